Source: an optimization exercise on an open RTL-to-GDS flow (aim: small area). Production flows keep margins and buffers that such runs may drop.
RTL that was checked went through simulation tests only; none was proved equivalent to the original.
Order is by start time. A run may have started before the one above it ended, and the first run may already hold edits.
Some runs may be left out. An edit can pass the tests and still lose a function that they never use.
For runs 2 and 11, only the layout was checked, not whether the RTL still works.
The clock cells of runs 9 to 12 come from the design's own scripts or RTL, not from TritonCTS.
No driver is modelled on the clock port, so clock power and skew are understated where the tree is cut down; a real chip needs a root buffer or a tree.

### design/flow/config.mk
export PLATFORM = sky130hd
export DESIGN_NAME = calculator
export DESIGN_NICKNAME = calculator
export VERILOG_FILES = /design/flow/design.v
export SDC_FILE = /design/flow/constraint.sdc
export NUM_CORES = 4
export LEC_CHECK = 0
export CAP_MARGIN = 20
export CORE_MARGIN = 2
export CORE_UTILIZATION = 40
export SLEW_MARGIN = 20
### design/flow/constraint.sdc
create_clock -name core_clock -period 15.0 [get_ports {clk_in}]
set_input_delay 3.0000 -clock core_clock [delete_from_list [all_inputs] [get_ports {clk_in}]]
set_output_delay 3.0000 -clock core_clock [all_outputs]
set_load 0.01 [all_outputs]
### design/flow/design.v
module keyboard (line, column, flag, out, clk, rst, tick);
input  clk;
input  rst;
input  tick;
output [3:0] line; 
input [3:0]column; 
output flag;
output [4:0] out;
reg [3:0] cflag;
reg [4:0] out;
reg [3:0] line; 
reg [1:0] i;
wire [1:0] i_next = i + 2'd1;
always @ (posedge clk) begin
    if (rst) begin
        out <= 5'd0;
        cflag <= 4'd0;
    end else if (tick) begin
        if (column[0]) begin
            out <= i + 5'd0;
            cflag[i] <= 1'b1;
        end else
        if (column[1]) begin
            out <= i + 5'd4;
            cflag[i] <= 1'b1;
        end else
        if (column[2]) begin
            out <= i + 5'd8;
            cflag[i] <= 1'b1;
        end else
        if (column[3]) begin
            out <= i + 5'd12;
            cflag[i] <= 1'b1;
        end else begin
            cflag[i] <= 1'b0;
        end
    end
end
always @(posedge clk) begin
    if (rst) begin
        line <= 4'd0;
        i <= 2'd0;
    end else if (tick) begin
        line <= (line & ~(4'b0001 << i)) | (4'b0001 << i_next);
        i <= i_next;
    end
end
assign flag = |cflag;
endmodule
module display_controller(num, first, second, third);
input logic[9:0] num;
output logic [6:0] first;
output logic [6:0] second;
output logic [6:0] third;
logic[3:0] num0;
logic[3:0] num1;
logic[3:0] num2;
always @* begin
        num0 = num % 10;
        num1 = (num / 10) % 10;
        num2 = ((num / 10) / 10) % 10;
        case (num0)
            4'd0 : first = 7'b0111111;
            4'd1 : first = 7'b0000110;
            4'd2 : first = 7'b1011011;
            4'd3 : first = 7'b1001111;
            4'd4 : first = 7'b1100110;
            4'd5 : first = 7'b1101101;
            4'd6 : first = 7'b1111101;
            4'd7 : first = 7'b0000111;
            4'd8 : first = 7'b1111111;
            4'd9 : first = 7'b1101111;    
            default : first = 7'b0000000;
        endcase
        case (num1)
            4'd0 : second = 7'b0111111;
            4'd1 : second = 7'b0000110;
            4'd2 : second = 7'b1011011;
            4'd3 : second = 7'b1001111;
            4'd4 : second = 7'b1100110;
            4'd5 : second = 7'b1101101;
            4'd6 : second = 7'b1111101;
            4'd7 : second = 7'b0000111;
            4'd8 : second = 7'b1111111;
            4'd9 : second = 7'b1101111;    
            default : second = 7'b0000000;
        endcase
        case (num2)
            4'd0 : third = 7'b0111111;
            4'd1 : third = 7'b0000110;
            4'd2 : third = 7'b1011011;
            4'd3 : third = 7'b1001111;
            4'd4 : third = 7'b1100110;
            4'd5 : third = 7'b1101101;
            4'd6 : third = 7'b1111101;
            4'd7 : third = 7'b0000111;
            4'd8 : third = 7'b1111111;
            4'd9 : third = 7'b1101111;    
            default : third = 7'b0000000;
        endcase
end
endmodule
module calculator(line, column, flag, out, first, second, third, clk_in, rst);
output [3:0] line; 
input [3:0]column; 
output flag;
output [4:0] out;
output logic [6:0] first;
output logic [6:0] second;
output logic [6:0] third;
input logic clk_in;
input logic rst;
logic [9:0] num;
logic [9:0] answ;
display_controller display(num, first, second, third); 
typedef enum {FIRST_NUM, SECOND_NUM, EQUAL} state_t;
state_t state, next_state; 
logic [9:0] clk_counter;
always @(posedge clk_in)
    if (rst)
        clk_counter <= 10'd0;
    else
        clk_counter <= clk_counter + 1;
logic tick;
assign tick = (clk_counter == 10'd511);
keyboard board(line, column, flag, out, clk_in, rst, tick);
logic prev_flag;
always @(posedge clk_in)
   if (rst)
       prev_flag <= 1'b0;
   else if (tick)
       prev_flag <= flag;
logic key_pressed;
assign key_pressed = !prev_flag & flag;
always @(posedge clk_in) begin
  if (rst) begin
    state <= FIRST_NUM;
    num = 0;
    answ = 0;
  end else if (tick) begin
    next_state = state;
    case(state)
    FIRST_NUM:
        if(out == 3 && key_pressed) begin
            next_state = SECOND_NUM;
            answ = num;
            num = 0;
        end
        else begin
            if (out >= 0 && out <= 2 && key_pressed) begin
                num = num * 10;
                num = num + out + 1;
            end else if (out >= 4 && out <= 6 && key_pressed) begin
                num = num * 10;
                num = num + out;
            end else if (out >= 8 && out <= 10 && key_pressed) begin
                num = num * 10;
                num = num + out - 1;
            end else if (out == 13 && key_pressed) begin
                num = num * 10;
                num = num + 0;
            end
        end
     SECOND_NUM:
        if(out == 7 && key_pressed) begin
             next_state = EQUAL;
             num = answ + num;
         end
         else begin
             if (out >= 0 && out <= 2 && key_pressed) begin
                num = num * 10;
                num = num + out + 1;
            end else if (out >= 4 && out <= 6 && key_pressed) begin
                num = num * 10;
                num = num + out;
            end else if (out >= 8 && out <= 10 && key_pressed) begin
                num = num * 10;
                num = num + out - 1;
            end else if (out == 13 && key_pressed) begin
                num = num * 10;
                num = num + 0;
            end
         end
      EQUAL:
        if(key_pressed) begin
            next_state = FIRST_NUM;
            num = 0;
            answ = 0;
        end
      default: ;
      endcase
      state <= next_state;
  end
end
endmodule
### design/flow/run.sh
#!/bin/bash
# synth_recipe.tcl (not shown) runs the flow's synth.tcl, then flattens the netlist and writes it again
# the make line also repeats each setting of config.mk as NAME=value (left out here)
make -C /OpenROAD-flow-scripts/flow DESIGN_CONFIG=/design/flow/config.mk WORK_HOME=/design/flow/orfs CLKGATE_MAP_FILE= SYNTH_SCRIPT=/design/flow/synth_recipe.tcl finish
==> impl_metrics.json, run 1 <==
{
  "netlist_instances": 907,
  "crit_buf_inv": 10,
  "gr-usage-met3": 0.0216,
  "nFillCells": 1637,
  "io_pins": 37,
  "grt_max_degree": 48,
  "cp-start-kind": "register",
  "core_area_um2": 15900,
  "synth_warnings": 3,
  "clock_latency_ps": 290,
  "clk_pin_slew_ps": 70,
  "syn_avg_cell_area_um2": 7.18,
  "ys_seq_area_frac": 0.144,
  "finalCritPeriodShare": 0.807,
  "clock_path_buffers": 2,
  "grt_usage": 0.194,
  "synthesis.nets": 977,
  "grtUsageMet2": 0.301,
  "required_ps": 12000,
  "slew_headroom": 0.444,
  "finalSetupViolations": 0,
  "cts-root-buf": "clkbuf_16",
  "fin_hold_ws_ps": 446,
  "cp_num_cells": 34,
  "die_h_um": 132,
  "ys_ff_latch": 47,
  "drc": 0,
  "critical_path_arrival_ps": 9100,
  "hold-path-cell-count": 1,
  "tightest_slew_ps": 827,
  "start_util": 0.410,
  "drt-initial-drc-count": 600,
  "wirelength_mm": 17.3,
  "dp_hpwl_mm": 13.2,
  "grt_pass1_vias": 5805,
  "wire_per_inst_um": 15.3,
  "routabilityCongestion": 0.945,
  "slowest_stage": "dfxtp_1",
  "netlist-cell-type-count": 93,
  "overflow": 0,
  "die_area_um2": 17300,
  "htree_levels": 2,
  "viasPerCell": 5.75,
  "ant_nets": 0,
  "io_buffer_count": 35,
  "clock_skew_ps": 4.90,
  "critPathKind": "reg -> out",
  "crit_path_frequent_cell": "inv_1",
  "finalHoldViolCount": 0,
  "cts_resized": 0,
  "slowest_delay_ps": 730,
  "crit_fanout": 16,
  "reg2reg_depth": 16,
  "status": "finished clean",
  "syn-cell-area_um2": 6510,
  "slew_violations": 0,
  "die_w_um": 132,
  "max_freq_mhz": 82.6,
  "rsz0062_at_grt": "no",
  "finalNetCount": 984,
  "async_flop_share": 0,
  "post_cts_buffers": 0,
  "maxCapViolCount": 0,
  "grt_first_pass_wirelength_mm": 28.9,
  "post-route-min-period_ps": 12100,
  "synth-edff-count": 0,
  "numCtsBuffers": 5,
  "diodes": 0,
  "cp_top_family": "compound AO/OA/AOI/OAI gates",
  "tritoncts": "yes",
  "antenna_found_initial": 0,
  "min_path_type": "reg -> reg",
  "drive_gt1_frac": 0.0623,
  "end_kind": "output pin",
  "drt-pass1-iter-count": 5,
  "rows": 46,
  "cts.sinks": 47,
  "vias": 6505,
  "grt.busiest_layer": "met2",
  "tns_ps": 0,
  "use_met1": 0.290,
  "hold_buffers": 0,
  "syn_to_final_growth_pct": 10.0,
  "synthFlopType": "dfxtp_1"
}
-- path summary, 6_finish.rpt --
| check | endpoint | from | slack (ps) |
|---|---|---|---|
| max | second[3] | num[8] | 2900 |
| min | clk_counter[0] | clk_counter[0] | 450 |
| max reg2reg | num[8] | num[2] | 10860 |
| min reg2reg | clk_counter[0] | clk_counter[0] | 450 |
-- logic make-up (layout without fill, tap and decap cells) --
group	after synthesis	after routing	share of synthesized area
flops	47	47	0.144
compound gates	295	295	0.311
fa+ha+maj	65	65	0.128
buf+inv	91	99	0.0574
mux	26	26	0.0419
xor+xnor	43	43	0.0578
simple gates	339	339	0.259
other cells	1	1	0.000576
-- worst reg2reg max path, delay by kind of cell (launching register included) --
| kind | cells | cell delay (ps) |
|---|---|---|
| AO/OA/AOI/OAI | 5 | 770 |
| XOR/XNOR | 2 | 710 |
| adder cells (fa/ha/maj) | 3 | 870 |
| buffers and inverters | 2 | 200 |
| flip-flops | 1 | 770 |
| AND/OR/NAND/NOR | 4 | 670 |
-- synth_stat cells, types with 9 or more instances --
| library cell | n | share of area |
|---|---|---|
| nor2_1 | 87 | 0.050 |
| a21oi_1 | 74 | 0.057 |
| nand2_1 | 95 | 0.055 |
| mux2i_1 | 22 | 0.034 |
| nor3b_1 | 9 | 0.010 |
| o22ai_1 | 9 | 0.0086 |
| ha_1 | 61 | 0.12 |
| a21o_1 | 24 | 0.028 |
| xnor2_1 | 30 | 0.040 |
| a211oi_1 | 15 | 0.017 |
| nor4_1 | 9 | 0.0086 |
| and3_1 | 10 | 0.0096 |
| o221ai_1 | 9 | 0.012 |
| nor3_1 | 19 | 0.015 |
| a31oi_1 | 11 | 0.011 |
| nand3_1 | 36 | 0.028 |
| o211ai_1 | 12 | 0.014 |
| o21ai_0 | 60 | 0.046 |
| or3_1 | 18 | 0.017 |
| xor2_1 | 13 | 0.017 |
| dfxtp_1 | 47 | 0.14 |
| clkbuf_1 | 27 | 0.016 |
| inv_1 | 44 | 0.025 |
-- metal layers --
metal  part of all wire  vias to the layer above
met5                  0                        -
met4             0.0088                        0
met3              0.039                       17
met2               0.43                      164
met1               0.52                     2976
li1                   -                     3348
-- cell type report --
type / instances / area [µm²] / share of cell area
clock buffers: 5 / 125 / 0.0175
inverters: 50 / 188 / 0.0262
repair buffers: 41 / 395 / 0.0552
flip-flops and latches: 47 / 941 / 0.131
well taps: 216 / 270 / 0.0377
multi-input cells: 769 / 5200 / 0.726
clock inverters: 3 / 47.5 / 0.00663
-- metrics by stage --
stage,cells,area (µm²),setup slack [ps],util
after floorplan,907,6510,5400,-
after global routing,1131,7170,1980,0.451
after detailed placement,1123,6990,3410,0.440
final,1131,7170,2900,0.451
after global placement,1123,6990,3510,0.440
after CTS,1131,7160,3060,0.451
-- cell usage in the layout (no fill, tap or decap), types with 5 or more instances in the layout --
master,netlist,layout
mux2i_1,22,22
nor4_1,9,9
buf_4,2,6
o221ai_1,9,9
a31oi_1,11,11
nor2_1,87,86
clkbuf_16,0,5
a21oi_1,74,74
xor2_1,13,13
dfxtp_1,47,47
o32ai_1,5,5
nor3_1,19,19
o21a_1,5,5
and2_1,7,7
o21bai_1,8,8
o211ai_1,12,12
nand4_1,6,6
a21o_1,24,24
nand3_1,36,36
nor3b_1,9,9
and3_1,10,10
inv_1,44,44
o21ai_0,60,60
a211oi_1,15,15
nand2b_1,8,8
clkdlybuf4s50_1,0,35
ha_1,61,61
xnor2_1,30,30
or2_2,8,8
or3_1,18,18
o22ai_1,9,9
nand2_1,95,95
Power of run 1 is not shown: the default activity estimate is doubtful for this run.
==> run 2, diff against run 1 <==
==> design/flow/design.v (replaced) <==
module keyboard (line, column, flag, out, clk, rst, tick, key_pressed);
input  clk;
input  rst;
input  tick;
output [3:0] line;
input [3:0] column;
output flag;
output [4:0] out;
output key_pressed;
reg [2:0] fs;
reg [3:0] code;
reg [1:0] i;
wire hit = |column;
wire started = |fs;
assign flag = fs[2] | fs[1];
assign key_pressed = ~fs[2] & fs[1];
assign out = {1'b0, code};
assign line = started ? (4'b0001 << i) : 4'b0000;
always @(posedge clk) begin
    if (rst) begin
        fs <= 3'b000;
        code <= 4'd0;
        i <= 2'd0;
    end else if (tick) begin
        i <= i + 2'd1;
        if (hit) begin
            code[1:0] <= i;
            code[3:2] <= column[0] ? 2'd0 : column[1] ? 2'd1 : column[2] ? 2'd2 : 2'd3;
            fs <= flag ? 3'b100 : 3'b010;
        end else if (fs[2])
            fs <= (fs == 3'b111) ? 3'b001 : fs + 3'd1;
        else if (fs[1])
            fs <= 3'b101;
        else
            fs <= 3'b001;
    end
end
endmodule
module seg7(input [3:0] d, output reg [6:0] s);
always @* begin
    case (d)
        4'd0 : s = 7'b0111111;
        4'd1 : s = 7'b0000110;
        4'd2 : s = 7'b1011011;
        4'd3 : s = 7'b1001111;
        4'd4 : s = 7'b1100110;
        4'd5 : s = 7'b1101101;
        4'd6 : s = 7'b1111101;
        4'd7 : s = 7'b0000111;
        4'd8 : s = 7'b1111111;
        4'd9 : s = 7'b1101111;
        default : s = 7'bxxxxxxx;
    endcase
end
endmodule
module display_controller(num, first, second, third);
input logic [9:0] num;
output logic [6:0] first;
output logic [6:0] second;
output logic [6:0] third;
function automatic [3:0] a3(input [3:0] x);
    a3 = (x >= 4'd5) ? x + 4'd3 : x;
endfunction
logic [25:0] s;
integer k;
always @* begin
    s = {16'd0, num};
    for (k = 0; k < 10; k = k + 1) begin
        if (k >= 3) begin
            s[13:10] = a3(s[13:10]);
            s[17:14] = a3(s[17:14]);
            s[21:18] = a3(s[21:18]);
        end
        s = s << 1;
    end
end
seg7 u0(s[13:10], first);
seg7 u1(s[17:14], second);
seg7 u2(s[21:18], third);
endmodule
module calculator(line, column, flag, out, first, second, third, clk_in, rst);
output [3:0] line;
input [3:0]column;
output flag;
output [4:0] out;
output logic [6:0] first;
output logic [6:0] second;
output logic [6:0] third;
input logic clk_in;
input logic rst;
logic [9:0] num;
logic [9:0] answ;
display_controller display(num, first, second, third);
localparam [1:0] FIRST_NUM = 2'd0, SECOND_NUM = 2'd1, EQUAL = 2'd2;
logic [1:0] state;
logic [9:0] clk_counter;
always @(posedge clk_in)
    if (rst)
        clk_counter <= 10'd0;
    else
        clk_counter <= clk_counter + 10'd1;
logic tick;
assign tick = (clk_counter == 10'd511);
logic key_pressed;
keyboard board(line, column, flag, out, clk_in, rst, tick, key_pressed);
wire [3:0] k = out[3:0];
wire is_plus = (k == 4'd3);
wire is_eq = (k == 4'd7);
logic is_digit;
logic [3:0] d;
always @* begin
    is_digit = 1'b1;
    case (k)
        4'd0: d = 4'd1;  4'd1: d = 4'd2;  4'd2: d = 4'd3;
        4'd4: d = 4'd4;  4'd5: d = 4'd5;  4'd6: d = 4'd6;
        4'd8: d = 4'd7;  4'd9: d = 4'd8;  4'd10: d = 4'd9;
        4'd13: d = 4'd0;
        default: begin d = 4'bxxxx; is_digit = 1'b0; end
    endcase
end
wire [9:0] num_d = {num[6:0], 3'b000} + {num[8:0], 1'b0} + {6'd0, d};
wire [9:0] num_s = answ + num;
always @(posedge clk_in) begin
    if (rst) begin
        state <= FIRST_NUM;
        num <= 10'd0;
    end else if (tick && key_pressed) begin
        case (state)
        FIRST_NUM:
            if (is_plus) begin
                state <= SECOND_NUM;
                num <= 10'd0;
            end else if (is_digit)
                num <= num_d;
        SECOND_NUM:
            if (is_eq) begin
                state <= EQUAL;
                num <= num_s;
            end else if (is_digit)
                num <= num_d;
        EQUAL: begin
            state <= FIRST_NUM;
            num <= 10'd0;
        end
        default: ;
        endcase
    end
end
always @(posedge clk_in)
    if (tick && key_pressed && state == FIRST_NUM && is_plus)
        answ <= num;
endmodule
==> impl_metrics.json, run 2 <==
{
  "io_pins": 37,
  "synth_warnings": 4,
  "synth_top_area_frac": 0.191,
  "finalSetupViolations": 0,
  "slew_violations": 0,
  "clock_skew_ps": 5.12,
  "htree_levels": 2,
  "clock_latency_ps": 280,
  "cp-start-kind": "register",
  "max_freq_mhz": 78.1,
  "top_regs": "answ x10, clk_counter x10, num x10",
  "maxCapViolCount": 0,
  "overflow": 0,
  "wire_per_inst_um": 12.5,
  "nFillCells": 1158,
  "drt-initial-drc-count": 109,
  "die_h_um": 116,
  "cts.sinks": 46,
  "synthesis.nets": 686,
  "grt_usage": 0.155,
  "wirelength_mm": 9.95,
  "slowest_delay_ps": 570,
  "io_buffer_count": 35,
  "ys_ff_latch": 46,
  "crit_fanout": 13,
  "viasPerCell": 5.15,
  "rsz0062_at_grt": "no",
  "ys_top_cells_by_area": "ha_1 19%, dfxtp_1 14%, edfxtp_1 6.0%",
  "syn_avg_cell_area_um2": 8.39,
  "async_flop_share": 0,
  "ys_seq_area_frac": 0.203,
  "post_cts_buffers": 0,
  "drc": 0,
  "hold_buffers": 0,
  "routabilityCongestion": 0.840,
  "grt_max_degree": 34,
  "grt_first_pass_wirelength_mm": 17.6,
  "finalNetCount": 715,
  "crit_path_frequent_cell": "ha_1",
  "dp_hpwl_mm": 7.89,
  "syn_to_final_growth_pct": 13.2,
  "critical_path_arrival_ps": 9800,
  "vias": 4109,
  "tightest_slew_ps": 980,
  "netlist_instances": 600,
  "drt-pass1-iter-count": 4,
  "rows": 40,
  "grt_pass1_vias": 3986,
  "cts_resized": 0,
  "antenna_found_initial": 0,
  "cts-root-buf": "clkbuf_16",
  "numCtsBuffers": 5,
  "drive_gt1_frac": 0.0825,
  "die_w_um": 116,
  "synth_common_cells": "77 x ha_1, 73 x nor2_1, 51 x inv_1, 38 x a21oi_1",
  "start_util": 0.414,
  "core_area_um2": 12200,
  "syn-cell-area_um2": 5030,
  "synth-edff-count": 10,
  "end_kind": "output pin",
  "post-route-min-period_ps": 12800,
  "clk_pin_slew_ps": 60,
  "yosysMostFrequentCell": "ha_1",
  "final_common_cell": "ha_1",
  "tritoncts": "yes",
  "status": "finished clean",
  "slew_headroom": 0.344,
  "critPathKind": "reg -> out",
  "tns_ps": 0,
  "netlist-cell-type-count": 77,
  "min_path_type": "reg -> reg",
  "synthFlopType": "dfxtp_1",
  "ant_nets": 0,
  "required_ps": 12000,
  "clock_path_buffers": 2,
  "finalCritPeriodShare": 0.853,
  "die_area_um2": 13500,
  "slowest_stage": "clkdlybuf4s50_1",
  "finalHoldViolCount": 0,
  "diodes": 0,
  "final_cell_mix": "77 x ha_1, 73 x nor2_1, 51 x inv_1, 38 x a21oi_1",
  "synth_top_cell_by_area": "ha_1"
}
-- run 2: cell types whose count changed after synthesis, moves of 11 or more --
cell / change
dfxtp_1: -11
a21oi_1: -36
nor3_1: -14
nand2_1: -59
clkbuf_1: -19
a21o_1: -15
nand3_1: -25
ha_1: +16
nor2_1: -14
o21ai_0: -39
-- run 2: worst max-delay path: cells and delay by family, from the launching register on --
family	cells	cell delay, ps
simple gates	10	1740
buf+inv	5	970
compound gates	13	3010
xor+xnor	5	1130
flops	1	560
mux	1	60
fa+ha+maj	8	2020
-- run 2: cell families (layout without fill, tap and decap cells) --
group | Yosys count | in the layout | synth area share
AO/OA/AOI/OAI | 144 | 144 | 0.196
multiplexers | 47 | 47 | 0.108
flip-flops | 46 | 46 | 0.203
buffers and inverters | 69 | 99 | 0.0562
other | 1 | 1 | 0.000745
AND/OR/NAND/NOR | 182 | 182 | 0.178
adder cells (fa/ha/maj) | 80 | 80 | 0.203
XOR/XNOR | 31 | 31 | 0.0554
-- run 2: worst paths after layout --
| kind | from | end | slack [ps] | depth (start not counted) |
|---|---|---|---|---|
| max reg2reg | num[0] | num[9] | 11790 | 13 |
| min reg2reg | clk_counter[0] | clk_counter[0] | 450 | 1 |
| max | num[8] | first[6] | 2200 | 42 |
| min | clk_counter[0] | clk_counter[0] | 450 | 1 |
-- run 2: stage by stage --
step	hold WS [ps]	std cells	util	area, µm²	setup slack (ps)
6_report	453	798	0.469	5700	2200
5_1_grt	487	798	0.469	5700	1260
4_1_cts	459	798	0.469	5700	2150
3_5_place_dp	444	790	0.455	5530	2470
3_3_place_gp	434	790	0.455	5530	3000
2_1_floorplan	418	600	-	5030	4020
-- run 2: cell type report --
cell class / instances / area [µm²] / area share
flip-flops and latches: 46 / 1020 / 0.179
multi-input cells: 485 / 3730 / 0.655
inverters: 54 / 203 / 0.0356
clock inverters: 3 / 43.8 / 0.00768
repair buffers: 37 / 365 / 0.0641
clock buffers: 5 / 125 / 0.0220
well taps: 168 / 210 / 0.0369
-- run 2: layer usage --
metal,GRT usage,routed length (µm),vias to the layer above,part of all wire
met2,0.286,4910,46,0.49
met4,0.0310,70,0,0.0070
li1,-,-,2173,-
met1,0.196,4760,1884,0.48
met3,0.0182,208,6,0.021
met5,0,0,-,0
Power of run 2 is not shown: the default activity estimate is doubtful for this run.
==> run 3, diff against run 2 <==
--- a/design/flow/design.v
+++ b/design/flow/design.v
@@ -37,20 +37,18 @@
 end
 endmodule
-module seg7(input [3:0] d, output reg [6:0] s);
-always @* begin
-    case (d)
-        4'd0 : s = 7'b0111111;
-        4'd1 : s = 7'b0000110;
-        4'd2 : s = 7'b1011011;
-        4'd3 : s = 7'b1001111;
-        4'd4 : s = 7'b1100110;
-        4'd5 : s = 7'b1101101;
-        4'd6 : s = 7'b1111101;
-        4'd7 : s = 7'b0000111;
-        4'd8 : s = 7'b1111111;
-        4'd9 : s = 7'b1101111;
-        default : s = 7'bxxxxxxx;
-    endcase
-end
+module dd_add3(input [3:0] x, output [3:0] y);
+assign y[0] = (~x[0]&x[1]&x[2]) | (~x[0]&x[3]) | (x[0]&~x[2]&~x[3]);
+assign y[1] = (x[0]&x[1]) | (x[1]&~x[2]) | (~x[0]&x[3]);
+assign y[2] = (~x[0]&~x[1]&x[2]) | (x[0]&x[3]);
+assign y[3] = (x[0]&x[2]) | (x[1]&x[2]) | x[3];
+endmodule
+module seg7(input [3:0] d, output [6:0] s);
+assign s[0] = d[1] | (~d[0]&~d[2]) | (d[0]&d[2]) | d[3];
+assign s[1] = (~d[0]&~d[1]) | (d[0]&d[1]) | ~d[2];
+assign s[2] = d[0] | ~d[1] | d[2];
+assign s[3] = (~d[0]&d[1]) | (~d[0]&~d[2]) | (d[1]&~d[2]) | (d[0]&~d[1]&d[2]) | d[3];
+assign s[4] = ~(d[0] | (~d[1]&d[2]));
+assign s[5] = (~d[0]&~d[1]) | (~d[0]&d[2]) | (~d[1]&d[2]) | d[3];
+assign s[6] = ~((d[0]&d[1]&d[2]) | (~d[1]&~d[2]&~d[3]));
 endmodule
 module display_controller(num, first, second, third);
@@ -59,23 +57,26 @@
 output logic [6:0] second;
 output logic [6:0] third;
-function automatic [3:0] a3(input [3:0] x);
-    a3 = (x >= 4'd5) ? x + 4'd3 : x;
-endfunction
-logic [25:0] s;
-integer k;
-always @* begin
-    s = {16'd0, num};
-    for (k = 0; k < 10; k = k + 1) begin
-        if (k >= 3) begin
-            s[13:10] = a3(s[13:10]);
-            s[17:14] = a3(s[17:14]);
-            s[21:18] = a3(s[21:18]);
-        end
-        s = s << 1;
-    end
-end
-seg7 u0(s[13:10], first);
-seg7 u1(s[17:14], second);
-seg7 u2(s[21:18], third);
+wire [3:0] o1, o2, o3, o4, o5, o6, o7;
+wire [3:0] p1, p2, p3, p4, p5, p6, p7;
+dd_add3 a1({1'b0, num[9:7]}, o1);
+dd_add3 a2({o1[2:0], num[6]}, o2);
+dd_add3 a3({o2[2:0], num[5]}, o3);
+dd_add3 a4({o3[2:0], num[4]}, o4);
+dd_add3 a5({o4[2:0], num[3]}, o5);
+dd_add3 a6({o5[2:0], num[2]}, o6);
+dd_add3 a7({o6[2:0], num[1]}, o7);
+wire [3:0] ones = {o7[2:0], num[0]};
+wire [3:0] t1, t2, t3, t4;
+dd_add3 b1({1'b0, o1[3], o2[3], o3[3]}, t1);
+dd_add3 b2({t1[2:0], o4[3]}, t2);
+dd_add3 b3({t2[2:0], o5[3]}, t3);
+dd_add3 b4({t3[2:0], o6[3]}, t4);
+wire [3:0] tens = {t4[2:0], o7[3]};
+wire [3:0] h1;
+dd_add3 c1({1'b0, t1[3], t2[3], t3[3]}, h1);
+wire [3:0] hund = {h1[2:0], t4[3]};
+seg7 u0(ones, first);
+seg7 u1(tens, second);
+seg7 u2(hund, third);
 endmodule
 module calculator(line, column, flag, out, first, second, third, clk_in, rst);
@@ -95,11 +96,12 @@
 logic [1:0] state;
 logic [9:0] clk_counter;
+wire low_zero = ~|clk_counter[8:0];
+logic tick;
+assign tick = low_zero & ~clk_counter[9];
 always @(posedge clk_in)
     if (rst)
-        clk_counter <= 10'd0;
+        clk_counter <= 10'b1000010000;
     else
-        clk_counter <= clk_counter + 10'd1;
-logic tick;
-assign tick = (clk_counter == 10'd511);
+        clk_counter <= {clk_counter[8:0], clk_counter[9] ^ clk_counter[6] ^ low_zero};
 logic key_pressed;
 keyboard board(line, column, flag, out, clk_in, rst, tick, key_pressed);
@@ -107,18 +109,23 @@
 wire is_plus = (k == 4'd3);
 wire is_eq = (k == 4'd7);
-logic is_digit;
-logic [3:0] d;
-always @* begin
-    is_digit = 1'b1;
-    case (k)
-        4'd0: d = 4'd1;  4'd1: d = 4'd2;  4'd2: d = 4'd3;
-        4'd4: d = 4'd4;  4'd5: d = 4'd5;  4'd6: d = 4'd6;
-        4'd8: d = 4'd7;  4'd9: d = 4'd8;  4'd10: d = 4'd9;
-        4'd13: d = 4'd0;
-        default: begin d = 4'bxxxx; is_digit = 1'b0; end
-    endcase
+wire is_digit = ~((k[0] & k[1]) | (~k[0] & k[2] & k[3]));
+wire d0 = (~k[0] & ~k[2]) | (k[0] & k[2] & ~k[3]);
+wire [1:0] ep;
+assign ep[0] = k[1] | (k[0] & ~k[2]) | (~k[0] & k[3]);
+assign ep[1] = (k[2] & ~k[3]) | (~k[2] & k[3]);
+wire e4 = k[3] & ~k[2] & (k[0] | k[1]);
+wire [9:0] add_a = is_eq ? answ : {num[7:0], ep};
+wire add_c = ~is_eq & e4;
+logic [9:0] sum;
+always @* begin : adder
+    reg c;
+    integer n;
+    c = add_c;
+    for (n = 0; n < 10; n = n + 1) begin
+        sum[n] = add_a[n] ^ num[n] ^ c;
+        c = (add_a[n] & num[n]) | (c & (add_a[n] ^ num[n]));
+    end
 end
-wire [9:0] num_d = {num[6:0], 3'b000} + {num[8:0], 1'b0} + {6'd0, d};
-wire [9:0] num_s = answ + num;
+wire [9:0] num_d = {sum[8:0], d0};
 always @(posedge clk_in) begin
     if (rst) begin
@@ -136,5 +143,5 @@
             if (is_eq) begin
                 state <= EQUAL;
-                num <= num_s;
+                num <= sum;
             end else if (is_digit)
                 num <= num_d;
--- a/design/flow/config.mk
+++ b/design/flow/config.mk
@@ -6,4 +6,5 @@
 export NUM_CORES = 4
 export LEC_CHECK = 0
+export ABC_AREA = 1
 export CAP_MARGIN = 20
 export CORE_MARGIN = 2
==> impl_metrics.json, run 3 <==
{
  "ys_ff_latch": 41,
  "synth-edff-count": 10,
  "slowest_delay_ps": 560,
  "die_h_um": 98.5,
  "overflow": 0,
  "reg2reg_slack_ps": 9270,
  "drc": 0,
  "crit_path_frequent_cell": "nand2_1",
  "final_common_cell": "nand2_1",
  "yosysMostFrequentCell": "nand2_1",
  "slew_headroom": 0.471,
  "htree_levels": 2,
  "ys_seq_area_frac": 0.258,
  "synth_warnings": 2,
  "tns_ps": 0,
  "die_w_um": 98.5,
  "slew_violations": 0,
  "clk_pin_slew_ps": 80,
  "clock_path_buffers": 2,
  "r2r-end": "num[9]",
  "status": "finished clean",
  "finalNetCount": 588,
  "top_regs": "answ x10, clk_counter x10, num x10",
  "rows": 34,
  "vias": 3331,
  "async_flop_share": 0,
  "end_kind": "output pin",
  "cp-start-kind": "register",
  "instances_no_fill": 658,
  "synthFlopType": "dfxtp_1",
  "finalSetupViolations": 0,
  "netlist_instances": 516,
  "maxCapViolCount": 0,
  "nFillCells": 889,
  "grt_first_pass_wirelength_mm": 13.4,
  "clock_skew_ps": 13.0,
  "slowest_stage": "dfxtp_1",
  "synth_top_cell_by_area": "dfxtp_1",
  "drt-pass1-iter-count": 4,
  "tightest_slew_ps": 791,
  "reg2reg_depth": 21,
  "finalHoldViolCount": 0,
  "core_area_um2": 8680,
  "io_pins": 37,
  "die_area_um2": 9710,
  "syn_to_final_growth_pct": 15.8,
  "hold-path-endpoint": "clk_counter[6]",
  "placed_cells": 650,
  "post_cts_buffers": 0,
  "wire_per_inst_um": 11.1,
  "hold_buffers": 0,
  "hp-start": "clk_counter[5]",
  "diodes": 0,
  "start_util": 0.412,
  "hold-path-cell-count": 2,
  "viasPerCell": 5.06,
  "r2r_start": "board.code[3]",
  "finalCritPeriodShare": 0.447,
  "cts_resized": 0,
  "synth_top_area_frac": 0.174,
  "ant_nets": 0,
  "cp_cell_sequence": "nand2_1, nand2_1, nand2_2, inv_2, nand2_2, nand2_4, nand2_1, nand2_2, nand2_2, nand2_1, nand2_1, nand2_2, inv_1, o21ai_2, inv_1, nand2_1, nand3_2, nand2_1, nand2_2, nand2_4, inv_1, ha_1, or2_1, clkdlybuf4s50_1",
  "synthesis.nets": 555,
  "post-route-min-period_ps": 6710,
  "critical_path_arrival_ps": 3710,
  "routabilityCongestion": 0.820,
  "cts-root-buf": "clkbuf_8",
  "syn_avg_cell_area_um2": 6.93,
  "rsz0062_at_grt": "no",
  "netlist-cell-type-count": 44,
  "max_freq_mhz": 149,
  "syn-cell-area_um2": 3570,
  "required_ps": 12000,
  "min_path_type": "reg -> reg",
  "dp_hpwl_mm": 5.77,
  "cts.sinks": 41,
  "final_cell_mix": "128 x nand2_1, 64 x inv_1, 37 x nor2_1, 35 x clkdlybuf4s50_1, 33 x nand3_1",
  "drt-initial-drc-count": 127,
  "ys_top_cells_by_area": "dfxtp_1 17%, nand2_1 13%, edfxtp_1 8.4%",
  "numCtsBuffers": 5,
  "critPathKind": "reg -> out",
  "antenna_found_initial": 0,
  "grt_pass1_vias": 3054,
  "grt_usage": 0.160,
  "tritoncts": "yes",
  "wirelength_mm": 7.32,
  "io_buffer_count": 35,
  "drive_gt1_frac": 0.125,
  "grt_max_degree": 24,
  "synth_common_cells": "128 x nand2_1, 64 x inv_1, 37 x nor2_1, 33 x nand3_1",
  "clock_latency_ps": 310,
  "crit_fanout": 11
}
run 3: cell count changes after synthesis, moves of 9 or more:
cell     previous run  this run
nand2_1            36       128
ha_1               77        24
nor2_1             73        37
mux2i_1            30         0
nand2_2             0        25
nand3_1            11        33
xnor2_1            22         0
a21oi_1            38        22
inv_1              51        64
o21ai_0            21        31
a21o_1              9         0
and2_1              9         0
run 3: layer usage:
| layer | wire length, µm | global-route usage | up-vias |
|---|---|---|---|
| met5 | 0 | 0 | - |
| met4 | 85 | 0.0464 | 0 |
| met3 | 178 | 0.0213 | 7 |
| met2 | 3200 | 0.253 | 39 |
| met1 | 3850 | 0.230 | 1526 |
| li1 | - | - | 1759 |
run 3: worst max-delay path by stage:
| stage | startpoint | end | depth (start not counted) |
|---|---|---|---|
| final | num[9] | first[1] | 24 |
| after global routing | num[9] | third[3] | 23 |
| after CTS | num[9] | first[1] | 24 |
| after detailed placement | num[9] | first[1] | 24 |
| after global placement | num[9] | third[3] | 23 |
| after floorplan | num[8] | first[1] | 21 |
run 3: area by class of cell:
class | count | area [µm²] | share of cell area
clock inverters | 1 | 8.76 | 0.00212
inverters | 76 | 288 | 0.0695
multi-input cells | 389 | 2310 | 0.558
repair buffers | 36 | 358 | 0.0865
clock buffers | 7 | 119 | 0.0287
flip-flops and latches | 41 | 921 | 0.223
well taps | 108 | 135 | 0.0327
run 3: logic make-up after synthesis:
| group | share of synthesized area |
|---|---|
| AOI/OAI and AO/OA | 0.160 |
| xor gates and xnor gates | 0.00490 |
| adders and majority gates | 0.134 |
| buffers and inverters | 0.0966 |
| DFF | 0.258 |
| other | 0.00105 |
| and+or+nand+nor | 0.345 |
run 3: critical path, delay by kind of cell, from the launching register on:
kind | cells | cell delay (ps)
compound gates | 1 | 200
fa+ha+maj | 1 | 280
buf+inv | 5 | 730
flops | 1 | 560
simple gates | 17 | 1650
run 3: stage by stage:
stage | hold slack (ps) | util | area [µm²] | setup slack [ps]
floorplan | 403 | - | 3570 | 9430
global placement | 407 | 0.462 | 4010 | 8720
detailed placement | 412 | 0.462 | 4010 | 8610
CTS | 424 | 0.477 | 4140 | 8270
global route | 446 | 0.477 | 4140 | 7890
finish | 421 | 0.477 | 4140 | 8290
Power of run 3 is not shown: the default activity estimate is doubtful for this run.
==> run 4, diff against run 3 <==
==> design/flow/flow/run.sh (new file) <==
#!/bin/bash
# Own layout flow: the standard synthesis, then its combinational logic
# mapped again with a stronger ABC script (the registers, their cells and
# names are kept as the standard synthesis made them), then the standard
# layout with the ports buffered by buf_1 cells.
set -euo pipefail
W=$PWD
R=$W/orfs/results/$FLOW_PLATFORM/calculator/base
bash standard.sh $R/1_2_yosys.v > $W/std_synth.log 2>&1
cp $R/1_2_yosys.v $W/std_1_2_yosys.v
bash flow/resynth.sh $W/std_1_2_yosys.v $W/resynth_1_2_yosys.v > $W/resynth.log 2>&1
cp $W/resynth_1_2_yosys.v $R/1_2_yosys.v
bash standard.sh finish "BUFFER_PORTS_ARGS=-buffer_cell sky130_fd_sc_hd__buf_1" > $W/finish.log 2>&1
==> design/flow/flow/resynth.sh (new file) <==
#!/bin/bash
# resynth.sh IN.v OUT.v: map the combinational logic of a mapped netlist
# again; the flip-flop cells stay as they are (black boxes).
set -euo pipefail
LIB=$FLOW_HOME/platforms/sky130hd/lib/sky130_fd_sc_hd__tt_025C_1v80.lib
IN=$1; OUT=$2
S="+strash;&get,-n;&deepsyn,-T,60;&dch,-f;&nf,-R,1000;&put;topo"
FFS=$(grep -o "sky130_fd_sc_hd__e*df[a-z0-9_]*" $IN | sort -u | tr '\n' ' ')
DU="-dont_use *lpflow* -dont_use *probe* -dont_use *clkdlybuf* -dont_use *dlygate* -dont_use *dlymetal* -dont_use *clkbuf* -dont_use *clkinv* -dont_use sky130_fd_sc_hd__buf_*"
yosys -p "read_liberty -ignore_miss_func $LIB; blackbox $FFS; read_verilog $IN; hierarchy -top $FLOW_TOP; flatten; delete t:\$scopeinfo; opt -purge; abc -liberty $LIB $DU -script $S; opt_clean -purge; rename -hide w:*.*; opt_clean -purge; hilomap -singleton -hicell sky130_fd_sc_hd__conb_1 HI -locell sky130_fd_sc_hd__conb_1 LO; opt_clean -purge; splitnets; opt_clean -purge; read_liberty -lib $LIB; stat -liberty $LIB; write_verilog -noattr -noexpr -nohex -nodec $OUT"
==> design/flow/standard.sh (new file) <==
#!/bin/bash
# synth_recipe.tcl (not shown) runs the flow's synth.tcl, then flattens the netlist and writes it again
# the make line also repeats each setting of config.mk as NAME=value (left out here)
make -C /OpenROAD-flow-scripts/flow DESIGN_CONFIG=/design/flow/config.mk WORK_HOME=/design/flow/orfs CLKGATE_MAP_FILE= SYNTH_SCRIPT=/design/flow/synth_recipe.tcl "${@:-finish}"
removed: design/flow/run.sh
==> impl_metrics.json, run 4 <==
{
  "max_freq_mhz": 109,
  "io_buffer_count": 35,
  "wirelength_mm": 5.94,
  "drc": 0,
  "hold_buffers": 0,
  "post_cts_buffers": 0,
  "ant_nets": 0,
  "tritoncts": "yes",
  "rsz0062_at_grt": "no",
  "clk_pin_slew_ps": 80,
  "viasPerCell": 5.53,
  "final_common_cell": "nor2_1",
  "grt_first_pass_wirelength_mm": 10.3,
  "finalSetupViolations": 0,
  "finalCritPeriodShare": 0.613,
  "core_area_um2": 6310,
  "required_ps": 12000,
  "cts-root-buf": "clkbuf_8",
  "dp_hpwl_mm": 4.45,
  "netlist_instances": 336,
  "die_h_um": 84.8,
  "crit_fanout": 11,
  "tns_ps": 0,
  "slew_headroom": 0.452,
  "clock_skew_ps": 7.15,
  "clock_path_buffers": 2,
  "syn_avg_cell_area_um2": 7.76,
  "end_kind": "output pin",
  "fin_hold_ws_ps": 449,
  "drive_gt1_frac": 0.0262,
  "grt_max_degree": 19,
  "critical_path_arrival_ps": 6200,
  "grt_pass1_vias": 2368,
  "drt-pass1-iter-count": 5,
  "routabilityCongestion": 0.860,
  "cts.sinks": 41,
  "cp-start-kind": "register",
  "use_met1": 0.219,
  "numCtsBuffers": 5,
  "antenna_found_initial": 0,
  "grt.busiest_layer": "met2",
  "start_util": 0.413,
  "vias": 2532,
  "min_path_type": "reg -> reg",
  "finalNetCount": 386,
  "maxCapViolCount": 0,
  "grtUsageMet2": 0.288,
  "status": "finished clean",
  "htree_levels": 2,
  "critPathKind": "reg -> out",
  "syn_to_final_growth_pct": 14.0,
  "die_w_um": 84.8,
  "rows": 29,
  "die_area_um2": 7180,
  "slew_violations": 0,
  "gr-usage-met3": 0.0324,
  "io_pins": 37,
  "synth_warnings": 2,
  "grt_usage": 0.171,
  "overflow": 0,
  "wire_per_inst_um": 13.0,
  "syn-cell-area_um2": 2610,
  "post-route-min-period_ps": 9200,
  "synthesis.nets": 342,
  "diodes": 0,
  "finalHoldViolCount": 0,
  "clock_latency_ps": 290,
  "final_cell_mix": "45 x nor2_1, 35 x buf_1, 32 x nand2_1, 31 x o21ai_0, 31 x dfxtp_1",
  "drt-initial-drc-count": 86,
  "top_regs": "answ x10, clk_counter x10, num x10",
  "tightest_slew_ps": 814,
  "cts_resized": 0
}
==> run 4: routing by layer <==
metal  wire (µm)  share of wire
met1        2710           0.46
met2        2850           0.48
met3         289          0.049
met4          89          0.015
met5           0              0
==> run 4: worst max-delay path, stage by stage (launching register included) <==
cell	delay, ps
dfxtp_1	550
inv_1	180
nor2_1	300
o21ai_0	160
o21ai_0	140
a32oi_1	140
a31oi_1	360
xnor2_1	150
o21ai_0	150
o21ai_0	680
nand2_1	150
a21oi_1	310
nor2_1	140
a22oi_1	440
inv_1	120
a221o_1	460
xnor2_1	460
nor3_1	120
a211o_1	310
nor2_1	130
a22oi_1	100
a31o_1	210
buf_1	120
==> run 4: final timing paths <==
kind / slack (ps) / end / depth (start not counted) / startpoint
worst max register to register: 11050 / num[9] / 19 / board.code[0]
worst max-delay path: 5800 / second[0] / 22 / num[6]
worst min register to register: 450 / clk_counter[9] / 1 / clk_counter[8]
worst min-delay path: 450 / clk_counter[9] / 1 / clk_counter[8]
==> run 4: cell type report <==
type | instances | area (µm²)
fill | 638 | 3340
multi-input combinational | 281 | 1640
sequential | 41 | 921
timing repair buffer | 37 | 146
tap | 77 | 96.3
clock buffer | 7 | 86.3
inverter | 14 | 52.6
clock inverter | 1 | 30.0
==> run 4: metrics by stage <==
| stage | std cells | utilization | area, µm² | setup slack, ps |
|---|---|---|---|---|
| after floorplan | 336 | - | 2610 | 7100 |
| after global placement | 450 | 0.452 | 2850 | 6530 |
| after detailed placement | 450 | 0.452 | 2850 | 6270 |
| after CTS | 458 | 0.470 | 2970 | 5920 |
| after global routing | 458 | 0.471 | 2970 | 5100 |
| final | 458 | 0.471 | 2970 | 5800 |
Power of run 4 is not shown: the default activity estimate is doubtful for this run.
==> run 5, diff against run 4 <==
--- a/design/flow/config.mk
+++ b/design/flow/config.mk
@@ -10,3 +10,4 @@
 export CORE_MARGIN = 2
 export CORE_UTILIZATION = 40
+export CTS_BUF_LIST = sky130_fd_sc_hd__clkbuf_4
 export SLEW_MARGIN = 20
==> impl_metrics.json, run 5 <==
{
  "status": "finished clean",
  "tritoncts": "yes",
  "clock_path_buffers": 2,
  "wirelength_mm": 5.91,
  "finalSetupViolations": 0,
  "synthesis.nets": 342,
  "critPathKind": "reg -> out",
  "drt-initial-drc-count": 92,
  "fin_util": 0.465,
  "grt_first_pass_wirelength_mm": 10.3,
  "post_cts_buffers": 0,
  "crit_path_frequent_cell": "o21ai_0",
  "grt_usage": 0.171,
  "required_ps": 12000,
  "htree_levels": 2,
  "post-route-min-period_ps": 9270,
  "grt_max_degree": 19,
  "crit_fanout": 11,
  "die_h_um": 84.8,
  "cp_cell_sequence": "inv_1, nor2_1, o21ai_0, o21ai_0, a32oi_1, a31oi_1, xnor2_1, o21ai_0, o21ai_0, nand2_1, a21oi_1, nor2_1, a22oi_1, inv_1, a221o_1, xnor2_1, nor3_1, a211o_1, nor2_1, a22oi_1, a31o_1, buf_1",
  "syn-cell-area_um2": 2610,
  "synth_warnings": 2,
  "finalNetCount": 386,
  "io_buffer_count": 35,
  "start_util": 0.413,
  "cts.sinks": 41,
  "diodes": 0,
  "timing.final.ws_setup_ps": 5730,
  "instances_no_fill": 458,
  "nFillCells": 650,
  "slew_violations": 0,
  "reg2reg_slack_ps": 11040,
  "overflow": 0,
  "drc": 0,
  "viasPerCell": 5.48,
  "crit_buf_inv": 3,
  "cp_top_family": "compound AO/OA/AOI/OAI gates",
  "cts-root-buf": "clkbuf_4",
  "finalCritPeriodShare": 0.618,
  "placed_cells": 450,
  "critical_path_arrival_ps": 6270,
  "min_path_type": "reg -> reg",
  "cts_resized": 0,
  "grt_pass1_vias": 2359,
  "ant_nets": 0,
  "slowest_stage": "o21ai_0",
  "top_regs": "answ x10, clk_counter x10, num x10",
  "cp-start-kind": "register",
  "io_pins": 37,
  "clk_pin_slew_ps": 110,
  "antenna_found_initial": 0,
  "tightest_slew_ps": 811,
  "drive_gt1_frac": 0.0262,
  "vias": 2509,
  "slew_headroom": 0.454,
  "final_common_cell": "nor2_1",
  "rsz0062_at_grt": "no",
  "slowest_delay_ps": 680,
  "die_area_um2": 7180,
  "maxCapViolCount": 0,
  "max_freq_mhz": 108,
  "hold_buffers": 0,
  "clock_skew_ps": 12.8,
  "end_kind": "output pin",
  "tns_ps": 0,
  "drt-pass1-iter-count": 5,
  "numCtsBuffers": 5,
  "finalHoldViolCount": 0,
  "routabilityCongestion": 0.860,
  "syn_avg_cell_area_um2": 7.76,
  "die_w_um": 84.8,
  "syn_to_final_growth_pct": 12.5,
  "clock_latency_ps": 340,
  "final_cell_mix": "45 x nor2_1, 35 x buf_1, 32 x nand2_1, 31 x o21ai_0, 31 x dfxtp_1",
  "core_area_um2": 6310,
  "dp_hpwl_mm": 4.45,
  "rows": 29,
  "dp_slack_ps": 6270,
  "netlist_instances": 336,
  "wire_per_inst_um": 12.9
}
==> run 5: through the flow <==
step                hold WS (ps)  cell area (µm²)
finish                       459             2940
global route                 476             2940
CTS                          465             2930
detailed placement           442             2850
global placement             428             2850
floorplan                    417             2610
==> run 5: layout make-up <==
| type | instances | area [µm²] | area share |
|---|---|---|---|
| Sequential cell | 41 | 921 | 0.314 |
| Multi-Input combinational cell | 281 | 1640 | 0.559 |
| Clock buffer | 6 | 45.0 | 0.0153 |
| Clock inverter | 2 | 33.8 | 0.0115 |
| Timing Repair Buffer | 37 | 146 | 0.0499 |
| Tap cell | 77 | 96.3 | 0.0328 |
| Inverter | 14 | 52.6 | 0.0179 |
==> run 5: worst reg2reg max path, stage by stage, from the launching register on <==
cell	delay, ps
dfxtp_1	430
inv_1	90
o21ai_0	180
o21a_1	170
xor2_1	90
and2_0	170
o21ai_0	220
a22oi_1	200
maj3_1	420
nor2_1	130
nor3_1	70
o21a_1	230
nor2_1	90
a21oi_1	70
maj3_1	420
o21ai_0	300
xor2_1	290
a21oi_1	100
o21ai_0	90
nand3_1	90
==> run 5: routing by layer <==
layer	track usage	wire length [µm]	part of all wire	vias to the layer above
met5	0	0	0	-
met4	0.0577	89	0.015	0
met3	0.0265	266	0.045	8
met2	0.291	2850	0.48	72
met1	0.221	2710	0.46	1119
li1	-	-	-	1310
==> run 5: final timing paths <==
check	from	to	cells after the start
setup reg to reg	board.code[0]	num[9]	19
hold reg to reg	clk_counter[8]	clk_counter[9]	1
hold / removal	clk_counter[8]	clk_counter[9]	1
setup / recovery	num[6]	second[0]	22
Power of run 5 is not shown: the default activity estimate is doubtful for this run.
==> run 6, diff against run 5 <==
--- a/design/flow/design.v
+++ b/design/flow/design.v
@@ -128,30 +128,21 @@
 end
 wire [9:0] num_d = {sum[8:0], d0};
-always @(posedge clk_in) begin
-    if (rst) begin
+wire upd = tick & key_pressed;
+wire go_second = upd & (state == FIRST_NUM) & is_plus;    
+wire go_equal = upd & (state == SECOND_NUM) & is_eq;      
+wire go_first = upd & (state == EQUAL);                   
+wire do_digit = upd & ~state[1] & is_digit;               
+always @(posedge clk_in)
+    if (rst | go_first)
         state <= FIRST_NUM;
-        num <= 10'd0;
-    end else if (tick && key_pressed) begin
-        case (state)
-        FIRST_NUM:
-            if (is_plus) begin
-                state <= SECOND_NUM;
-                num <= 10'd0;
-            end else if (is_digit)
-                num <= num_d;
-        SECOND_NUM:
-            if (is_eq) begin
-                state <= EQUAL;
-                num <= sum;
-            end else if (is_digit)
-                num <= num_d;
-        EQUAL: begin
-            state <= FIRST_NUM;
-            num <= 10'd0;
-        end
-        default: ;
-        endcase
-    end
-end
+    else if (go_second)
+        state <= SECOND_NUM;
+    else if (go_equal)
+        state <= EQUAL;
+wire num_en = rst | go_second | go_equal | go_first | do_digit;
+wire [9:0] num_next = (rst | go_second | go_first) ? 10'd0 : go_equal ? sum : num_d;
+always @(posedge clk_in)
+    if (num_en)
+        num <= num_next;
 always @(posedge clk_in)
     if (tick && key_pressed && state == FIRST_NUM && is_plus)
==> design/flow/flow/resynth.sh (replaced) <==
#!/bin/bash
# resynth.sh IN.v OUT.v: map the combinational logic of a mapped netlist
# again with several ABC scripts; the flip-flop cells stay as they are
# (black boxes). Each result is proved equivalent to IN.v with Yosys; the
# smallest proved one is written to OUT.v (IN.v itself if none is).
set -uo pipefail
LIB=$FLOW_HOME/platforms/sky130hd/lib/sky130_fd_sc_hd__tt_025C_1v80.lib
IN=$1; OUT=$2
D=$(dirname $OUT)/resynth
mkdir -p $D
FFS=$(grep -o "sky130_fd_sc_hd__e*df[a-z0-9_]*" $IN | sort -u | tr '\n' ' ')
DU="-dont_use *lpflow* -dont_use *probe* -dont_use *clkdlybuf* -dont_use *dlygate* -dont_use *dlymetal* -dont_use *clkbuf* -dont_use *clkinv* -dont_use sky130_fd_sc_hd__buf_*"
SCRIPTS=(
"+strash;&get,-n;&deepsyn,-T,40;&put;dch,-f;amap,-F,20,-A,30;topo"
"+strash;&get,-n;&deepsyn,-T,40;&put;dch,-f;amap;topo"
"+strash;&get,-n;&deepsyn,-T,40;&dch,-f;&nf,-R,1000;&put;topo"
"+strash;dch,-f;amap,-F,20,-A,30;topo"
)
n=0
for S in "${SCRIPTS[@]}"; do
  n=$((n+1))
  (
  yosys -p "read_liberty -ignore_miss_func $LIB; blackbox $FFS; read_verilog $IN; hierarchy -top $FLOW_TOP; flatten; delete t:\$scopeinfo; opt -purge; abc -liberty $LIB $DU -script $S; opt_clean -purge; rename -hide w:*.*; opt_clean -purge; hilomap -singleton -hicell sky130_fd_sc_hd__conb_1 HI -locell sky130_fd_sc_hd__conb_1 LO; opt_clean -purge; splitnets; opt_clean -purge; read_liberty -lib $LIB; tee -o $D/stat_$n.txt stat -liberty $LIB; write_verilog -noattr -noexpr -nohex -nodec $D/cand_$n.v" > $D/map_$n.log 2>&1
  yosys -p "read_liberty -ignore_miss_func $LIB; read_verilog $IN; rename $FLOW_TOP gold; read_verilog $D/cand_$n.v; rename $FLOW_TOP gate; flatten; delete t:\$scopeinfo; rename -hide w:_*; opt_clean; equiv_make gold gate eq; hierarchy -top eq; equiv_simple -seq 2; equiv_induct -seq 2; equiv_status -assert" > $D/eq_$n.log 2>&1 && touch $D/ok_$n
  ) &
done
wait
best=""; barea=""
for i in $(seq 1 $n); do
  [[ -f $D/ok_$i ]] || { echo "candidate $i: not proved"; continue; }
  a=$(grep "Chip area" $D/stat_$i.txt | awk '{print $NF}')
  echo "candidate $i: area $a"
  if [[ -z "$best" ]] || awk "BEGIN{exit !($a < $barea)}"; then best=$i; barea=$a; fi
done
if [[ -n "$best" ]]; then echo "using candidate $best ($barea)"; cp $D/cand_$best.v $OUT; else echo "using the standard netlist"; cp $IN $OUT; fi
--- a/design/flow/config.mk
+++ b/design/flow/config.mk
@@ -10,4 +10,3 @@
 export CORE_MARGIN = 2
 export CORE_UTILIZATION = 40
-export CTS_BUF_LIST = sky130_fd_sc_hd__clkbuf_4
 export SLEW_MARGIN = 20
==> impl_metrics.json, run 6 <==
{
  "finalNetCount": 394,
  "wire_per_inst_um": 11.5,
  "drc": 0,
  "die_area_um2": 6890,
  "synthesis.nets": 352,
  "clock_latency_ps": 300,
  "drt-initial-drc-count": 135,
  "syn_avg_cell_area_um2": 7.22,
  "max_freq_mhz": 98.9,
  "io_pins": 37,
  "netlist_instances": 346,
  "finalHoldViolCount": 0,
  "end_kind": "output pin",
  "drt-pass1-iter-count": 4,
  "syn_to_final_growth_pct": 12.5,
  "required_ps": 12000,
  "cp-start-kind": "register",
  "core_area_um2": 5990,
  "final_cell_mix": "79 x nor2_1, 50 x o21ai_0, 47 x inv_1, 35 x buf_1, 24 x nand2_1",
  "overflow": 0,
  "antenna_found_initial": 0,
  "slowest_delay_ps": 500,
  "slew_violations": 0,
  "crit_fanout": 7,
  "rsz0062_at_grt": "no",
  "vias": 2464,
  "numCtsBuffers": 5,
  "cts-root-buf": "clkbuf_8",
  "finalSetupViolations": 0,
  "grt_first_pass_wirelength_mm": 9.24,
  "grt_pass1_vias": 2108,
  "dp_hpwl_mm": 4.11,
  "hold_buffers": 0,
  "grt_usage": 0.158,
  "clk_pin_slew_ps": 80,
  "routabilityCongestion": 0.788,
  "grt_max_degree": 20,
  "htree_levels": 2,
  "critPathKind": "reg -> out",
  "slowest_stage": "o21ai_0",
  "die_h_um": 83.0,
  "cts.sinks": 41,
  "tns_ps": 0,
  "reg2reg_depth": 25,
  "io_buffer_count": 35,
  "post_cts_buffers": 0,
  "die_w_um": 83.0,
  "viasPerCell": 5.31,
  "maxCapViolCount": 0,
  "clock_skew_ps": 8.92,
  "ant_nets": 0,
  "tritoncts": "yes",
  "top_regs": "answ x10, clk_counter x10, num x10",
  "clock_path_buffers": 2,
  "rows": 28,
  "post-route-min-period_ps": 10110,
  "min_path_type": "reg -> reg",
  "status": "finished clean",
  "hold-path-cell-count": 1,
  "start_util": 0.417,
  "wirelength_mm": 5.36,
  "cts_resized": 0,
  "slew_headroom": 0.288,
  "finalCritPeriodShare": 0.674,
  "diodes": 0,
  "critical_path_arrival_ps": 7110,
  "final_common_cell": "nor2_1",
  "tightest_slew_ps": 1060,
  "syn-cell-area_um2": 2500,
  "drive_gt1_frac": 0.0206,
  "synth_warnings": 2
}
[run 6: critical path: cells and delay by family (launching register included)]
kind / cells / cell delay (ps)
buffers and inverters: 6 / 790
AND/OR/NAND/NOR: 15 / 2330
AO/OA/AOI/OAI: 15 / 3310
flip-flops: 1 / 400
[run 6: layout make-up]
| cell class | instances | area (µm²) |
|---|---|---|
| fill | 626 | 3180 |
| multi-input combinational | 258 | 1300 |
| sequential | 41 | 1020 |
| inverter | 47 | 176 |
| timing repair buffer | 35 | 131 |
| tap | 75 | 93.8 |
| clock buffer | 5 | 68.8 |
| clock inverter | 3 | 17.5 |
[run 6: per-layer routing]
metal  routed length [µm]  GRT usage  part of all wire
met3                  160     0.0239             0.030
met5                    0          0                 0
met2                 2510      0.269              0.47
met4                   76     0.0537             0.014
met1                 2610      0.205              0.49
[run 6: per-stage QoR]
| step | setup slack [ps] | cells | util | area, µm² | hold WS (ps) |
|---|---|---|---|---|---|
| after floorplan | 6150 | 346 | - | 2500 | 416 |
| after global placement | 5550 | 456 | 0.454 | 2720 | 428 |
| after detailed placement | 5280 | 456 | 0.454 | 2720 | 435 |
| after CTS | 4910 | 464 | 0.469 | 2810 | 450 |
| after global routing | 3780 | 464 | 0.469 | 2810 | 464 |
| final | 4890 | 464 | 0.469 | 2810 | 446 |
[run 6: worst paths after layout]
path,start,endpoint,slack [ps]
worst max-delay path,num[8],first[0],4890
worst min-delay path,clk_counter[3],clk_counter[4],450
worst max register to register,board.code[2],num[9],10960
worst min register to register,clk_counter[3],clk_counter[4],450
Power of run 6 is not shown: the default activity estimate is doubtful for this run.
==> run 7, diff against run 6 <==
--- a/design/flow/config.mk
+++ b/design/flow/config.mk
@@ -10,3 +10,4 @@
 export CORE_MARGIN = 2
 export CORE_UTILIZATION = 40
+export CTS_BUF_LIST = sky130_fd_sc_hd__clkbuf_4 sky130_fd_sc_hd__clkbuf_8
 export SLEW_MARGIN = 20
==> impl_metrics.json, run 7 <==
{
  "syn_to_final_growth_pct": 12.5,
  "vias": 2464,
  "wirelength_mm": 5.36,
  "clock_latency_ps": 300,
  "dp_slack_ps": 5280,
  "die_area_um2": 6890,
  "final_common_cell": "nor2_1",
  "finalNetCount": 394,
  "crit_start": "num[8]",
  "ant_nets": 0,
  "syn_avg_cell_area_um2": 7.22,
  "cts_resized": 0,
  "synth_warnings": 2,
  "numCtsBuffers": 5,
  "slew_headroom": 0.288,
  "wire_per_inst_um": 11.5,
  "drt-pass1-iter-count": 4,
  "crit_fanout": 7,
  "fin_util": 0.469,
  "tns_ps": 0,
  "post-route-min-period_ps": 10110,
  "fin_hold_ws_ps": 446,
  "final_cell_mix": "79 x nor2_1, 50 x o21ai_0, 47 x inv_1, 35 x buf_1, 24 x nand2_1",
  "antenna_found_initial": 0,
  "clk_pin_slew_ps": 80,
  "cts-root-buf": "clkbuf_8",
  "maxCapViolCount": 0,
  "die_h_um": 83.0,
  "drt-initial-drc-count": 135,
  "drive_gt1_frac": 0.0206,
  "required_ps": 12000,
  "core_area_um2": 5990,
  "hold_buffers": 0,
  "rsz0062_at_grt": "no",
  "grt_usage": 0.158,
  "htree_levels": 2,
  "grt_pass1_vias": 2108,
  "viasPerCell": 5.31,
  "start_util": 0.417,
  "tritoncts": "yes",
  "r2r_start": "board.code[2]",
  "crit_buf_inv": 6,
  "die_w_um": 83.0,
  "clock_skew_ps": 8.92,
  "diodes": 0,
  "grt_max_degree": 20,
  "grt_first_pass_wirelength_mm": 9.24,
  "critPathKind": "reg -> out",
  "cp_top_family": "compound AO/OA/AOI/OAI gates",
  "slowest_delay_ps": 500,
  "critical_path_arrival_ps": 7110,
  "rows": 28,
  "end_kind": "output pin",
  "cp-start-kind": "register",
  "finalHoldViolCount": 0,
  "cts.sinks": 41,
  "timing.final.ws_setup_ps": 4890,
  "status": "finished clean",
  "tightest_slew_ps": 1060,
  "io_buffer_count": 35,
  "dp_hpwl_mm": 4.11,
  "min_path_type": "reg -> reg",
  "routabilityCongestion": 0.788,
  "overflow": 0,
  "clock_path_buffers": 2,
  "max_freq_mhz": 98.9,
  "syn-cell-area_um2": 2500,
  "hp-start": "clk_counter[3]",
  "post_cts_buffers": 0,
  "synthesis.nets": 352,
  "drc": 0,
  "finalSetupViolations": 0,
  "slowest_stage": "o21ai_0",
  "io_pins": 37,
  "top_regs": "answ x10, clk_counter x10, num x10",
  "netlist_instances": 346,
  "finalCritPeriodShare": 0.674,
  "slew_violations": 0
}
-- run 7: cell counts in the layout (fill, tap and decap cells not counted) --
Identical to the previous run, type by type.
-- run 7: through the flow --
stage / area [µm²] / cells
3_3_place_gp: 2720 / 456
4_1_cts: 2810 / 464
6_report: 2810 / 464
5_1_grt: 2810 / 464
2_1_floorplan: 2500 / 346
3_5_place_dp: 2720 / 456
-- run 7: worst reg2reg max path: cells and delay by family (launching register included) --
kind	cells	cell delay [ps]
compound gates	10	1320
simple gates	12	1570
buf+inv	3	490
flops	1	400
-- run 7: layout make-up --
class	count	area, µm²
clock buffer	5	68.8
multi-input combinational	258	1300
fill	626	3180
tap	75	93.8
inverter	47	176
sequential	41	1020
clock inverter	3	17.5
timing repair buffer	35	131
-- run 7: path summary, 6_finish.rpt --
kind | endpoint | slack [ps] | cells past startpoint
hold / removal | clk_counter[4] | 450 | 1
setup reg to reg | num[9] | 10960 | 25
hold reg to reg | clk_counter[4] | 450 | 1
setup / recovery | first[0] | 4890 | 36
-- run 7: metal layers --
layer,global-route usage,vias up,routed length (µm)
li1,-,1303,-
met1,0.205,1120,2610
met2,0.269,35,2510
met3,0.0239,6,160
met4,0.0537,0,76
met5,0,-,0
Power of run 7 is not shown: the default activity estimate is doubtful for this run.
==> run 8, diff against run 7 <==
==> design/flow/flow/run.sh (replaced) <==
#!/bin/bash
# Own layout flow: the standard synthesis, then its combinational logic
# mapped again with stronger ABC scripts (the registers, their cells and
# names are kept as the standard synthesis made them), then the standard
# layout with the ports buffered by buf_1 cells and a clock tree built from
# one cluster of sinks without dummy loads.
set -euo pipefail
W=$PWD
R=$W/orfs/results/$FLOW_PLATFORM/calculator/base
bash standard.sh $R/1_2_yosys.v > $W/std_synth.log 2>&1
cp $R/1_2_yosys.v $W/std_1_2_yosys.v
bash flow/resynth.sh $W/std_1_2_yosys.v $W/resynth_1_2_yosys.v > $W/resynth.log 2>&1
cp $W/resynth_1_2_yosys.v $R/1_2_yosys.v
CTS="-sink_clustering_enable -repair_clock_nets -dont_use_dummy_load $(cat flow/cts_args.txt)"
bash standard.sh finish "BUFFER_PORTS_ARGS=-buffer_cell sky130_fd_sc_hd__buf_1" "CTS_ARGS=$CTS" > $W/finish.log 2>&1
==> design/flow/flow/cts_args.txt (new file) <==
-buf_list sky130_fd_sc_hd__clkbuf_8 -sink_clustering_size 50 -sink_clustering_max_diameter 500
--- a/design/flow/config.mk
+++ b/design/flow/config.mk
@@ -10,4 +10,4 @@
 export CORE_MARGIN = 2
 export CORE_UTILIZATION = 40
-export CTS_BUF_LIST = sky130_fd_sc_hd__clkbuf_4 sky130_fd_sc_hd__clkbuf_8
+export GPL_TIMING_DRIVEN = 0
 export SLEW_MARGIN = 20
==> impl_metrics.json, run 8 <==
{
  "status": "finished clean",
  "numCtsBuffers": 5,
  "routabilityCongestion": 0.797,
  "antenna_found_initial": 0,
  "drc": 0,
  "wire_per_inst_um": 11.5,
  "slew_headroom": 0.306,
  "cp-start-kind": "register",
  "start_util": 0.417,
  "dp_hpwl_mm": 4.14,
  "grt_first_pass_wirelength_mm": 9.30,
  "clk_pin_slew_ps": 80,
  "core_area_um2": 5990,
  "critical_path_arrival_ps": 7280,
  "critPathKind": "reg -> out",
  "io_pins": 37,
  "post_cts_buffers": 0,
  "required_ps": 12000,
  "syn_avg_cell_area_um2": 7.22,
  "r2r_start": "board.code[2]",
  "tightest_slew_ps": 1040,
  "die_w_um": 83.0,
  "io_buffer_count": 35,
  "htree_levels": 2,
  "max_freq_mhz": 97.3,
  "final_cell_mix": "79 x nor2_1, 50 x o21ai_0, 47 x inv_1, 35 x buf_1, 24 x nand2_1",
  "clock_path_buffers": 2,
  "top_regs": "answ x10, clk_counter x10, num x10",
  "final_common_cell": "nor2_1",
  "grt_usage": 0.157,
  "grt_pass1_vias": 2152,
  "min_path_type": "reg -> reg",
  "syn_to_final_growth_pct": 11.8,
  "slew_violations": 0,
  "finalNetCount": 394,
  "drive_gt1_frac": 0.0130,
  "post-route-min-period_ps": 10280,
  "cts_resized": 0,
  "synthesis.nets": 352,
  "reg2reg_slack_ps": 11030,
  "overflow": 0,
  "cts.sinks": 41,
  "synth_warnings": 2,
  "hp-start": "clk_counter[3]",
  "clock_skew_ps": 15.1,
  "wirelength_mm": 5.31,
  "die_area_um2": 6890,
  "die_h_um": 83.0,
  "rows": 28,
  "syn-cell-area_um2": 2500,
  "viasPerCell": 5.24,
  "diodes": 0,
  "finalSetupViolations": 0,
  "slowest_stage": "o21ai_0",
  "cts-root-buf": "clkbuf_8",
  "crit_start": "num[8]",
  "crit_fanout": 7,
  "tns_ps": 0,
  "maxCapViolCount": 0,
  "netlist_instances": 346,
  "grt_max_degree": 20,
  "finalCritPeriodShare": 0.685,
  "rsz0062_at_grt": "no",
  "crit_path_frequent_cell": "o21ai_0",
  "hold_buffers": 0,
  "ant_nets": 0,
  "slowest_delay_ps": 500,
  "clock_latency_ps": 290,
  "end_kind": "output pin",
  "drt-pass1-iter-count": 4,
  "vias": 2417,
  "finalHoldViolCount": 0,
  "drt-initial-drc-count": 75,
  "tritoncts": "yes"
}
run 8: path summary, 6_finish.rpt:
| check | end | cells past startpoint |
|---|---|---|
| worst min register to register | clk_counter[4] | 1 |
| worst max register to register | num[9] | 25 |
| worst min-delay path | clk_counter[4] | 1 |
| worst max-delay path | first[0] | 35 |
run 8: metal layers:
| layer | vias up | share of wire | GRT usage |
|---|---|---|---|
| li1 | 1296 | - | - |
| met1 | 1068 | 0.47 | 0.198 |
| met2 | 49 | 0.48 | 0.279 |
| met3 | 4 | 0.039 | 0.0268 |
| met4 | 0 | 0.011 | 0.0402 |
| met5 | - | 0 | 0 |
run 8: cell type report:
cell class              instances  area, µm²
clock buffers                   5       68.8
fillers                       607       3200
inverters                      47        176
multi-input cells             258       1300
flip-flops and latches         41       1020
well taps                      75       93.8
repair buffers                 35        131
run 8: through the flow:
stage | hold slack (ps) | utilization | instance area [µm²] | instances | setup slack [ps]
floorplan | 416 | - | 2500 | 346 | 6150
global placement | 423 | 0.454 | 2720 | 456 | 5260
detailed placement | 436 | 0.454 | 2720 | 456 | 5040
CTS | 454 | 0.466 | 2790 | 461 | 4710
global route | 465 | 0.466 | 2790 | 461 | 3770
finish | 443 | 0.466 | 2790 | 461 | 4720
run 8: critical path, delay by kind of cell (launching register included):
kind                   cells  cell delay, ps
AO/OA/AOI/OAI             15            3830
AND/OR/NAND/NOR           14            1900
buffers and inverters      6             810
flip-flops                 1             420
Power of run 8 is not shown: the default activity estimate is doubtful for this run.
==> run 9, diff against run 8 <==
==> design/flow/flow/run.sh (replaced) <==
#!/bin/bash
# Own layout flow: the standard synthesis, then its combinational logic
# mapped again with stronger ABC scripts (the registers, their cells and
# names are kept as the standard synthesis made them), then the standard
# layout with the ports buffered by buf_1 cells and the clock sinks driven
# from one root clock buffer (flow/post_cts.tcl).
set -euo pipefail
W=$PWD
R=$W/orfs/results/$FLOW_PLATFORM/calculator/base
bash standard.sh $R/1_2_yosys.v > $W/std_synth.log 2>&1
cp $R/1_2_yosys.v $W/std_1_2_yosys.v
bash flow/resynth.sh $W/std_1_2_yosys.v $W/resynth_1_2_yosys.v > $W/resynth.log 2>&1
cp $W/resynth_1_2_yosys.v $R/1_2_yosys.v
CTS="-sink_clustering_enable -repair_clock_nets -dont_use_dummy_load $(cat flow/cts_args.txt)"
bash standard.sh finish "BUFFER_PORTS_ARGS=-buffer_cell sky130_fd_sc_hd__buf_1" "CTS_ARGS=$CTS" "POST_CTS_TCL=$W/flow/post_cts.tcl" > $W/finish.log 2>&1
==> design/flow/flow/post_cts.tcl (new file) <==
# After CTS: replace the two-level clock tree with NLEAF clkbuf_8 buffers
# fed straight from the clock port (which then drives NLEAF cell pins),
# each driving a third of the clock sinks, split by x position, and placed
# at the middle of its sinks.
set nleaf 3
set block [ord::get_db_block]
set db [ord::get_db]
set root [$block findInst clkbuf_0_clk_in]
set clk_net [[$root findITerm A] getNet]
set root_net [[$root findITerm X] getNet]
set sinks {}
set dead_insts {}
set dead_nets {}
foreach it [$root_net getITerms] {
  set inst [$it getInst]
  if { $inst == $root } { continue }
  set out_net [[$inst findITerm X] getNet]
  foreach s [$out_net getITerms] {
    if { [$s getInst] == $inst } { continue }
    lappend sinks $s
  }
  lappend dead_insts $inst
  lappend dead_nets $out_net
}
lappend dead_insts $root
lappend dead_nets $root_net
foreach s $sinks { $s disconnect }
foreach inst $dead_insts {
  foreach it [$inst getITerms] { $it disconnect }
  puts "removed clock buffer [$inst getName]"
  odb::dbInst_destroy $inst
}
foreach n $dead_nets { odb::dbNet_destroy $n }
set keyed {}
foreach s $sinks {
  lassign [[$s getInst] getLocation] x y
  lappend keyed [list $x $y $s]
}
set keyed [lsort -integer -index 0 $keyed]
set n [llength $keyed]
set master [$db findMaster sky130_fd_sc_hd__clkbuf_8]
for { set k 0 } { $k < $nleaf } { incr k } {
  set lo [expr { $k * $n / $nleaf }]
  set hi [expr { ($k + 1) * $n / $nleaf - 1 }]
  set group [lrange $keyed $lo $hi]
  set net [odb::dbNet_create $block "clknet_leaf_$k"]
  $net setSigType CLOCK
  set buf [odb::dbInst_create $block $master "clkbuf_leaf_$k"]
  [$buf findITerm A] connect $clk_net
  [$buf findITerm X] connect $net
  set sx 0; set sy 0
  foreach g $group {
    lassign $g x y s
    $s connect $net
    incr sx $x; incr sy $y
  }
  set cnt [llength $group]
  $buf setLocation [expr { $sx / $cnt }] [expr { $sy / $cnt }]
  $buf setPlacementStatus PLACED
  puts "clkbuf_leaf_$k drives $cnt sinks"
}
detailed_placement
check_placement -verbose
estimate_parasitics -placement
report_clock_min_period
==> impl_metrics.json, run 9 <==
{
  "die_h_um": 83.0,
  "dp_hpwl_mm": 4.14,
  "rows": 28,
  "cp-start-kind": "register",
  "crit_path_frequent_cell": "o21ai_0",
  "nFillCells": 605,
  "clock_skew_ps": 4.87,
  "critPathKind": "reg -> out",
  "grt_usage": 0.154,
  "placed_cells": 456,
  "finalHoldViolCount": 0,
  "required_ps": 12000,
  "post-route-min-period_ps": 10150,
  "ant_nets": 0,
  "cts.sinks": 41,
  "top_regs": "answ x10, clk_counter x10, num x10",
  "grt.busiest_layer": "met2",
  "die_w_um": 83.0,
  "finalSetupViolations": 0,
  "io_pins": 37,
  "wirelength_mm": 5.27,
  "synth_warnings": 2,
  "syn_to_final_growth_pct": 10.7,
  "r2r-end": "num[9]",
  "instances_no_fill": 459,
  "tns_ps": 0,
  "min_path_type": "reg -> reg",
  "cp_top_family": "compound AO/OA/AOI/OAI gates",
  "drc": 0,
  "antenna_found_initial": 0,
  "reg2reg_depth": 25,
  "cp_num_cells": 35,
  "crit_start": "num[8]",
  "vias": 2419,
  "gr-usage-met3": 0.0149,
  "end_kind": "output pin",
  "slew_violations": 0,
  "tightest_slew_ps": 1010,
  "syn_avg_cell_area_um2": 7.22,
  "slowest_stage": "o21ai_0",
  "multi_input_area_um2": 1300,
  "synthesis.nets": 352,
  "crit_path_end": "first[0]",
  "syn-cell-area_um2": 2500,
  "clock_latency_ps": 140,
  "final_cell_mix": "79 x nor2_1, 50 x o21ai_0, 47 x inv_1, 35 x buf_1, 24 x nand2_1",
  "diodes": 0,
  "start_util": 0.417,
  "final_common_cell": "nor2_1",
  "routabilityCongestion": 0.797,
  "critical_path_arrival_ps": 7150,
  "finalNetCount": 392,
  "drt-pass1-iter-count": 4,
  "r2r_start": "board.code[2]",
  "slew_headroom": 0.326,
  "reg2reg_slack_ps": 10990,
  "grt_max_degree": 20,
  "max_freq_mhz": 98.5,
  "ff_latch_area_um2": 1020,
  "drive_gt1_frac": 0.00781,
  "status": "finished clean",
  "grt_first_pass_wirelength_mm": 9.32,
  "clk_pin_slew_ps": 90,
  "io_buffer_count": 35,
  "overflow": 0,
  "slowest_delay_ps": 510,
  "crit_buf_inv": 6,
  "use_met1": 0.194,
  "die_area_um2": 6890,
  "core_area_um2": 5990,
  "drt-initial-drc-count": 73,
  "wire_per_inst_um": 11.5,
  "grtUsageMet2": 0.290,
  "finalCritPeriodShare": 0.676,
  "crit_fanout": 7,
  "netlist_instances": 346,
  "maxCapViolCount": 0,
  "rsz0062_at_grt": "no",
  "viasPerCell": 5.27,
  "grt_pass1_vias": 2170
}
==> run 9: worst min-delay path by stage <==
stage	cells past startpoint	start	slack (ps)	endpoint
after global placement	1	clk_counter[3]	420	clk_counter[4]
final	1	clk_counter[3]	450	clk_counter[4]
after detailed placement	1	clk_counter[3]	440	clk_counter[4]
after floorplan	1	clk_counter[3]	420	clk_counter[4]
after global routing	1	clk_counter[3]	480	clk_counter[4]
==> run 9: layout make-up <==
class,instances,share of cell area
Multi-Input combinational cell,258,0.470
Sequential cell,41,0.369
Inverter,47,0.0638
Timing Repair Buffer,35,0.0475
Tap cell,75,0.0340
Buffer,3,0.0149
==> run 9: worst register-to-register path: cells and delay by family, from the launching register on <==
family,cells,cell delay [ps]
flip-flops,1,400
AO/OA/AOI/OAI,10,1310
AND/OR/NAND/NOR,12,1530
buffers and inverters,3,490
==> run 9: through the flow <==
step	instance area (µm²)	worst slack, ps	hold slack (ps)	util
global route	2760	3920	478	0.461
detailed placement	2720	5040	436	0.454
global placement	2720	5260	423	0.454
floorplan	2500	6150	416	-
finish	2760	4850	448	0.461
==> run 9: layer usage <==
| layer | routed length (µm) | vias up |
|---|---|---|
| li1 | - | 1290 |
| met1 | 2500 | 1083 |
| met2 | 2570 | 43 |
| met3 | 166 | 3 |
| met4 | 35 | 0 |
| met5 | 0 | - |
Power of run 9 is not shown: the default activity estimate is doubtful for this run.
==> run 10, diff against run 9 <==
--- a/design/flow/flow/post_cts.tcl
+++ b/design/flow/flow/post_cts.tcl
@@ -3,5 +3,6 @@
 # each driving a third of the clock sinks, split by x position, and placed
 # at the middle of its sinks.
-set nleaf 3
+set nleaf [expr { [info exists ::env(CLK_NLEAF)] ? $::env(CLK_NLEAF) : 3 }]
+set leafcell [expr { [info exists ::env(CLK_LEAF_CELL)] ? $::env(CLK_LEAF_CELL) : "sky130_fd_sc_hd__clkbuf_8" }]
 set block [ord::get_db_block]
 set db [ord::get_db]
@@ -39,5 +40,5 @@
 set keyed [lsort -integer -index 0 $keyed]
 set n [llength $keyed]
-set master [$db findMaster sky130_fd_sc_hd__clkbuf_8]
+set master [$db findMaster $leafcell]
 for { set k 0 } { $k < $nleaf } { incr k } {
   set lo [expr { $k * $n / $nleaf }]
==> design/flow/flow/resynth.sh (replaced) <==
#!/bin/bash
# resynth.sh IN.v OUT.v: map the combinational logic of a mapped netlist
# again with ABC (deepsyn with several seeds, then amap), in rounds that
# start from the best netlist so far. The flip-flop cells stay as they are
# (black boxes). Each result is proved equivalent to IN.v with Yosys; the
# smallest proved one is written to OUT.v (IN.v itself if none is).
set -uo pipefail
LIB=$FLOW_HOME/platforms/sky130hd/lib/sky130_fd_sc_hd__tt_025C_1v80.lib
IN=$(readlink -f $1); OUT=$2
D=$(dirname $(readlink -f $OUT))/resynth
mkdir -p $D
ROUNDS=${RESYNTH_ROUNDS:-6}
SEEDS=${RESYNTH_SEEDS:-6}
FFS=$(grep -o "sky130_fd_sc_hd__e*df[a-z0-9_]*" $IN | sort -u | tr '\n' ' ')
DU="-dont_use *lpflow* -dont_use *probe* -dont_use *clkdlybuf* -dont_use *dlygate* -dont_use *dlymetal* -dont_use *clkbuf* -dont_use *clkinv* -dont_use sky130_fd_sc_hd__buf_*"

# one candidate: map_one START TAG SCRIPT
map_one() {
  local start=$1 tag=$2 S=$3
  yosys -p "read_liberty -ignore_miss_func $LIB; blackbox $FFS; read_verilog $start; hierarchy -top $FLOW_TOP; flatten; delete t:\$scopeinfo; opt -purge; abc -liberty $LIB $DU -script $S; opt_clean -purge; rename -hide w:*.*; opt_clean -purge; hilomap -singleton -hicell sky130_fd_sc_hd__conb_1 HI -locell sky130_fd_sc_hd__conb_1 LO; opt_clean -purge; splitnets; opt_clean -purge; read_liberty -lib $LIB; tee -o $D/stat_$tag.txt stat -liberty $LIB; write_verilog -noattr -noexpr -nohex -nodec $D/cand_$tag.v" > $D/map_$tag.log 2>&1 || return 0
  yosys -p "read_liberty -ignore_miss_func $LIB; read_verilog $IN; rename $FLOW_TOP gold; read_verilog $D/cand_$tag.v; rename $FLOW_TOP gate; flatten; delete t:\$scopeinfo; rename -hide w:_*; opt_clean; equiv_make gold gate eq; hierarchy -top eq; equiv_simple -seq 2; equiv_induct -seq 2; equiv_status -assert" > $D/eq_$tag.log 2>&1 && echo "$(grep 'Chip area' $D/stat_$tag.txt | awk '{print $NF}') $tag" >> $D/proved.txt
}
export -f map_one
export LIB FFS DU D IN FLOW_TOP

start=$IN
: > $D/proved.txt
for r in $(seq 1 $ROUNDS); do
  : > $D/jobs_$r.txt
  for s in $(seq 1 $SEEDS); do
    echo "$start r${r}s${s}a +strash;&get,-n;&deepsyn,-T,30,-S,$((s + 10 * r));&put;dch,-f;amap,-F,20,-A,30;topo" >> $D/jobs_$r.txt
  done
  for s in $(seq 0 $((SEEDS - 1))); do
    echo "$start r${r}s${s}b +strash;&get,-n;&deepsyn,-T,30,-S,$((s + 10 * r));&put;dch,-f;amap;topo" >> $D/jobs_$r.txt
  done
  cat $D/jobs_$r.txt | xargs -P ${NUM_CORES:-4} -L 1 bash -c 'map_one "$0" "$1" "$2"'
  best=$(sort -g $D/proved.txt | head -1)
  echo "round $r: best so far $best"
  [[ -n "$best" ]] && start=$D/cand_$(echo $best | awk '{print $2}').v
  # stop after two rounds without a gain
  [[ "$best" == "${prev1:-}" && "$best" == "${prev2:-}" ]] && break
  prev2=${prev1:-}; prev1=$best
done
best=$(sort -g $D/proved.txt | head -1)
if [[ -n "$best" ]]; then echo "using $best"; cp $D/cand_$(echo $best | awk '{print $2}').v $OUT; else echo "using the standard netlist"; cp $IN $OUT; fi
==> impl_metrics.json, run 10 <==
{
  "slew_violations": 0,
  "clk_pin_slew_ps": 90,
  "grt_max_degree": 15,
  "overflow": 0,
  "reg2reg_depth": 26,
  "drive_gt1_frac": 0.0167,
  "clock_skew_ps": 10.6,
  "die_w_um": 81.4,
  "min_path_type": "reg -> reg",
  "io_buffer_count": 35,
  "grt_pass1_vias": 2016,
  "antenna_found_initial": 0,
  "hold-path-cell-count": 2,
  "ant_nets": 0,
  "drt-pass1-iter-count": 4,
  "fin_hold_ws_ps": 448,
  "routabilityCongestion": 0.729,
  "core_area_um2": 5850,
  "syn-cell-area_um2": 2400,
  "critical_path_arrival_ps": 6430,
  "end_kind": "output pin",
  "slowest_delay_ps": 490,
  "cts.sinks": 41,
  "finalNetCount": 368,
  "final_cell_mix": "60 x nor2_1, 40 x o21ai_0, 39 x inv_1, 35 x buf_1, 30 x a21oi_1",
  "rows": 28,
  "cp-start-kind": "register",
  "viasPerCell": 5.34,
  "max_freq_mhz": 106,
  "grt_first_pass_wirelength_mm": 8.71,
  "post-route-min-period_ps": 9430,
  "grt_usage": 0.162,
  "tns_ps": 0,
  "clock_latency_ps": 150,
  "reg2reg_slack_ps": 10580,
  "required_ps": 12000,
  "syn_to_final_growth_pct": 11.8,
  "slew_headroom": 0.477,
  "dp_hpwl_mm": 4.09,
  "diodes": 0,
  "final_common_cell": "nor2_1",
  "status": "finished clean",
  "wire_per_inst_um": 11.9,
  "crit_fanout": 7,
  "start_util": 0.410,
  "finalCritPeriodShare": 0.629,
  "finalSetupViolations": 0,
  "drt-initial-drc-count": 75,
  "maxCapViolCount": 0,
  "crit_path_frequent_cell": "nor2_1",
  "synthesis.nets": 327,
  "synth_warnings": 2,
  "vias": 2323,
  "die_h_um": 81.4,
  "die_area_um2": 6630,
  "finalHoldViolCount": 0,
  "tightest_slew_ps": 780,
  "critPathKind": "reg -> out",
  "syn_avg_cell_area_um2": 7.46,
  "rsz0062_at_grt": "no",
  "io_pins": 37,
  "slowest_stage": "edfxtp_1",
  "drc": 0,
  "top_regs": "answ x10, clk_counter x10, num x10",
  "netlist_instances": 321,
  "wirelength_mm": 5.18
}
-- run 10: worst paths after layout --
path / start / to
worst max-delay path: num[9] / first[6]
worst min-delay path: clk_counter[7] / clk_counter[8]
worst max register to register: board.code[2] / num[9]
worst min register to register: clk_counter[7] / clk_counter[8]
-- run 10: routing by layer --
layer / track usage / vias to the layer above / share of wire
met2: 0.284 / 36 / 0.46
met1: 0.215 / 1053 / 0.50
met3: 0.0167 / 3 / 0.027
met5: 0 / - / 0
met4: 0.0356 / 0 / 0.0079
li1: - / 1231 / -
-- run 10: final cells by class --
class                           instances  area [µm²]
Sequential cell                        41        1020
Fill cell                             625        3170
Multi-Input combinational cell        241        1240
Buffer                                  3        41.3
Timing Repair Buffer                   36         136
Tap cell                               75        93.8
Inverter                               39         146
-- run 10: critical path: cells and delay by family (launching register included) --
family | cells | cell delay, ps
flip-flops | 1 | 490
AO/OA/AOI/OAI | 14 | 3360
buffers and inverters | 6 | 800
AND/OR/NAND/NOR | 13 | 1650
-- run 10: stage by stage --
step / setup slack, ps / instance area [µm²] / util / std cells
3_3_place_gp: 5850 / 2620 / 0.448 / 431
2_1_floorplan: 6880 / 2400 / - / 321
3_5_place_dp: 5750 / 2640 / 0.451 / 432
5_1_grt: 4580 / 2680 / 0.458 / 435
6_report: 5570 / 2680 / 0.458 / 435
Power of run 10 is not shown: the default activity estimate is doubtful for this run.
==> run 11, diff against run 10 <==
--- a/design/flow/design.v
+++ b/design/flow/design.v
@@ -91,9 +91,13 @@
 input logic rst;
 logic [9:0] num;
+logic [9:0] num_n;    
+assign num = ~num_n;
 logic [9:0] answ;
 display_controller display(num, first, second, third);
 localparam [1:0] FIRST_NUM = 2'd0, SECOND_NUM = 2'd1, EQUAL = 2'd2;
 logic [1:0] state;
-logic [9:0] clk_counter;
+localparam [9:0] CPOL = 10'b0101010101;
+logic [9:0] cnt_q;
+wire [9:0] clk_counter = cnt_q ^ CPOL;
 wire low_zero = ~|clk_counter[8:0];
 logic tick;
@@ -101,7 +105,7 @@
 always @(posedge clk_in)
     if (rst)
-        clk_counter <= 10'b1000010000;
+        cnt_q <= 10'b1000010000 ^ CPOL;
     else
-        clk_counter <= {clk_counter[8:0], clk_counter[9] ^ clk_counter[6] ^ low_zero};
+        cnt_q <= {clk_counter[8:0], clk_counter[9] ^ clk_counter[6] ^ low_zero} ^ CPOL;
 logic key_pressed;
 keyboard board(line, column, flag, out, clk_in, rst, tick, key_pressed);
@@ -144,5 +148,5 @@
 always @(posedge clk_in)
     if (num_en)
-        num <= num_next;
+        num_n <= ~num_next;
 always @(posedge clk_in)
     if (tick && key_pressed && state == FIRST_NUM && is_plus)
==> impl_metrics.json, run 11 <==
{
  "tns_ps": 0,
  "slowest_stage": "edfxtp_1",
  "reg2reg_slack_ps": 10560,
  "io_buffer_count": 35,
  "wire_per_inst_um": 11.9,
  "antenna_found_initial": 0,
  "grt_max_degree": 15,
  "finalSetupViolations": 0,
  "synth_warnings": 2,
  "diodes": 0,
  "clk_pin_slew_ps": 90,
  "post-route-min-period_ps": 9400,
  "final_cell_mix": "64 x nor2_1, 42 x inv_1, 42 x o21ai_0, 35 x buf_1, 31 x nand2_1",
  "io_pins": 37,
  "max_freq_mhz": 106,
  "finalCritPeriodShare": 0.627,
  "required_ps": 12000,
  "ff_latch_area_um2": 1020,
  "die_h_um": 82.4,
  "grt_usage": 0.159,
  "nFillCells": 621,
  "fin_hold_ws_ps": 390,
  "top_regs": "answ x10, cnt_q x10, num_n x10",
  "finalNetCount": 380,
  "netlist_instances": 333,
  "finalHoldViolCount": 0,
  "critical_path_arrival_ps": 6400,
  "dp_hpwl_mm": 4.29,
  "slowest_delay_ps": 400,
  "die_w_um": 82.4,
  "rows": 28,
  "rsz0062_at_grt": "no",
  "final_common_cell": "nor2_1",
  "syn_to_final_growth_pct": 11.8,
  "tightest_slew_ps": 870,
  "grt_pass1_vias": 2096,
  "slew_headroom": 0.416,
  "core_area_um2": 5920,
  "min_path_type": "reg -> reg",
  "grt_first_pass_wirelength_mm": 8.68,
  "maxCapViolCount": 0,
  "clock_latency_ps": 150,
  "synthesis.nets": 339,
  "gr-usage-met3": 0.0163,
  "cts.sinks": 41,
  "fin_util": 0.464,
  "overflow": 0,
  "grt.busiest_layer": "met2",
  "crit_buf_inv": 9,
  "slew_violations": 0,
  "end_kind": "output pin",
  "routabilityCongestion": 0.816,
  "grtUsageMet2": 0.308,
  "use_met1": 0.188,
  "die_area_um2": 6780,
  "drc": 0,
  "wirelength_mm": 5.31,
  "start_util": 0.415,
  "drt-pass1-iter-count": 4,
  "syn-cell-area_um2": 2460,
  "multi_input_area_um2": 1290,
  "clock_skew_ps": 12.3,
  "cp_top_family": "compound AO/OA/AOI/OAI gates",
  "drt-initial-drc-count": 83,
  "syn_avg_cell_area_um2": 7.38,
  "ant_nets": 0,
  "status": "finished clean",
  "viasPerCell": 5.23,
  "drive_gt1_frac": 0.0161,
  "cp-start-kind": "register",
  "critPathKind": "reg -> out",
  "crit_fanout": 6,
  "vias": 2338
}
run 11: layer usage:
metal  up-vias  share of wire
met4         0         0.0072
met5         -              0
li1       1270              -
met3         5          0.024
met1      1032           0.47
met2        31           0.50
run 11: worst paths after layout:
path	from	end	cells after the start
max	num_n[7]	first[3]	35
min reg2reg	cnt_q[7]	cnt_q[8]	1
min	cnt_q[7]	cnt_q[8]	1
max reg2reg	board.code[2]	num_n[9]	20
run 11: stage by stage:
stage | area (µm²) | setup WS, ps | cells
6_report | 2750 | 5600 | 447
5_1_grt | 2750 | 4720 | 447
3_5_place_dp | 2710 | 5830 | 444
3_3_place_gp | 2680 | 6040 | 443
2_1_floorplan | 2460 | 6860 | 333
run 11: final cells by class:
| type | count | area share |
|---|---|---|
| plain buffers | 3 | 0.0150 |
| inverters | 42 | 0.0574 |
| multi-input cells | 250 | 0.470 |
| flip-flops and latches | 41 | 0.372 |
| well taps | 75 | 0.0342 |
| repair buffers | 36 | 0.0519 |
Power of run 11 is not shown: the default activity estimate is doubtful for this run.
==> run 12, diff against run 11 <==
--- a/design/flow/design.v
+++ b/design/flow/design.v
@@ -91,13 +91,9 @@
 input logic rst;
 logic [9:0] num;
-logic [9:0] num_n;    
-assign num = ~num_n;
 logic [9:0] answ;
 display_controller display(num, first, second, third);
 localparam [1:0] FIRST_NUM = 2'd0, SECOND_NUM = 2'd1, EQUAL = 2'd2;
 logic [1:0] state;
-localparam [9:0] CPOL = 10'b0101010101;
-logic [9:0] cnt_q;
-wire [9:0] clk_counter = cnt_q ^ CPOL;
+logic [9:0] clk_counter;
 wire low_zero = ~|clk_counter[8:0];
 logic tick;
@@ -105,7 +101,7 @@
 always @(posedge clk_in)
     if (rst)
-        cnt_q <= 10'b1000010000 ^ CPOL;
+        clk_counter <= 10'b1000010000;
     else
-        cnt_q <= {clk_counter[8:0], clk_counter[9] ^ clk_counter[6] ^ low_zero} ^ CPOL;
+        clk_counter <= {clk_counter[8:0], clk_counter[9] ^ clk_counter[6] ^ low_zero};
 logic key_pressed;
 keyboard board(line, column, flag, out, clk_in, rst, tick, key_pressed);
@@ -148,5 +144,5 @@
 always @(posedge clk_in)
     if (num_en)
-        num_n <= ~num_next;
+        num <= num_next;
 always @(posedge clk_in)
     if (tick && key_pressed && state == FIRST_NUM && is_plus)
--- a/design/flow/config.mk
+++ b/design/flow/config.mk
@@ -7,7 +7,7 @@
 export LEC_CHECK = 0
 export ABC_AREA = 1
-export CAP_MARGIN = 20
+export CAP_MARGIN = 0
 export CORE_MARGIN = 2
 export CORE_UTILIZATION = 40
 export GPL_TIMING_DRIVEN = 0
-export SLEW_MARGIN = 20
+export SLEW_MARGIN = 0
==> impl_metrics.json, run 12 <==
{
  "final_common_cell": "nor2_1",
  "finalSetupViolations": 0,
  "rsz0062_at_grt": "no",
  "timing.final.ws_setup_ps": 5600,
  "io_buffer_count": 35,
  "clk_pin_slew_ps": 90,
  "rows": 28,
  "antenna_found_initial": 0,
  "grt_pass1_vias": 2024,
  "placed_cells": 432,
  "clock_latency_ps": 150,
  "min_path_type": "reg -> reg",
  "core_area_um2": 5850,
  "instances_no_fill": 435,
  "slew_headroom": 0.227,
  "syn_avg_cell_area_um2": 7.46,
  "drive_gt1_frac": 0.0139,
  "critical_path_arrival_ps": 6400,
  "crit_path_frequent_cell": "nor2_1",
  "drt-initial-drc-count": 55,
  "vias": 2339,
  "viasPerCell": 5.38,
  "synth_warnings": 2,
  "ant_nets": 0,
  "grt_first_pass_wirelength_mm": 8.74,
  "wire_per_inst_um": 12.1,
  "io_pins": 37,
  "cts.sinks": 41,
  "die_h_um": 81.4,
  "post-route-min-period_ps": 9400,
  "multi_input_area_um2": 1230,
  "slew_violations": 0,
  "clock_skew_ps": 11.2,
  "grt_max_degree": 15,
  "routabilityCongestion": 0.729,
  "synthesis.nets": 327,
  "top_regs": "answ x10, clk_counter x10, num x10",
  "nFillCells": 602,
  "finalCritPeriodShare": 0.627,
  "end_kind": "output pin",
  "ff_latch_area_um2": 1020,
  "netlist_instances": 321,
  "finalHoldViolCount": 0,
  "drt-pass1-iter-count": 4,
  "syn_to_final_growth_pct": 11.7,
  "maxCapViolCount": 0,
  "slowest_stage": "edfxtp_1",
  "die_w_um": 81.4,
  "overflow": 0,
  "status": "finished clean",
  "required_ps": 12000,
  "dp_hpwl_mm": 4.10,
  "diodes": 0,
  "syn-cell-area_um2": 2400,
  "critPathKind": "reg -> out",
  "finalNetCount": 368,
  "grt_usage": 0.165,
  "start_util": 0.410,
  "final_cell_mix": "60 x nor2_1, 40 x o21ai_0, 39 x inv_1, 35 x buf_1, 30 x a21oi_1",
  "drc": 0,
  "die_area_um2": 6630,
  "slowest_delay_ps": 500,
  "fin_util": 0.457,
  "dp_slack_ps": 5760,
  "max_freq_mhz": 106,
  "wirelength_mm": 5.26,
  "tightest_slew_ps": 1150,
  "tns_ps": 0,
  "crit_fanout": 7,
  "cp-start-kind": "register"
}
run 12: cell count changes in the layout (fill, tap and decap cells not counted), sizes merged, moves of 2 or more:
cell,before,now
o21ai,43,41
a31o,0,2
o22a,6,1
inv,42,39
or3,1,3
a21oi,23,30
nor2,64,60
o211ai,2,0
nor2b,3,10
o21a,0,2
nor3,13,4
a21boi,3,1
nand2,31,27
o32ai,4,2
run 12: final timing paths:
path	to	startpoint	slack [ps]	cells past startpoint
setup / recovery	first[6]	num[9]	5600	33
hold / removal	clk_counter[8]	clk_counter[7]	450	2
setup reg to reg	num[9]	board.code[2]	10080	26
hold reg to reg	clk_counter[8]	clk_counter[7]	450	2
run 12: worst max-delay path, delay by kind of cell, from the launching register on:
family | cells | cell delay, ps
and+or+nand+nor | 13 | 1640
DFF | 1 | 500
buffers and inverters | 6 | 810
AOI/OAI and AO/OA | 14 | 3330
run 12: final cells by class:
cell class	count	share of cell area
Multi-Input combinational cell	241	0.461
Timing Repair Buffer	36	0.0519
Sequential cell	41	0.381
Inverter	39	0.0547
Buffer	3	0.0154
Tap cell	75	0.0351
run 12: metrics by stage:
stage                     hold slack [ps]  cell area, µm²
after global routing                  463            2680
after global placement                433            2620
after detailed placement              438            2640
after floorplan                       410            2400
final                                 449            2680
run 12: per-layer routing:
layer,up-vias,wire length [µm],part of all wire,global-route usage
met4,0,52,0.0099,0.0356
li1,1234,-,-,-
met3,5,187,0.036,0.0300
met2,45,2420,0.46,0.288
met5,-,0,0,0
met1,1055,2600,0.49,0.213
Power of run 12 is not shown: the default activity estimate is doubtful for this run.

port drivers added, routing unchanged:
Ports are ideal in the flow. The routed layouts listed here were re-timed in OpenROAD.
Step 1 assumes that a clkbuf_16 drives the clock port and a buf_2 every other input.
Step 2 moves the port delays by t, midway between the first and last clock arrival at a register: inputs arrive t later, outputs are due t later. That takes back most of the time a late clock gives input paths.
Slacks: no drivers / after step 1 / after step 2; pairs: no drivers / after step 1.
| run | shift t [ns] | slack for setup (ns) | clock arrival spread, ns | cell pins on the clock port's net |
|---|---|---|---|---|
| run 1 | 0.322 | 2.899 / 2.864 / 3.185 | 0.005 / 0.005 | 1 |
| run 2 | 0.312 | 2.199 / 2.164 / 2.477 | 0.005 / 0.005 | 1 |
| run 3 | 0.330 | 8.289 / 8.258 / 8.588 | 0.013 / 0.013 | 1 |
| run 4 | 0.309 | 5.804 / 5.777 / 6.087 | 0.007 / 0.007 | 1 |
| run 5 | 0.361 | 5.732 / 5.708 / 6.070 | 0.013 / 0.013 | 1 |
| run 6 | 0.321 | 4.889 / 4.861 / 5.182 | 0.009 / 0.009 | 1 |
| run 7 | 0.321 | 4.889 / 4.861 / 5.182 | 0.009 / 0.009 | 1 |
| run 8 | 0.309 | 4.724 / 4.698 / 5.007 | 0.015 / 0.015 | 1 |
| run 9 | 0.184 | 4.853 / 4.811 / 4.995 | 0.005 / 0.005 | 3 |
| run 10 | 0.185 | 5.572 / 5.531 / 5.716 | 0.011 / 0.011 | 3 |
| run 11 | 0.186 | 5.601 / 5.559 / 5.745 | 0.013 / 0.013 | 3 |
| run 12 | 0.191 | 5.600 / 5.554 / 5.745 | 0.012 / 0.011 | 3 |
After both steps setup and hold are still met in every run listed.
